This design comes from an exercise in tuning for small area, a short achievable clock period and few clock cycles per item on the open sky130 flow, not from production work.
Only simulation tests tie the RTL to the original design; equivalence was not proved.
Runs are listed by start time; runs that overlapped did not see each other's results, and the first one shown may already differ from the original design.
Some runs may be left out. An edit can pass the tests and still lose a function that they never use.
Power and IR drop assume default switching activity.

### flow/config.mk
export PLATFORM = sky130hd
export DESIGN_NAME = svm_detection
export DESIGN_NICKNAME = svm_detection
export VERILOG_FILES = /design/flow/design.v
export SDC_FILE = /design/flow/constraint.sdc
export NUM_CORES = 4
export LEC_CHECK = 0
export CAP_MARGIN = 20
export CORE_MARGIN = 2
export CORE_UTILIZATION = 40
export SLEW_MARGIN = 20
export SYNTH_MEMORY_MAX_BITS = 16384
### flow/constraint.sdc
create_clock -name core_clock -period 8.0 [get_ports {clk}]
set_input_delay 1.6000 -clock core_clock [delete_from_list [all_inputs] [get_ports {clk}]]
set_output_delay 1.6000 -clock core_clock [all_outputs]
set_load 0.01 [all_outputs]
### flow/design.v
`timescale 1ns / 1ps
module multi_sum
#(
	parameter VALUE_WIDTH = 8,
	parameter VALUE_COUNT = 2,
	parameter SUM_WIDTH = 9
)
(
    input [VALUE_WIDTH * VALUE_COUNT - 1:0] values,
    output [SUM_WIDTH - 1:0] sum
);
   function integer log2;
      input integer number;
      begin
         log2=0;
         while(2**log2<number) begin
            log2=log2+1;
         end
      end
   endfunction
	function integer sum_count;
		input integer count;
		input integer level;
		begin
			if (count % (2 ** level) > 0) begin
				sum_count = count / (2 ** level) + 1;
			end else begin
				sum_count = count / (2 ** level);
			end
		end
	endfunction
	wire [SUM_WIDTH-1:0] sum_tmp [0:VALUE_COUNT-1][0:VALUE_COUNT-1];
	generate
		genvar j, k;
		for (j = 0; j <= log2(VALUE_COUNT); j = j + 1) begin : add_level
			for (k = 0; k < sum_count(VALUE_COUNT, j); k = k + 1) begin : add_item
				if (j == 0)
					assign sum_tmp[0][k] = values[k * VALUE_WIDTH + VALUE_WIDTH - 1: k * VALUE_WIDTH];
				else if (2 * k + 1 < sum_count(VALUE_COUNT, j-1))
					assign sum_tmp[j][k] = sum_tmp[j-1][2 * k] + sum_tmp[j-1][2 * k + 1];
				else
					assign sum_tmp[j][k] = sum_tmp[j-1][2 * k];
			end
		end
	endgenerate
	assign sum = sum_tmp[log2(VALUE_COUNT)][0];
endmodule
`timescale 1ns / 1ps
module small_fifo
#(
	parameter WIDTH = 72,
	parameter MAX_DEPTH_BITS = 3
)
(
	input [WIDTH-1:0] din,
	input wr_en,
	input rd_en,
	output reg [WIDTH-1:0] dout,
	input clk,
	input reset
);
	localparam MAX_DEPTH = 2 ** MAX_DEPTH_BITS;
	reg [WIDTH-1:0] queue [0:MAX_DEPTH-1];
	reg [MAX_DEPTH_BITS-1:0] rd_ptr;
	reg [MAX_DEPTH_BITS-1:0] wr_ptr;
	always @(posedge clk) begin
		if (wr_en)
			queue[wr_ptr] <= din;
		if (rd_en)
			dout <= queue[rd_ptr];
	end
	always @(posedge clk) begin
		if (reset) begin
			rd_ptr <= 0;
			wr_ptr <= 0;
		end else begin
			if (wr_en) wr_ptr <= wr_ptr + 1'b1;
			if (rd_en) rd_ptr <= rd_ptr + 1'b1;
		end
	end
endmodule
`timescale 1ns / 1ps
module cordic
(
	input [15 - 1:0] x,
	input [15 - 1:0] y,
	input enable,
	output [15 - 1:0] result,
	output data_valid_nxt,
	input clk,
	input reset
);
	reg [17-1:0] e_value [0:15];
	reg [17-1:0] b_value [0:15];
	reg step_en [0:15];
	always @(*) begin
		e_value[0] = {x, {(17 - 15){1'b0}}};
		b_value[0] = {y, {(17 - 15){1'b0}}};
		step_en[0] = reset ? 0 : enable;
	end
	generate
		genvar step_id;
		for (step_id = 0; step_id < 15; step_id = step_id + 1) begin: cordic_step
			always @(posedge clk) begin
				if (e_value[step_id] >= (step_id == 0 ? 17'hd47f : step_id == 1 ? 17'h62a2 : step_id == 2 ? 17'h62a2 : step_id == 3 ? 17'h2fac : step_id == 4 ? 17'h1773 : step_id == 5 ? 17'hba1 : step_id == 6 ? 17'h5cb : step_id == 7 ? 17'h2e4 : step_id == 8 ? 17'h171 : step_id == 9 ? 17'hb8 : step_id == 10 ? 17'h5c : step_id == 11 ? 17'h2e : step_id == 12 ? 17'h17 : step_id == 13 ? 17'hb : step_id == 14 ? 17'h5 : 0)) begin
					e_value[step_id+1] <= e_value[step_id] - (step_id == 0 ? 17'hd47f : step_id == 1 ? 17'h62a2 : step_id == 2 ? 17'h62a2 : step_id == 3 ? 17'h2fac : step_id == 4 ? 17'h1773 : step_id == 5 ? 17'hba1 : step_id == 6 ? 17'h5cb : step_id == 7 ? 17'h2e4 : step_id == 8 ? 17'h171 : step_id == 9 ? 17'hb8 : step_id == 10 ? 17'h5c : step_id == 11 ? 17'h2e : step_id == 12 ? 17'h17 : step_id == 13 ? 17'hb : step_id == 14 ? 17'h5 : 0);
					b_value[step_id+1] <= b_value[step_id] - (b_value[step_id] >> (step_id == 0 ? 4'h2 : step_id == 1 ? 4'h3 : step_id == 2 ? 4'h3 : step_id == 3 ? 4'h4 : step_id == 4 ? 4'h5 : step_id == 5 ? 4'h6 : step_id == 6 ? 4'h7 : step_id == 7 ? 4'h8 : step_id == 8 ? 4'h9 : step_id == 9 ? 4'ha : step_id == 10 ? 4'hb : step_id == 11 ? 4'hc : step_id == 12 ? 4'hd : step_id == 13 ? 4'he : step_id == 14 ? 4'hf : 0));
				end else begin
					e_value[step_id+1] <= e_value[step_id];
					b_value[step_id+1] <= b_value[step_id];
				end
				step_en[step_id+1] <= step_en[step_id];
			end
		end
	endgenerate
	assign result = b_value[15][17 - 1:17 - 15];
	assign data_valid_nxt = step_en[15-1];
endmodule
`timescale 1ns / 1ps
module svm_kernel_cordic
(
	input [11 * 3 - 1:0] x,
	input [11 * 3 - 1:0] sv,
	input [4 - 1:0] sv_class,
	input [(0 + 16) * (8 - 1) - 1:0] coef_scaled,
	input [8 - 2:0] coef_sign,
	input new_computation,
	input clk,
	input reset,
	input data_valid,
	output [(8 + 16) * 28 - 1:0] distance
);
	reg enable_diff;
	reg [11 * 3 - 1:0] x_reg_diff;
	reg [11 * 3 - 1:0] sv_reg_diff;
	reg [4 - 1:0] sv_class_reg_diff;
	reg [(0 + 16) * (8 - 1) - 1:0] coef_scaled_reg_diff;
	reg [(8 - 1) - 1:0] coef_sign_reg_diff;
	reg new_computation_reg_diff;
	reg enable_sum;
	reg [4 - 1:0] sv_class_reg_sum;
	reg [(0 + 16) * (8 - 1) - 1:0] coef_scaled_reg_sum;
	reg [(8 - 1) - 1:0] coef_sign_reg_sum;
	reg new_computation_reg_sum;
	reg enable_ceil;
	reg [4 - 1:0] sv_class_reg_ceil;
	reg [(0 + 16) * (8 - 1) - 1:0] coef_scaled_reg_ceil;
	reg [(8 - 1) - 1:0] coef_sign_reg_ceil;
	reg new_computation_reg_ceil;
	reg enable_cord;
	reg [4 - 1:0] sv_class_reg_cord;
	reg [(0 + 16) * (8 - 1) - 1:0] coef_scaled_reg_cord;
	reg [(8 - 1) - 1:0] coef_sign_reg_cord;
	reg new_computation_reg_cord;
	reg enable_shift;
	wire [4 - 1:0] sv_class_reg_shift;
	wire [(8 - 1) - 1:0] coef_sign_reg_shift;
	wire new_computation_reg_shift;
	wire [4 - 1:0] cordic_shift_reg_shift;
	reg enable_dist;
	reg [4 - 1:0] sv_class_reg_dist;
	reg [(8 - 1) - 1:0] coef_sign_reg_dist;
	reg new_computation_reg_dist;
	wire [11 - 1:0] x_vector [0:3 - 1];
	wire [11 - 1:0] sv_vector [0:3 - 1];
	wire signed [0 + 16 - 1:0] coefs_scaled [0:8 - 2];
	reg signed [8 + 16 - 1:0] distances [0:28 - 1];
	wire signed [11 + 1 - 1:0] diff_vector [0:3 - 1];
	reg [11 - 1:0] diff_vector_abs [0:3 - 1];
	wire [11 * 3 - 1:0] diff_vector_packed;
	wire [11 + 2 - 1:0] diff_sum_out;
	reg [11 + 2 - 1:0] diff_sum;
	wire [11 + 2 - 1:0] cordic_shift_tmp;
	reg [4 - 1:0] cordic_shift;
	reg [15 - 1:0] cordic_input;
	wire [15 - 1:0] cordic_output [0:8 - 2];
	wire cordic_output_rdy_nxt;
	reg [15 - 1:0] cordic_output_shifted [0:8 - 2];
	generate
		genvar pack_var;
		for (pack_var = 0; pack_var < ((3)>(28)?(3):(28)); pack_var = pack_var + 1) begin: pack_block
if (pack_var < (3))
	assign x_vector[pack_var] = x_reg_diff[(11)*pack_var+((11)-1):(11)*pack_var];
if (pack_var < (3))
	assign sv_vector[pack_var] = sv_reg_diff[(11)*pack_var+((11)-1):(11)*pack_var];
if (pack_var < (8 - 1))
	assign coefs_scaled[pack_var] = coef_scaled_reg_cord[(0 + 16)*pack_var+((0 + 16)-1):(0 + 16)*pack_var];
if (pack_var < (28))
	assign distance[(8 + 16)*pack_var+((8 + 16)-1):(8 + 16)*pack_var] = distances[pack_var];
if (pack_var < (3))
	assign diff_vector_packed[(11)*pack_var+((11)-1):(11)*pack_var] = diff_vector_abs[pack_var];
		end
	endgenerate
	always @(posedge clk) begin
		x_reg_diff <= x;
		sv_reg_diff <= sv;
		sv_class_reg_diff <= sv_class;
		coef_scaled_reg_diff <= coef_scaled;
		coef_sign_reg_diff <= coef_sign;
		new_computation_reg_diff <= new_computation;
		enable_diff <= reset ? 0 : data_valid;
		sv_class_reg_sum <= sv_class_reg_diff;
		coef_scaled_reg_sum <= coef_scaled_reg_diff;
		coef_sign_reg_sum <= coef_sign_reg_diff;
		new_computation_reg_sum <= new_computation_reg_diff;
		enable_sum <= enable_diff;
		sv_class_reg_ceil <= sv_class_reg_sum;
		coef_scaled_reg_ceil <= coef_scaled_reg_sum;
		coef_sign_reg_ceil <= coef_sign_reg_sum;
		new_computation_reg_ceil <= new_computation_reg_sum;
		enable_ceil <= enable_sum;
		sv_class_reg_cord <= sv_class_reg_ceil;
		coef_scaled_reg_cord <= coef_scaled_reg_ceil;
		coef_sign_reg_cord <= coef_sign_reg_ceil;
		new_computation_reg_cord <= new_computation_reg_ceil;
		enable_cord <= enable_ceil;
		enable_shift <= cordic_output_rdy_nxt;
		sv_class_reg_dist <= sv_class_reg_shift;
		coef_sign_reg_dist <= coef_sign_reg_shift;
		coef_sign_reg_dist <= coef_sign_reg_shift;
		new_computation_reg_dist <= new_computation_reg_shift;
		enable_dist <= reset ? 0 : enable_shift;
	end
	small_fifo #(
		.WIDTH(4 + (8-1) + 1 + 4),
		.MAX_DEPTH_BITS(4)
	) cord_fifo (
		.din({sv_class_reg_cord, coef_sign_reg_cord, new_computation_reg_cord, cordic_shift}),
		.dout({sv_class_reg_shift, coef_sign_reg_shift, new_computation_reg_shift, cordic_shift_reg_shift}),
		.wr_en(enable_cord),
		.rd_en(cordic_output_rdy_nxt),
        .clk(clk),
        .reset(reset)
	);
	generate
		genvar i;
		for (i = 0; i < 3; i = i + 1) begin: square_block
			assign diff_vector[i] = x_vector[i] - sv_vector[i];
			always @(posedge clk) begin
				diff_vector_abs[i] <= diff_vector[i] >= 0 ? diff_vector[i] : -diff_vector[i];
			end
		end
	endgenerate
	multi_sum #(
		.VALUE_WIDTH(11),
		.VALUE_COUNT(3),
		.SUM_WIDTH(11 + 2)
	) diff_adder (
		.values(diff_vector_packed),
		.sum(diff_sum_out)
	);
	always @(posedge clk) begin
		diff_sum <= diff_sum_out;
	end
    assign cordic_shift_tmp = diff_sum[11 + 2 - 1 : 7];
	always @(posedge clk) begin
		cordic_shift <= cordic_shift_tmp > 15 ? 15 : cordic_shift_tmp;
		cordic_input <= {diff_sum[7-1:0], {(15-7){1'b0}}};
	end
	generate
		genvar coef_index;
		for (coef_index = 0; coef_index < 8 - 1; coef_index = coef_index + 1) begin: cordic_block
			wire data_rdy_nxt;
			cordic cordic_computer (
                .enable(enable_cord),
				.x(cordic_input),
				.y(coefs_scaled[coef_index]),
				.result(cordic_output[coef_index]),
				.data_valid_nxt(data_rdy_nxt),
				.clk(clk),
				.reset(reset)
			);
			if (coef_index == 0)
				assign cordic_output_rdy_nxt = data_rdy_nxt;
		end
	endgenerate
	generate
		for (coef_index = 0; coef_index < 8 - 1; coef_index = coef_index + 1) begin: shift_block
			always @(posedge clk) begin
				cordic_output_shifted[coef_index] <= cordic_output[coef_index] >> cordic_shift_reg_shift;
			end
		end
	endgenerate
	generate
		genvar dec_id;
		for (dec_id = 0; dec_id < 28; dec_id = dec_id + 1) begin: reset_block
			always @(posedge clk) begin
				if (reset)
					distances[dec_id] <= 0;
				else if (enable_dist && sv_class_reg_dist == (dec_id == 0 ? 4'h0 : dec_id == 1 ? 4'h0 : dec_id == 2 ? 4'h0 : dec_id == 3 ? 4'h0 : dec_id == 4 ? 4'h0 : dec_id == 5 ? 4'h0 : dec_id == 6 ? 4'h0 : dec_id == 7 ? 4'h1 : dec_id == 8 ? 4'h1 : dec_id == 9 ? 4'h1 : dec_id == 10 ? 4'h1 : dec_id == 11 ? 4'h1 : dec_id == 12 ? 4'h1 : dec_id == 13 ? 4'h2 : dec_id == 14 ? 4'h2 : dec_id == 15 ? 4'h2 : dec_id == 16 ? 4'h2 : dec_id == 17 ? 4'h2 : dec_id == 18 ? 4'h3 : dec_id == 19 ? 4'h3 : dec_id == 20 ? 4'h3 : dec_id == 21 ? 4'h3 : dec_id == 22 ? 4'h4 : dec_id == 23 ? 4'h4 : dec_id == 24 ? 4'h4 : dec_id == 25 ? 4'h5 : dec_id == 26 ? 4'h5 : dec_id == 27 ? 4'h6 : 0))
					distances[dec_id] <= (new_computation_reg_dist ? 0 : distances[dec_id]) + (coef_sign_reg_dist[(dec_id == 0 ? 4'h0 : dec_id == 1 ? 4'h1 : dec_id == 2 ? 4'h2 : dec_id == 3 ? 4'h3 : dec_id == 4 ? 4'h4 : dec_id == 5 ? 4'h5 : dec_id == 6 ? 4'h6 : dec_id == 7 ? 4'h1 : dec_id == 8 ? 4'h2 : dec_id == 9 ? 4'h3 : dec_id == 10 ? 4'h4 : dec_id == 11 ? 4'h5 : dec_id == 12 ? 4'h6 : dec_id == 13 ? 4'h2 : dec_id == 14 ? 4'h3 : dec_id == 15 ? 4'h4 : dec_id == 16 ? 4'h5 : dec_id == 17 ? 4'h6 : dec_id == 18 ? 4'h3 : dec_id == 19 ? 4'h4 : dec_id == 20 ? 4'h5 : dec_id == 21 ? 4'h6 : dec_id == 22 ? 4'h4 : dec_id == 23 ? 4'h5 : dec_id == 24 ? 4'h6 : dec_id == 25 ? 4'h5 : dec_id == 26 ? 4'h6 : dec_id == 27 ? 4'h6 : 0)] ? -cordic_output_shifted[(dec_id == 0 ? 4'h0 : dec_id == 1 ? 4'h1 : dec_id == 2 ? 4'h2 : dec_id == 3 ? 4'h3 : dec_id == 4 ? 4'h4 : dec_id == 5 ? 4'h5 : dec_id == 6 ? 4'h6 : dec_id == 7 ? 4'h1 : dec_id == 8 ? 4'h2 : dec_id == 9 ? 4'h3 : dec_id == 10 ? 4'h4 : dec_id == 11 ? 4'h5 : dec_id == 12 ? 4'h6 : dec_id == 13 ? 4'h2 : dec_id == 14 ? 4'h3 : dec_id == 15 ? 4'h4 : dec_id == 16 ? 4'h5 : dec_id == 17 ? 4'h6 : dec_id == 18 ? 4'h3 : dec_id == 19 ? 4'h4 : dec_id == 20 ? 4'h5 : dec_id == 21 ? 4'h6 : dec_id == 22 ? 4'h4 : dec_id == 23 ? 4'h5 : dec_id == 24 ? 4'h6 : dec_id == 25 ? 4'h5 : dec_id == 26 ? 4'h6 : dec_id == 27 ? 4'h6 : 0)] : cordic_output_shifted[(dec_id == 0 ? 4'h0 : dec_id == 1 ? 4'h1 : dec_id == 2 ? 4'h2 : dec_id == 3 ? 4'h3 : dec_id == 4 ? 4'h4 : dec_id == 5 ? 4'h5 : dec_id == 6 ? 4'h6 : dec_id == 7 ? 4'h1 : dec_id == 8 ? 4'h2 : dec_id == 9 ? 4'h3 : dec_id == 10 ? 4'h4 : dec_id == 11 ? 4'h5 : dec_id == 12 ? 4'h6 : dec_id == 13 ? 4'h2 : dec_id == 14 ? 4'h3 : dec_id == 15 ? 4'h4 : dec_id == 16 ? 4'h5 : dec_id == 17 ? 4'h6 : dec_id == 18 ? 4'h3 : dec_id == 19 ? 4'h4 : dec_id == 20 ? 4'h5 : dec_id == 21 ? 4'h6 : dec_id == 22 ? 4'h4 : dec_id == 23 ? 4'h5 : dec_id == 24 ? 4'h6 : dec_id == 25 ? 4'h5 : dec_id == 26 ? 4'h6 : dec_id == 27 ? 4'h6 : 0)]);
				else if (enable_dist && sv_class_reg_dist == (dec_id == 0 ? 4'h1 : dec_id == 1 ? 4'h2 : dec_id == 2 ? 4'h3 : dec_id == 3 ? 4'h4 : dec_id == 4 ? 4'h5 : dec_id == 5 ? 4'h6 : dec_id == 6 ? 4'h7 : dec_id == 7 ? 4'h2 : dec_id == 8 ? 4'h3 : dec_id == 9 ? 4'h4 : dec_id == 10 ? 4'h5 : dec_id == 11 ? 4'h6 : dec_id == 12 ? 4'h7 : dec_id == 13 ? 4'h3 : dec_id == 14 ? 4'h4 : dec_id == 15 ? 4'h5 : dec_id == 16 ? 4'h6 : dec_id == 17 ? 4'h7 : dec_id == 18 ? 4'h4 : dec_id == 19 ? 4'h5 : dec_id == 20 ? 4'h6 : dec_id == 21 ? 4'h7 : dec_id == 22 ? 4'h5 : dec_id == 23 ? 4'h6 : dec_id == 24 ? 4'h7 : dec_id == 25 ? 4'h6 : dec_id == 26 ? 4'h7 : dec_id == 27 ? 4'h7 : 0))
					distances[dec_id] <= (new_computation_reg_dist ? 0 : distances[dec_id]) + (coef_sign_reg_dist[(dec_id == 0 ? 4'h0 : dec_id == 1 ? 4'h0 : dec_id == 2 ? 4'h0 : dec_id == 3 ? 4'h0 : dec_id == 4 ? 4'h0 : dec_id == 5 ? 4'h0 : dec_id == 6 ? 4'h0 : dec_id == 7 ? 4'h1 : dec_id == 8 ? 4'h1 : dec_id == 9 ? 4'h1 : dec_id == 10 ? 4'h1 : dec_id == 11 ? 4'h1 : dec_id == 12 ? 4'h1 : dec_id == 13 ? 4'h2 : dec_id == 14 ? 4'h2 : dec_id == 15 ? 4'h2 : dec_id == 16 ? 4'h2 : dec_id == 17 ? 4'h2 : dec_id == 18 ? 4'h3 : dec_id == 19 ? 4'h3 : dec_id == 20 ? 4'h3 : dec_id == 21 ? 4'h3 : dec_id == 22 ? 4'h4 : dec_id == 23 ? 4'h4 : dec_id == 24 ? 4'h4 : dec_id == 25 ? 4'h5 : dec_id == 26 ? 4'h5 : dec_id == 27 ? 4'h6 : 0)] ? -cordic_output_shifted[(dec_id == 0 ? 4'h0 : dec_id == 1 ? 4'h0 : dec_id == 2 ? 4'h0 : dec_id == 3 ? 4'h0 : dec_id == 4 ? 4'h0 : dec_id == 5 ? 4'h0 : dec_id == 6 ? 4'h0 : dec_id == 7 ? 4'h1 : dec_id == 8 ? 4'h1 : dec_id == 9 ? 4'h1 : dec_id == 10 ? 4'h1 : dec_id == 11 ? 4'h1 : dec_id == 12 ? 4'h1 : dec_id == 13 ? 4'h2 : dec_id == 14 ? 4'h2 : dec_id == 15 ? 4'h2 : dec_id == 16 ? 4'h2 : dec_id == 17 ? 4'h2 : dec_id == 18 ? 4'h3 : dec_id == 19 ? 4'h3 : dec_id == 20 ? 4'h3 : dec_id == 21 ? 4'h3 : dec_id == 22 ? 4'h4 : dec_id == 23 ? 4'h4 : dec_id == 24 ? 4'h4 : dec_id == 25 ? 4'h5 : dec_id == 26 ? 4'h5 : dec_id == 27 ? 4'h6 : 0)] : cordic_output_shifted[(dec_id == 0 ? 4'h0 : dec_id == 1 ? 4'h0 : dec_id == 2 ? 4'h0 : dec_id == 3 ? 4'h0 : dec_id == 4 ? 4'h0 : dec_id == 5 ? 4'h0 : dec_id == 6 ? 4'h0 : dec_id == 7 ? 4'h1 : dec_id == 8 ? 4'h1 : dec_id == 9 ? 4'h1 : dec_id == 10 ? 4'h1 : dec_id == 11 ? 4'h1 : dec_id == 12 ? 4'h1 : dec_id == 13 ? 4'h2 : dec_id == 14 ? 4'h2 : dec_id == 15 ? 4'h2 : dec_id == 16 ? 4'h2 : dec_id == 17 ? 4'h2 : dec_id == 18 ? 4'h3 : dec_id == 19 ? 4'h3 : dec_id == 20 ? 4'h3 : dec_id == 21 ? 4'h3 : dec_id == 22 ? 4'h4 : dec_id == 23 ? 4'h4 : dec_id == 24 ? 4'h4 : dec_id == 25 ? 4'h5 : dec_id == 26 ? 4'h5 : dec_id == 27 ? 4'h6 : 0)]);
				else if (enable_dist && new_computation_reg_dist)
					distances[dec_id] <= 0;
				else
					distances[dec_id] <= distances[dec_id];
			end
		end
	endgenerate
endmodule
`timescale 1ns / 1ps
module svm_detection
(
    input [11 * 3 - 1:0] x,
	 input data_valid,
    input clk,
    input reset,
    output [4 - 1:0] result_class,
	 output new_result,
    output ready
);
	reg distance_ready_keep;
	reg signed [8 + 16 - 1:0] distances_keep [0:1-1][0:28-1];
	generate
		genvar r, p, c, k, d;
		for (r = 0; r < 1; r = r + 1) begin: roll
			localparam ROM_WIDTH = 11 * 3 + 4 + (16 + 0 + 1) * (8 - 1);
			reg [ROM_WIDTH - 1 : 0] sv_rom [0 : ((r == (1 - 1)) ? 64 : 64) - 1];
			initial $readmemh("sv_rom.hex", sv_rom);
			reg [7 - 1:0] counter_read;
			reg enable_read;
			reg enable_compute;
			reg [11 * 3 - 1:0] x_read;
			always @(posedge clk) begin
				if (reset) begin
					counter_read <= 0;
					enable_read <= 0;
					enable_compute <= 0;
					x_read <= 0;
				end else	begin
					if (ready && data_valid) begin
						counter_read <= 1;  
						enable_read <= 1;  
						enable_compute <= 1;
						x_read <= x;
					end else begin
						enable_compute <= enable_read;
						if (enable_read) begin
							if ((counter_read + 1) < ((r == (1 - 1)) ? 64 : 64)) begin
								counter_read <= counter_read + 1;
								enable_read <= 1;
							end else begin
								counter_read <= 0;
								enable_read <= 0;
							end
						end else begin
							counter_read <= 0;
							enable_read <= 0;
						end
					end
				end
			end
			if (r == 0) begin
				assign ready = !enable_read;
			end
			reg [ROM_WIDTH - 1 : 0] rom_read;
			always @(posedge clk) begin
				rom_read <= reset ? 0 : sv_rom[counter_read];
			end
			wire [11 * 3 - 1:0] sv_read;
			wire [4 - 1:0] sv_class_read;
			wire [(0 + 16) * (8 - 1) - 1:0] coef_read;
			wire [1 * (8 - 1) - 1:0] coef_sign_read;
			assign {coef_sign_read, coef_read, sv_class_read, sv_read} = rom_read;
			wire [(8 + 16) * (28) - 1:0] distance_computed;
			wire last_compute;
			wire new_computation_read;
			assign last_compute = enable_compute && !enable_read;
			assign new_computation_read = enable_read && counter_read == 1;
                svm_kernel_cordic kernel_computation (
                    .x(x_read),
                    .sv(sv_read),
                    .sv_class(sv_class_read),
                    .coef_scaled(coef_read),
                    .coef_sign(coef_sign_read),
                    .new_computation(new_computation_read),
                    .data_valid(enable_compute),
                    .clk(clk),
                    .reset(reset),
                    .distance(distance_computed)
                );
			reg enable_reg_keep [0:20-1];
			always @(posedge clk) begin
				enable_reg_keep[0] <= reset ? 0 : last_compute;
			end
			for (k = 1; k < 20; k = k + 1) begin: wait_for_keep
				always @(posedge clk) begin
					enable_reg_keep[k] <= reset ? 0 : enable_reg_keep[k-1];
				end
			end
			reg enable_keep;
			always @(posedge clk) begin
				enable_keep <= reset ? 0 : enable_reg_keep[20-1];
				if (r == 0) begin
					distance_ready_keep <= enable_keep;
				end
			end
			for (d = 0; d < 28; d = d + 1) begin:unpack_distance
				always @(posedge clk) begin
					if (enable_keep)
						distances_keep[r][d] <= distance_computed[(d + 1) * (8 + 16) - 1 : d * (8 + 16)];
				end
			end
		end
	endgenerate
	localparam sum_first_count = 1 % 2 > 0 ? (1 / 2 + 1) : (1 / 2);
	reg enable_reg_compare [0:1-1];
	wire enable_compare;
	wire signed [8 + 16 - 1:0] distances_sum [0:28-1];
	generate
		genvar u, v;
		for (d = 0; d < 28; d = d + 1) begin: add_distance
			reg signed [8 + 16 - 1:0] distances_sum_tmp [0:1-1][0:sum_first_count-1];
			for (u = 0; u < 1; u = u + 1) begin : add_distances_level
				for (v = 0; v < (1 % (2 ** (u+1)) > 0 ? (1 / (2 ** (u+1)) + 1) : (1 / (2 ** (u+1)))); v = v + 1) begin : add_distances
					always @(posedge clk) begin
						if (u == 0 && (2 * v + 1) < 1)
							distances_sum_tmp[u][v] <= distances_keep[2 * v][d] + distances_keep[2 * v + 1][d];
						else if (u == 0)
							distances_sum_tmp[u][v] <= distances_keep[2 * v][d];
						else if (2 * v + 1 < (1 % (2 ** u) > 0 ? (1 / (2 ** u) + 1) : (1 / (2 ** u))))
							distances_sum_tmp[u][v] <= distances_sum_tmp[u-1][2 * v] + distances_sum_tmp[u-1][2 * v + 1];
						else
							distances_sum_tmp[u][v] <= distances_sum_tmp[u-1][2 * v];
					end
					always @(posedge clk) begin
						if (d == 0) begin
							if (u == 0)
								enable_reg_compare[0] <= distance_ready_keep;
							else
								enable_reg_compare[u] <= enable_reg_compare[u-1];
						end
					end
					if (u == (1 - 1) && v == 0)
						assign distances_sum[d] = distances_sum_tmp[u][v];
				end
			end
		end
	endgenerate
	assign enable_compare = enable_reg_compare[1-1];
	reg signed [0 + 17 - 1 : 0] rho [0 : 28 - 1];
	generate
		genvar dec_id;
		for (dec_id = 0; dec_id < 28; dec_id = dec_id + 1) begin:init_rho
			always @(posedge clk) begin
				if (reset)
					rho[dec_id] <= (dec_id == 0 ? 17'sh1fe70 : dec_id == 1 ? 17'sh1f943 : dec_id == 2 ? 17'sh1fab6 : dec_id == 3 ? 17'sh1f86c : dec_id == 4 ? 17'sh1f9ed : dec_id == 5 ? 17'sh1f812 : dec_id == 6 ? 17'sh1f789 : dec_id == 7 ? 17'sh1f982 : dec_id == 8 ? 17'sh1fab9 : dec_id == 9 ? 17'sh1f534 : dec_id == 10 ? 17'sh1fb2a : dec_id == 11 ? 17'sh1f6ec : dec_id == 12 ? 17'sh1f09e : dec_id == 13 ? 17'sh3b8 : dec_id == 14 ? 17'sh1fa0a : dec_id == 15 ? 17'sh1f1 : dec_id == 16 ? 17'sh1f8b0 : dec_id == 17 ? 17'sh1f85e : dec_id == 18 ? 17'sh1f827 : dec_id == 19 ? 17'sh1fe02 : dec_id == 20 ? 17'sh1f877 : dec_id == 21 ? 17'sh1f2ca : dec_id == 22 ? 17'sh6a8 : dec_id == 23 ? 17'sh1fc89 : dec_id == 24 ? 17'sh1f866 : dec_id == 25 ? 17'sh1f91e : dec_id == 26 ? 17'sh1f739 : dec_id == 27 ? 17'sh88 : 0);
				else
					rho[dec_id] <= rho[dec_id];
			end
		end
	endgenerate
	reg enable_vote;
	reg comparisons [0:28-1];
	generate
		for (d = 0; d < 28; d = d + 1) begin:unpack_distance
			always @(posedge clk) begin
				if (enable_compare)
					comparisons[d] <= distances_sum[d] > rho[d];
				if (d == 0)
					enable_vote <= reset ? 0 : enable_compare;
			end
		end
	endgenerate
	wire [8-2:0] votes_list [0:8-1];
	generate
		for (dec_id = 0; dec_id < 28; dec_id = dec_id + 1) begin:select_votes
			assign votes_list[(dec_id == 0 ? 4'h0 : dec_id == 1 ? 4'h0 : dec_id == 2 ? 4'h0 : dec_id == 3 ? 4'h0 : dec_id == 4 ? 4'h0 : dec_id == 5 ? 4'h0 : dec_id == 6 ? 4'h0 : dec_id == 7 ? 4'h1 : dec_id == 8 ? 4'h1 : dec_id == 9 ? 4'h1 : dec_id == 10 ? 4'h1 : dec_id == 11 ? 4'h1 : dec_id == 12 ? 4'h1 : dec_id == 13 ? 4'h2 : dec_id == 14 ? 4'h2 : dec_id == 15 ? 4'h2 : dec_id == 16 ? 4'h2 : dec_id == 17 ? 4'h2 : dec_id == 18 ? 4'h3 : dec_id == 19 ? 4'h3 : dec_id == 20 ? 4'h3 : dec_id == 21 ? 4'h3 : dec_id == 22 ? 4'h4 : dec_id == 23 ? 4'h4 : dec_id == 24 ? 4'h4 : dec_id == 25 ? 4'h5 : dec_id == 26 ? 4'h5 : dec_id == 27 ? 4'h6 : 0)][(dec_id == 0 ? 4'h0 : dec_id == 1 ? 4'h1 : dec_id == 2 ? 4'h2 : dec_id == 3 ? 4'h3 : dec_id == 4 ? 4'h4 : dec_id == 5 ? 4'h5 : dec_id == 6 ? 4'h6 : dec_id == 7 ? 4'h1 : dec_id == 8 ? 4'h2 : dec_id == 9 ? 4'h3 : dec_id == 10 ? 4'h4 : dec_id == 11 ? 4'h5 : dec_id == 12 ? 4'h6 : dec_id == 13 ? 4'h2 : dec_id == 14 ? 4'h3 : dec_id == 15 ? 4'h4 : dec_id == 16 ? 4'h5 : dec_id == 17 ? 4'h6 : dec_id == 18 ? 4'h3 : dec_id == 19 ? 4'h4 : dec_id == 20 ? 4'h5 : dec_id == 21 ? 4'h6 : dec_id == 22 ? 4'h4 : dec_id == 23 ? 4'h5 : dec_id == 24 ? 4'h6 : dec_id == 25 ? 4'h5 : dec_id == 26 ? 4'h6 : dec_id == 27 ? 4'h6 : 0)] = comparisons[dec_id];
			assign votes_list[(dec_id == 0 ? 4'h1 : dec_id == 1 ? 4'h2 : dec_id == 2 ? 4'h3 : dec_id == 3 ? 4'h4 : dec_id == 4 ? 4'h5 : dec_id == 5 ? 4'h6 : dec_id == 6 ? 4'h7 : dec_id == 7 ? 4'h2 : dec_id == 8 ? 4'h3 : dec_id == 9 ? 4'h4 : dec_id == 10 ? 4'h5 : dec_id == 11 ? 4'h6 : dec_id == 12 ? 4'h7 : dec_id == 13 ? 4'h3 : dec_id == 14 ? 4'h4 : dec_id == 15 ? 4'h5 : dec_id == 16 ? 4'h6 : dec_id == 17 ? 4'h7 : dec_id == 18 ? 4'h4 : dec_id == 19 ? 4'h5 : dec_id == 20 ? 4'h6 : dec_id == 21 ? 4'h7 : dec_id == 22 ? 4'h5 : dec_id == 23 ? 4'h6 : dec_id == 24 ? 4'h7 : dec_id == 25 ? 4'h6 : dec_id == 26 ? 4'h7 : dec_id == 27 ? 4'h7 : 0)][(dec_id == 0 ? 4'h0 : dec_id == 1 ? 4'h0 : dec_id == 2 ? 4'h0 : dec_id == 3 ? 4'h0 : dec_id == 4 ? 4'h0 : dec_id == 5 ? 4'h0 : dec_id == 6 ? 4'h0 : dec_id == 7 ? 4'h1 : dec_id == 8 ? 4'h1 : dec_id == 9 ? 4'h1 : dec_id == 10 ? 4'h1 : dec_id == 11 ? 4'h1 : dec_id == 12 ? 4'h1 : dec_id == 13 ? 4'h2 : dec_id == 14 ? 4'h2 : dec_id == 15 ? 4'h2 : dec_id == 16 ? 4'h2 : dec_id == 17 ? 4'h2 : dec_id == 18 ? 4'h3 : dec_id == 19 ? 4'h3 : dec_id == 20 ? 4'h3 : dec_id == 21 ? 4'h3 : dec_id == 22 ? 4'h4 : dec_id == 23 ? 4'h4 : dec_id == 24 ? 4'h4 : dec_id == 25 ? 4'h5 : dec_id == 26 ? 4'h5 : dec_id == 27 ? 4'h6 : 0)] = !comparisons[dec_id];
		end
	endgenerate
	wire [4-1:0] votes_sum [0:8-1];
	reg [4-1:0] votes [0:8-1];
	generate
		for (c = 0; c < 8; c = c + 1) begin:sum_votes
			multi_sum #(
				.VALUE_WIDTH(1),
				.VALUE_COUNT(8-1),
				.SUM_WIDTH(4)
			) square_adder (
				.values(votes_list[c]),
				.sum(votes_sum[c])
			);
			always @(posedge clk) begin
				if (enable_vote)
					votes[c] <= votes_sum[c];
			end
		end
	endgenerate
	reg enable_select;
	always @(posedge clk) begin
		enable_select <= reset ? 0 : enable_vote;
	end
	localparam select_first_count = 8 % 2 > 0 ? (8 / 2 + 1) : (8 / 2);
	reg [4-1:0] votes_tmp [0:3-1][0:select_first_count-1];
	reg [4-1:0] classes_tmp [0:3-1][0:select_first_count-1];
	reg enable_reg_out [0:3-1];
	generate
		for (u = 0; u < 3; u = u + 1) begin : max_level
			for (v = 0; v < (8 % (2 ** (u+1)) > 0 ? (8 / (2 ** (u+1)) + 1) : (8 / (2 ** (u+1)))); v = v + 1) begin : max_instance
				always @(posedge clk) begin
					if (u == 0) begin
						if ((2 * v + 1) < 8) begin
							votes_tmp[u][v] <= (votes[(2 * v + 1) < 8 ? (2 * v + 1) : 0] > votes[2 * v]) ? votes[(2 * v + 1) < 8 ? (2 * v + 1) : 0] : votes[2 * v];
							classes_tmp[u][v] <= (votes[(2 * v + 1) < 8 ? (2 * v + 1) : 0] > votes[2 * v]) ? (2 * v + 1) : (2 * v);
						end else begin
							votes_tmp[u][v] <= votes[2 * v];
							classes_tmp[u][v] <= (2 * v);
						end
					end else begin
						if ((2 * v + 1) < (8 % (2 ** u) > 0 ? (8 / (2 ** u) + 1) : (8 / (2 ** u)))) begin
							votes_tmp[u][v] <= (votes_tmp[u == 0 ? 0 : (u-1)][(2 * v + 1) < (8 % (2 ** u) > 0 ? (8 / (2 ** u) + 1) : (8 / (2 ** u))) ? (2 * v + 1) : 0] > votes_tmp[u == 0 ? 0 : (u-1)][2 * v]) ? votes_tmp[u == 0 ? 0 : (u-1)][(2 * v + 1) < (8 % (2 ** u) > 0 ? (8 / (2 ** u) + 1) : (8 / (2 ** u))) ? (2 * v + 1) : 0] : votes_tmp[u == 0 ? 0 : (u-1)][2 * v];
							classes_tmp[u][v] <= (votes_tmp[u == 0 ? 0 : (u-1)][(2 * v + 1) < (8 % (2 ** u) > 0 ? (8 / (2 ** u) + 1) : (8 / (2 ** u))) ? (2 * v + 1) : 0] > votes_tmp[u == 0 ? 0 : (u-1)][2 * v]) ? classes_tmp[u == 0 ? 0 : (u-1)][(2 * v + 1) < (8 % (2 ** u) > 0 ? (8 / (2 ** u) + 1) : (8 / (2 ** u))) ? (2 * v + 1) : 0] : classes_tmp[u == 0 ? 0 : (u-1)][2 * v];
						end else begin
							votes_tmp[u][v] <= votes_tmp[u-1][2 * v];
							classes_tmp[u][v] <= classes_tmp[u-1][2 * v];
						end
					end
				end
			end
			always @(posedge clk) begin
				if (u == 0)
					enable_reg_out[0] <= reset ? 0 : enable_select;
				else
					enable_reg_out[u] <= reset ? 0 : enable_reg_out[u-1];
			end
		end
	endgenerate
	assign new_result = enable_reg_out[3-1];
	assign result_class = classes_tmp[3-1][0];
endmodule
### flow/sv_rom.hex
0000000001efa0000000000000000000a014181
0000000000000000000000000121b800a01422a
00000000000000000000000000001a00a0f6028
00000000000000003800a000803cca0668cb196
000000000000000000000000006df200a0cd196
000000000000000000000000d0000000a0d69ad
00000000000000000000000001feda00a01419a
0000000001ea9c000000000000000000a014156
000000000000000000000000012d2400a01413c
000000000052bc000000000000000005381414d
00000000000000000054560000000000a18a028
00000000005a50000000000000000020a01a0af
00000000000000000000009b18000020a01a0b8
0200000000e09c708fffffffffecce20a0140c6
02000000011dea0001fffe7877fffe20a014165
000000000000000000234c0000000020b056092
020000000004040000161400aa886a260cc1983
020000000024ca00002b4c1e06017a20a076916
02000000000000000000000000247820b0ce10f
0000000001fffe000000000000000020a0140ae
020000000010e4000016000ba6068a22dc140d0
0400000001a61c0001fffe0290000040a07e028
06006c00cc0bdc027018f4155bfffe40a224828
060000001941540000578394d3fffe40a094828
060000001aa57200012badfffffffe40a0ba028
06000000900b7201226c5ffffffffe40a0d6828
06000000008d000001fffed37058a440a07e828
0400000001fffe000000002812000040a06e828
06006000c00b060232109a13581248510088828
060000000000000000000000de002260a03b028
040000000000004032000013de0000623824828
060000000057c800000001fffe024060a01408e
040000000000000000000032d2000060a047028
06d87000002c2600000001fffe2a72612414030
0c000000000990000001f08a44000060a05004a
0e000000a60bbc003614e02d11fffe60a1d9028
02000000000000000000000001ffe460d03b028
0200000000000000000000000128a260a03b028
02000000000000000000000001fffe60a03b028
1e077e019d8a51fffffffe7a6293e6809c138da
02000000000000000000000001b2be809c1390e
1e0074052fb5965f6e521d798be96a809c1390e
1e000006182d51fffe1f29fffe2bcc82604c098
160000000000014f780001fffeee0880a03d828
1e275002827c05ffe821fbfffffd1680a03d828
1e17fe053211331a020d45712635ea81d42c828
1ffffe017c4209fffe09d9fffe7fc080b81d028
02000000000000000000000000e82aa0a014112
0600000000000000000001fffffffea0a014143
080000000000000001fffe00000000a0a0140e6
10000000000001fffe000000000000a0a07a828
02000000000000000000000001fffea0a014112
080000000000000001fffe00000000a0a06f028
0800000000000000008e6e00000000a0a0710e2
080000000000000001fffe00000000a0a074028
7e126c1ee818542ae0660450964af8c80021828
46000020b6000000000001ffff808ee0a014030
fe01fddd302852bab40ab1ffff94f0e0a014030
26000000000c7c00000001fffffffee0a014028
1000000000000032f2000000000000e0a01e028
10000000000001fffe000000000000e0a01e028
10000000000001fffe000000000000e0a01e028
10000000000001fffe000000000000e0a01e028
10000000000001fffe000000000000e0a01e028
### flow/run.sh
#!/bin/bash
# synth_recipe.tcl (not shown) runs the flow's synth.tcl, then flattens the netlist and writes it again
# the make line also repeats each setting of config.mk as NAME=value (left out here)
make -C /OpenROAD-flow-scripts/flow DESIGN_CONFIG=/design/flow/config.mk WORK_HOME=/design/flow/orfs CLKGATE_MAP_FILE= SYNTH_SCRIPT=/design/flow/synth_recipe.tcl finish
==> out/results.ini, run 1 <==
[clock_network]
cts_tree=built
cts-buffers-inserted=582
cts_resized=0
clock-sinks=5252
cts_root_buffer=clkbuf_16
cts_max_path_buffers=4
clkLatencyLatePin_ns=1.14
htree_levels=6
hold_buffers=0
cts_setup_buffers=0
cts.clk_slew.worst_paths_ns=0.07

[yosys]
synth_edf_count=976
async_flop_share_pct=0
ys_warn_count=89
synth_area_um2=271000
syn_area_per_cell_um2=9.17
synth_cells=29537
synth_seq_cells=5252
synth_top_flop_cell=dfxtp_1
yosysUniqueCellTypes=128
ys_seq_area_share_pct=42.4

[routing]
dr.pass1.iters=9
wirelength_um=926000
vias=217952
via_per_inst=5.56
antenna_left=0
drt_iter0_drc=20187
routedWlPerCell_um=23.6
drc_errors=0

[place]
placed_area_um2=283000
gp_congestion=1.00
dp_hpwl_um=694000
io_buffers=40
place_inst=38007

[floorplanning]
core_um2=676000
io_pins=42
die_x_um=827
num_rows=302
die_h_um=827
initial_core_util_pct=40.1
dieArea_um2=684000

[finish]
fillers=64585
design_area_um2=304000
layout.nets=31763
drive_gt1_share_pct=6.55
stdcell_count=39197
area_growth_pct=12.2

[run]
maxCapViolCount=0

[global_route]
grt_max_degree=165
grt_pass1_wl_um=1340000
grt_pass1_vias=208333
track_usage_pct=26.0
overflow=0
grt_antenna_before_repair=81

[critical_path]
cp-end-kind=flop
r2r_slack_ns=1.42
crit_type=reg2reg
crit_fanout=38
cp-start-kind=flop
rr_startpoint=roll[0].kernel_computation.new_computation_reg_dist$_DFF_P_
rr_worst_depth=20
required_ns=9.06
worstPathArrival_ns=7.63
reg2reg_to=roll[0].kernel_computation.distances[1][22]$_SDFFE_PP0P_

[power]
p_per_area_nw_per_um2=352
power_uw=107000
power.leakage_uw=0.125
vdd_drop_max_v=0.000342

[timing]
fmax_mhz=152
finClkSkew_ns=0.0755
period_share_pct=82.2
slew_headroom_pct=14.9
fin_tns_setup_ns=0
setup_viol=0
rsz0062_at_grt=false
drv_slew=0
tightest_slew_ns=1.26
finalHoldViolCount=0
finalCriticalPeriod_ns=6.58

[worst_hold_path]
min_path_cells=0
worstHoldPathType=reg2reg
whs_endpoint=roll[0].kernel_computation.coef_scaled_reg_sum[85]$_DFF_P_
min_from=roll[0].kernel_computation.coef_scaled_reg_diff[85]$_DFF_P_

[status]
status=finished clean

placed cells by master, fill, tap and decap left out, types with 197 or more instances in the layout:
master and n:
o31ai_1 527, ha_1 1935, a21boi_0 282, a222oi_1 197, nor2b_1 925, and2_1 253
inv_1 2171, buf_4 464, nand4_1 200, clkbuf_16 597, nand2_1 2554, nand3_1 408
xor2_1 655, a21o_1 374, nand2b_1 455, nor2_1 2642, or3_1 211, edfxtp_1 976
dfxtp_1 4265, o21ai_0 1600, nor3_1 515, a21oi_1 1888, a31oi_1 245, xnor2_1 1891
worst max path at each step:
stage,start,end,slack [ns]
2_1_floorplan,roll[0].kernel_computation.new_computation_reg_dist$_DFF_P_,roll[0].kernel_computation.distances[24][21]$_SDFFE_PP0P_,0.83
3_3_place_gp,flop,roll[0].kernel_computation.distances[24][21]$_SDFFE_PP0P_,1.42
3_5_place_dp,flop,roll[0].kernel_computation.distances[24][21]$_SDFFE_PP0P_,1.46
4_1_cts,flop,roll[0].kernel_computation.distances[24][21]$_SDFFE_PP0P_,1.48
5_1_grt,roll[0].kernel_computation.new_computation_reg_dist$_DFF_P_,roll[0].kernel_computation.distances[1][22]$_SDFFE_PP0P_,1.23
6_report,roll[0].kernel_computation.new_computation_reg_dist$_DFF_P_,roll[0].kernel_computation.distances[1][22]$_SDFFE_PP0P_,1.42
critical path: stages (launching register included):
cell and delay, ns:
dfxtp_4 0.81, buf_4 0.63, buf_4 0.53, nor2b_1 0.16, ha_1 0.23, inv_1 0.08
fa_1 0.21, nor2b_1 0.06, o31ai_1 0.37, a32oi_1 0.18, a2111oi_0 0.96, nor3_1 0.19
o31ai_1 0.50, a21oi_1 0.15, a21oi_1 0.28, a41o_1 0.27, o21ai_1 0.12, a21oi_1 0.22
mux2i_1 0.21, a22oi_1 0.08, a21oi_1 0.17
stage by stage:
| step | hold slack [ns] | utilization, % | setup slack (ns) |
|---|---|---|---|
| floorplan | 0.310 | - | 0.830 |
| global placement | 0.310 | 41.9 | 1.42 |
| detailed placement | 0.312 | 41.9 | 1.46 |
| CTS | 0.290 | 45.0 | 1.48 |
| global route | 0.305 | 45.0 | 1.23 |
| finish | 0.304 | 45.0 | 1.42 |
cells in the mapped netlist, drive strengths merged (259+ instances only):
master	count	area share, %
a21boi	287	0.80
a21o	376	1.0
a21oi	1896	3.5
and2	259	0.60
clkbuf	844	1.2
dfxtp	4276	32
edfxtp	976	11
ha	1935	8.9
inv	2220	3.1
nand2	2571	3.6
nand2b	457	1.1
nand3	410	0.76
nor2	2671	3.7
nor2b	928	2.1
nor3	523	0.97
o21ai	1638	3.0
o31ai	534	1.5
xnor2	1919	6.3
xor2	673	2.2
where the power goes:
part	internal, uW	leakage [uW]	total, uW	switching [uW]
sequential	33200	0.0446	38200	5020
combinational	17200	0.0709	40600	23400
clock	16600	0.00988	28300	11700
total	67000	0.125	107000	40100
state kept, by name (all words and copies together), names as in the netlist, 100 cells and up:
| name | count |
|---|---|
| roll.kernel_computation.coef_scaled_reg_sum | 100 |
| add_distance.distances_sum_tmp | 661 |
| roll.kernel_computation.distances | 672 |
| roll.kernel_computation.coef_scaled_reg_cord | 100 |
| roll.kernel_computation.cordic_block.cordic_computer.e_value | 220 |
| roll.kernel_computation.cordic_block.cordic_computer.b_value | 1771 |
| roll.kernel_computation.cord_fifo.queue | 240 |
| distances_keep | 661 |
| roll.kernel_computation.cordic_output_shifted | 105 |
| roll.kernel_computation.coef_scaled_reg_diff | 100 |
| roll.kernel_computation.coef_scaled_reg_ceil | 100 |
| roll.rom_read | 141 |
cell type report:
type                       instances  area [um^2]  area share [%]
sequential                      5252       115000            37.8
antenna                          116          290          0.0955
clock buffer                     752        16200            5.32
tap                             8968        11200            3.69
clock inverter                   322         4170            1.37
inverter                        2241         8440            2.78
multi-input combinational      21021       144000            47.5
timing repair buffer             525         4320            1.42
cell families (layout without fill, tap and decap cells):
| family | after synthesis | count (layout) | share of synthesized area, % |
|---|---|---|---|
| DFF | 5252 | 5252 | 42.4 |
| muxes | 248 | 248 | 1.35 |
| buffers and inverters | 3265 | 3840 | 4.56 |
| xor gates and xnor gates | 2637 | 2637 | 8.83 |
| AOI/OAI and AO/OA | 6959 | 6959 | 16.6 |
| and+or+nand+nor | 8954 | 8954 | 15.6 |
| other | 1 | 118 | 0.00138 |
| adders and majority gates | 2221 | 2221 | 10.6 |
layer usage:
metal,share of wire (%),track usage [%],vias to the layer above
li1,-,-,103813
met1,40,31.7,103790
met2,45,42.0,8074
met3,7.3,4.44,2245
met4,8.1,18.0,30
met5,0.040,0,-
## Run 2: large edit since run 1, in outline
flow/design.v: 532 -> 8501 lines; modules unchanged: 0
  svm_absd: new, 164 lines
  svm_dsum: new, 2652 lines, not shown
  svm_kern: new, 507 lines, not shown
  svm_dec: new, 4724 lines, shown in part
  svm_fin: new, 61 lines
  svm_cnt: new, 13 lines
  svm_sel: new, 22 lines
  svm_detection: edited, 230 -> 357 lines, not shown
  removed: multi_sum, small_fifo, cordic, svm_kernel_cordic
  code outside the modules changed too, not shown
==> module svm_absd as of run 2 <==
module svm_absd (
    input [32:0] x,
    output [935:0] ad
);
    wire [10:0] f0 = x[10:0];
    wire [10:0] f1 = x[21:11];
    wire [10:0] f2 = x[32:22];
    wire [11:0] d0 = {1'b0, f0} - 12'd385;
    assign ad[11:0] = {d0[11], d0[10:0] ^ {11{d0[11]}}};
    wire [11:0] d1 = {1'b0, f1} - 12'd40;
    assign ad[23:12] = {d1[11], d1[10:0] ^ {11{d1[11]}}};
    wire [11:0] d2 = {1'b0, f2} - 12'd40;
    assign ad[35:24] = {d2[11], d2[10:0] ^ {11{d2[11]}}};
    wire [11:0] d3 = {1'b0, f0} - 12'd554;
    assign ad[47:36] = {d3[11], d3[10:0] ^ {11{d3[11]}}};
    wire [11:0] d4 = {1'b0, f0} - 12'd40;
    assign ad[59:48] = {d4[11], d4[10:0] ^ {11{d4[11]}}};
    wire [11:0] d5 = {1'b0, f1} - 12'd492;
    assign ad[71:60] = {d5[11], d5[10:0] ^ {11{d5[11]}}};
    wire [11:0] d6 = {1'b0, f0} - 12'd406;
    assign ad[83:72] = {d6[11], d6[10:0] ^ {11{d6[11]}}};
    wire [11:0] d7 = {1'b0, f1} - 12'd406;
    assign ad[95:84] = {d7[11], d7[10:0] ^ {11{d7[11]}}};
    wire [11:0] d8 = {1'b0, f2} - 12'd410;
    assign ad[107:96] = {d8[11], d8[10:0] ^ {11{d8[11]}}};
    wire [11:0] d9 = {1'b0, f1} - 12'd410;
    assign ad[119:108] = {d9[11], d9[10:0] ^ {11{d9[11]}}};
    wire [11:0] d10 = {1'b0, f0} - 12'd429;
    assign ad[131:120] = {d10[11], d10[10:0] ^ {11{d10[11]}}};
    wire [11:0] d11 = {1'b0, f1} - 12'd429;
    assign ad[143:132] = {d11[11], d11[10:0] ^ {11{d11[11]}}};
    wire [11:0] d12 = {1'b0, f0} - 12'd410;
    assign ad[155:144] = {d12[11], d12[10:0] ^ {11{d12[11]}}};
    wire [11:0] d13 = {1'b0, f0} - 12'd342;
    assign ad[167:156] = {d13[11], d13[10:0] ^ {11{d13[11]}}};
    wire [11:0] d14 = {1'b0, f0} - 12'd316;
    assign ad[179:168] = {d14[11], d14[10:0] ^ {11{d14[11]}}};
    wire [11:0] d15 = {1'b0, f0} - 12'd333;
    assign ad[191:180] = {d15[11], d15[10:0] ^ {11{d15[11]}}};
    wire [11:0] d16 = {1'b0, f2} - 12'd334;
    assign ad[203:192] = {d16[11], d16[10:0] ^ {11{d16[11]}}};
    wire [11:0] d17 = {1'b0, f1} - 12'd788;
    assign ad[215:204] = {d17[11], d17[10:0] ^ {11{d17[11]}}};
    wire [11:0] d18 = {1'b0, f0} - 12'd175;
    assign ad[227:216] = {d18[11], d18[10:0] ^ {11{d18[11]}}};
    wire [11:0] d19 = {1'b0, f1} - 12'd52;
    assign ad[239:228] = {d19[11], d19[10:0] ^ {11{d19[11]}}};
    wire [11:0] d20 = {1'b0, f0} - 12'd184;
    assign ad[251:240] = {d20[11], d20[10:0] ^ {11{d20[11]}}};
    wire [11:0] d21 = {1'b0, f0} - 12'd198;
    assign ad[263:252] = {d21[11], d21[10:0] ^ {11{d21[11]}}};
    wire [11:0] d22 = {1'b0, f0} - 12'd357;
    assign ad[275:264] = {d22[11], d22[10:0] ^ {11{d22[11]}}};
    wire [11:0] d23 = {1'b0, f0} - 12'd146;
    assign ad[287:276] = {d23[11], d23[10:0] ^ {11{d23[11]}}};
    wire [11:0] d24 = {1'b0, f1} - 12'd172;
    assign ad[299:288] = {d24[11], d24[10:0] ^ {11{d24[11]}}};
    wire [11:0] d25 = {1'b0, f2} - 12'd44;
    assign ad[311:300] = {d25[11], d25[10:0] ^ {11{d25[11]}}};
    wire [11:0] d26 = {1'b0, f0} - 12'd387;
    assign ad[323:312] = {d26[11], d26[10:0] ^ {11{d26[11]}}};
    wire [11:0] d27 = {1'b0, f1} - 12'd387;
    assign ad[335:324] = {d27[11], d27[10:0] ^ {11{d27[11]}}};
    wire [11:0] d28 = {1'b0, f2} - 12'd387;
    assign ad[347:336] = {d28[11], d28[10:0] ^ {11{d28[11]}}};
    wire [11:0] d29 = {1'b0, f0} - 12'd278;
    assign ad[359:348] = {d29[11], d29[10:0] ^ {11{d29[11]}}};
    wire [11:0] d30 = {1'b0, f1} - 12'd237;
    assign ad[371:360] = {d30[11], d30[10:0] ^ {11{d30[11]}}};
    wire [11:0] d31 = {1'b0, f0} - 12'd271;
    assign ad[383:372] = {d31[11], d31[10:0] ^ {11{d31[11]}}};
    wire [11:0] d32 = {1'b0, f1} - 12'd412;
    assign ad[395:384] = {d32[11], d32[10:0] ^ {11{d32[11]}}};
    wire [11:0] d33 = {1'b0, f0} - 12'd174;
    assign ad[407:396] = {d33[11], d33[10:0] ^ {11{d33[11]}}};
    wire [11:0] d34 = {1'b0, f0} - 12'd208;
    assign ad[419:408] = {d34[11], d34[10:0] ^ {11{d34[11]}}};
    wire [11:0] d35 = {1'b0, f2} - 12'd183;
    assign ad[431:420] = {d35[11], d35[10:0] ^ {11{d35[11]}}};
    wire [11:0] d36 = {1'b0, f1} - 12'd252;
    assign ad[443:432] = {d36[11], d36[10:0] ^ {11{d36[11]}}};
    wire [11:0] d37 = {1'b0, f1} - 12'd1097;
    assign ad[455:444] = {d37[11], d37[10:0] ^ {11{d37[11]}}};
    wire [11:0] d38 = {1'b0, f1} - 12'd297;
    assign ad[467:456] = {d38[11], d38[10:0] ^ {11{d38[11]}}};
    wire [11:0] d39 = {1'b0, f1} - 12'd372;
    assign ad[479:468] = {d39[11], d39[10:0] ^ {11{d39[11]}}};
    wire [11:0] d40 = {1'b0, f1} - 12'd253;
    assign ad[491:480] = {d40[11], d40[10:0] ^ {11{d40[11]}}};
    wire [11:0] d41 = {1'b0, f1} - 12'd221;
    assign ad[503:492] = {d41[11], d41[10:0] ^ {11{d41[11]}}};
    wire [11:0] d42 = {1'b0, f1} - 12'd273;
    assign ad[515:504] = {d42[11], d42[10:0] ^ {11{d42[11]}}};
    wire [11:0] d43 = {1'b0, f2} - 12'd1088;
    assign ad[527:516] = {d43[11], d43[10:0] ^ {11{d43[11]}}};
    wire [11:0] d44 = {1'b0, f1} - 12'd118;
    assign ad[539:528] = {d44[11], d44[10:0] ^ {11{d44[11]}}};
    wire [11:0] d45 = {1'b0, f1} - 12'd73;
    assign ad[551:540] = {d45[11], d45[10:0] ^ {11{d45[11]}}};
    wire [11:0] d46 = {1'b0, f2} - 12'd142;
    assign ad[563:552] = {d46[11], d46[10:0] ^ {11{d46[11]}}};
    wire [11:0] d47 = {1'b0, f0} - 12'd142;
    assign ad[575:564] = {d47[11], d47[10:0] ^ {11{d47[11]}}};
    wire [11:0] d48 = {1'b0, f1} - 12'd142;
    assign ad[587:576] = {d48[11], d48[10:0] ^ {11{d48[11]}}};
    wire [11:0] d49 = {1'b0, f0} - 12'd48;
    assign ad[599:588] = {d49[11], d49[10:0] ^ {11{d49[11]}}};
    wire [11:0] d50 = {1'b0, f2} - 12'd73;
    assign ad[611:600] = {d50[11], d50[10:0] ^ {11{d50[11]}}};
    wire [11:0] d51 = {1'b0, f0} - 12'd74;
    assign ad[623:612] = {d51[11], d51[10:0] ^ {11{d51[11]}}};
    wire [11:0] d52 = {1'b0, f1} - 12'd160;
    assign ad[635:624] = {d52[11], d52[10:0] ^ {11{d52[11]}}};
    wire [11:0] d53 = {1'b0, f1} - 12'd946;
    assign ad[647:636] = {d53[11], d53[10:0] ^ {11{d53[11]}}};
    wire [11:0] d54 = {1'b0, f2} - 12'd52;
    assign ad[659:648] = {d54[11], d54[10:0] ^ {11{d54[11]}}};
    wire [11:0] d55 = {1'b0, f0} - 12'd218;
    assign ad[671:660] = {d55[11], d55[10:0] ^ {11{d55[11]}}};
    wire [11:0] d56 = {1'b0, f1} - 12'd39;
    assign ad[683:672] = {d56[11], d56[10:0] ^ {11{d56[11]}}};
    wire [11:0] d57 = {1'b0, f2} - 12'd39;
    assign ad[695:684] = {d57[11], d57[10:0] ^ {11{d57[11]}}};
    wire [11:0] d58 = {1'b0, f0} - 12'd270;
    assign ad[707:696] = {d58[11], d58[10:0] ^ {11{d58[11]}}};
    wire [11:0] d59 = {1'b0, f0} - 12'd152;
    assign ad[719:708] = {d59[11], d59[10:0] ^ {11{d59[11]}}};
    wire [11:0] d60 = {1'b0, f1} - 12'd152;
    assign ad[731:720] = {d60[11], d60[10:0] ^ {11{d60[11]}}};
    wire [11:0] d61 = {1'b0, f2} - 12'd152;
    assign ad[743:732] = {d61[11], d61[10:0] ^ {11{d61[11]}}};
    wire [11:0] d62 = {1'b0, f1} - 12'd123;
    assign ad[755:744] = {d62[11], d62[10:0] ^ {11{d62[11]}}};
    wire [11:0] d63 = {1'b0, f1} - 12'd89;
    assign ad[767:756] = {d63[11], d63[10:0] ^ {11{d63[11]}}};
    wire [11:0] d64 = {1'b0, f2} - 12'd117;
    assign ad[779:768] = {d64[11], d64[10:0] ^ {11{d64[11]}}};
    wire [11:0] d65 = {1'b0, f1} - 12'd58;
    assign ad[791:780] = {d65[11], d65[10:0] ^ {11{d65[11]}}};
    wire [11:0] d66 = {1'b0, f2} - 12'd46;
    assign ad[803:792] = {d66[11], d66[10:0] ^ {11{d66[11]}}};
    wire [11:0] d67 = {1'b0, f0} - 12'd274;
    assign ad[815:804] = {d67[11], d67[10:0] ^ {11{d67[11]}}};
    wire [11:0] d68 = {1'b0, f0} - 12'd323;
    assign ad[827:816] = {d68[11], d68[10:0] ^ {11{d68[11]}}};
    wire [11:0] d69 = {1'b0, f0} - 12'd230;
    assign ad[839:828] = {d69[11], d69[10:0] ^ {11{d69[11]}}};
    wire [11:0] d70 = {1'b0, f1} - 12'd245;
    assign ad[851:840] = {d70[11], d70[10:0] ^ {11{d70[11]}}};
    wire [11:0] d71 = {1'b0, f1} - 12'd222;
    assign ad[863:852] = {d71[11], d71[10:0] ^ {11{d71[11]}}};
    wire [11:0] d72 = {1'b0, f0} - 12'd226;
    assign ad[875:864] = {d72[11], d72[10:0] ^ {11{d72[11]}}};
    wire [11:0] d73 = {1'b0, f1} - 12'd226;
    assign ad[887:876] = {d73[11], d73[10:0] ^ {11{d73[11]}}};
    wire [11:0] d74 = {1'b0, f1} - 12'd232;
    assign ad[899:888] = {d74[11], d74[10:0] ^ {11{d74[11]}}};
    wire [11:0] d75 = {1'b0, f1} - 12'd67;
    assign ad[911:900] = {d75[11], d75[10:0] ^ {11{d75[11]}}};
    wire [11:0] d76 = {1'b0, f2} - 12'd512;
    assign ad[923:912] = {d76[11], d76[10:0] ^ {11{d76[11]}}};
    wire [11:0] d77 = {1'b0, f1} - 12'd60;
    assign ad[935:924] = {d77[11], d77[10:0] ^ {11{d77[11]}}};
endmodule
==> module svm_dec as of run 2, first 27 of 4724 lines <==
module svm_dec (
    input [2504:0] r_all,
    output [828:0] rows
);
    wire tq_1 = 1'b1 ^ ~r_all[510] ^ ~r_all[480];
    wire tq_2 = (1'b1 & ~r_all[510]) | (1'b1 & ~r_all[480]) | (~r_all[510] & ~r_all[480]);
    wire tq_3 = ~r_all[420] ^ ~r_all[360] ^ ~r_all[300];
    wire tq_4 = (~r_all[420] & ~r_all[360]) | (~r_all[420] & ~r_all[300]) | (~r_all[360] & ~r_all[300]);
    wire tq_5 = ~r_all[511] ^ ~r_all[481] ^ ~r_all[421];
    wire tq_6 = (~r_all[511] & ~r_all[481]) | (~r_all[511] & ~r_all[421]) | (~r_all[481] & ~r_all[421]);
    wire tq_7 = ~r_all[361] ^ ~r_all[301] ^ ~r_all[241];
    wire tq_8 = (~r_all[361] & ~r_all[301]) | (~r_all[361] & ~r_all[241]) | (~r_all[301] & ~r_all[241]);
    wire tq_9 = r_all[166] ^ r_all[136];
    wire tq_10 = r_all[166] & r_all[136];
    wire tq_11 = 1'b1 ^ ~r_all[512] ^ ~r_all[482];
    wire tq_12 = (1'b1 & ~r_all[512]) | (1'b1 & ~r_all[482]) | (~r_all[512] & ~r_all[482]);
    wire tq_13 = ~r_all[422] ^ ~r_all[362] ^ ~r_all[302];
    wire tq_14 = (~r_all[422] & ~r_all[362]) | (~r_all[422] & ~r_all[302]) | (~r_all[362] & ~r_all[302]);
    wire tq_15 = ~r_all[242] ^ r_all[167] ^ r_all[137];
    wire tq_16 = (~r_all[242] & r_all[167]) | (~r_all[242] & r_all[137]) | (r_all[167] & r_all[137]);
    wire tq_17 = r_all[107] ^ r_all[47];
    wire tq_18 = r_all[107] & r_all[47];
    wire tq_19 = ~r_all[513] ^ ~r_all[483] ^ ~r_all[423];
    wire tq_20 = (~r_all[513] & ~r_all[483]) | (~r_all[513] & ~r_all[423]) | (~r_all[483] & ~r_all[423]);
    wire tq_21 = ~r_all[363] ^ ~r_all[303] ^ ~r_all[243];
    wire tq_22 = (~r_all[363] & ~r_all[303]) | (~r_all[363] & ~r_all[243]) | (~r_all[303] & ~r_all[243]);
    wire tq_23 = r_all[168] ^ r_all[138] ^ r_all[108];
==> module svm_fin as of run 2 <==
module svm_fin (
    input [828:0] rows,
    output [27:0] win
);
    wire [17:0] dv0 = {1'b1, rows[16], rows[15], rows[14], rows[13], rows[12], rows[11], rows[10], rows[9], rows[8], rows[7], rows[6], rows[5], rows[4], rows[3], rows[2], rows[1], rows[0]} + {1'b0, rows[33], rows[32], rows[31], rows[30], rows[29], rows[28], rows[27], rows[26], rows[25], rows[24], rows[23], rows[22], rows[21], rows[20], rows[19], rows[18], rows[17]};
    assign win[0] = ~dv0[17];
    wire [18:0] dv1 = {1'b1, rows[51], rows[50], rows[49], rows[48], rows[47], rows[46], rows[45], rows[44], rows[43], rows[42], rows[41], rows[40], rows[39], rows[38], rows[37], rows[36], rows[35], rows[34]} + {1'b0, 1'b0, rows[68], rows[67], rows[66], rows[65], rows[64], rows[63], rows[62], rows[61], rows[60], rows[59], rows[58], rows[57], rows[56], rows[55], rows[54], rows[53], rows[52]};
    assign win[1] = ~dv1[18];
    wire [17:0] dv2 = {1'b1, rows[85], rows[84], rows[83], rows[82], rows[81], rows[80], rows[79], rows[78], rows[77], rows[76], rows[75], rows[74], rows[73], rows[72], rows[71], rows[70], rows[69]} + {1'b0, 1'b0, rows[101], rows[100], rows[99], rows[98], rows[97], rows[96], rows[95], rows[94], rows[93], rows[92], rows[91], rows[90], rows[89], rows[88], rows[87], rows[86]};
    assign win[2] = ~dv2[17];
    wire [18:0] dv3 = {1'b1, rows[119], rows[118], rows[117], rows[116], rows[115], rows[114], rows[113], rows[112], rows[111], rows[110], rows[109], rows[108], rows[107], rows[106], rows[105], rows[104], rows[103], rows[102]} + {1'b0, 1'b0, rows[136], rows[135], rows[134], rows[133], rows[132], rows[131], rows[130], rows[129], rows[128], rows[127], rows[126], rows[125], rows[124], rows[123], rows[122], rows[121], rows[120]};
    assign win[3] = ~dv3[18];
    wire [17:0] dv4 = {1'b1, rows[153], rows[152], rows[151], rows[150], rows[149], rows[148], rows[147], rows[146], rows[145], rows[144], rows[143], rows[142], rows[141], rows[140], rows[139], rows[138], rows[137]} + {1'b0, rows[170], rows[169], rows[168], rows[167], rows[166], rows[165], rows[164], rows[163], rows[162], rows[161], rows[160], rows[159], rows[158], rows[157], rows[156], rows[155], rows[154]};
    assign win[4] = ~dv4[17];
    wire [14:0] dv5 = {1'b1, rows[184], rows[183], rows[182], rows[181], rows[180], rows[179], rows[178], rows[177], rows[176], rows[175], rows[174], rows[173], rows[172], rows[171]} + {1'b0, 1'b0, 1'b0, 1'b0, 1'b1, 1'b1, 1'b1, 1'b1, 1'b1, 1'b1, 1'b0, 1'b1, 1'b1, 1'b1, 1'b0};
    assign win[5] = ~dv5[14];
    wire [17:0] dv6 = {1'b1, rows[201], rows[200], rows[199], rows[198], rows[197], rows[196], rows[195], rows[194], rows[193], rows[192], rows[191], rows[190], rows[189], rows[188], rows[187], rows[186], rows[185]} + {1'b0, 1'b0, rows[217], rows[216], rows[215], rows[214], rows[213], rows[212], rows[211], rows[210], rows[209], rows[208], rows[207], rows[206], rows[205], rows[204], rows[203], rows[202]};
    assign win[6] = ~dv6[17];
    wire [18:0] dv7 = {1'b1, rows[235], rows[234], rows[233], rows[232], rows[231], rows[230], rows[229], rows[228], rows[227], rows[226], rows[225], rows[224], rows[223], rows[222], rows[221], rows[220], rows[219], rows[218]} + {1'b0, 1'b0, rows[252], rows[251], rows[250], rows[249], rows[248], rows[247], rows[246], rows[245], rows[244], rows[243], rows[242], rows[241], rows[240], rows[239], rows[238], rows[237], rows[236]};
    assign win[7] = ~dv7[18];
    wire [17:0] dv8 = {1'b1, rows[269], rows[268], rows[267], rows[266], rows[265], rows[264], rows[263], rows[262], rows[261], rows[260], rows[259], rows[258], rows[257], rows[256], rows[255], rows[254], rows[253]} + {1'b0, rows[286], rows[285], rows[284], rows[283], rows[282], rows[281], rows[280], rows[279], rows[278], rows[277], rows[276], rows[275], rows[274], rows[273], rows[272], rows[271], rows[270]};
    assign win[8] = ~dv8[17];
    wire [18:0] dv9 = {1'b1, rows[304], rows[303], rows[302], rows[301], rows[300], rows[299], rows[298], rows[297], rows[296], rows[295], rows[294], rows[293], rows[292], rows[291], rows[290], rows[289], rows[288], rows[287]} + {1'b0, 1'b0, rows[321], rows[320], rows[319], rows[318], rows[317], rows[316], rows[315], rows[314], rows[313], rows[312], rows[311], rows[310], rows[309], rows[308], rows[307], rows[306], rows[305]};
    assign win[9] = ~dv9[18];
    wire [17:0] dv10 = {1'b1, 1'b1, rows[337], rows[336], rows[335], rows[334], rows[333], rows[332], rows[331], rows[330], rows[329], rows[328], rows[327], rows[326], rows[325], rows[324], rows[323], rows[322]} + {1'b0, rows[354], rows[353], rows[352], rows[351], rows[350], rows[349], rows[348], rows[347], rows[346], rows[345], rows[344], rows[343], rows[342], rows[341], rows[340], rows[339], rows[338]};
    assign win[10] = ~dv10[17];
    wire [14:0] dv11 = {1'b1, rows[368], rows[367], rows[366], rows[365], rows[364], rows[363], rows[362], rows[361], rows[360], rows[359], rows[358], rows[357], rows[356], rows[355]} + {1'b0, 1'b0, 1'b0, 1'b1, 1'b0, 1'b0, 1'b1, 1'b0, 1'b0, 1'b0, 1'b1, 1'b0, 1'b1, 1'b0, 1'b0};
    assign win[11] = ~dv11[14];
    wire [17:0] dv12 = {1'b1, rows[385], rows[384], rows[383], rows[382], rows[381], rows[380], rows[379], rows[378], rows[377], rows[376], rows[375], rows[374], rows[373], rows[372], rows[371], rows[370], rows[369]} + {1'b0, 1'b0, rows[401], rows[400], rows[399], rows[398], rows[397], rows[396], rows[395], rows[394], rows[393], rows[392], rows[391], rows[390], rows[389], rows[388], rows[387], rows[386]};
    assign win[12] = ~dv12[17];
    wire [17:0] dv13 = {1'b1, 1'b1, rows[417], rows[416], rows[415], rows[414], rows[413], rows[412], rows[411], rows[410], rows[409], rows[408], rows[407], rows[406], rows[405], rows[404], rows[403], rows[402]} + {1'b0, rows[434], rows[433], rows[432], rows[431], rows[430], rows[429], rows[428], rows[427], rows[426], rows[425], rows[424], rows[423], rows[422], rows[421], rows[420], rows[419], rows[418]};
    assign win[13] = ~dv13[17];
    wire [16:0] dv14 = {1'b1, rows[450], rows[449], rows[448], rows[447], rows[446], rows[445], rows[444], rows[443], rows[442], rows[441], rows[440], rows[439], rows[438], rows[437], rows[436], rows[435]} + {1'b0, 1'b0, rows[465], rows[464], rows[463], rows[462], rows[461], rows[460], rows[459], rows[458], rows[457], rows[456], rows[455], rows[454], rows[453], rows[452], rows[451]};
    assign win[14] = ~dv14[16];
    wire [18:0] dv15 = {1'b1, rows[483], rows[482], rows[481], rows[480], rows[479], rows[478], rows[477], rows[476], rows[475], rows[474], rows[473], rows[472], rows[471], rows[470], rows[469], rows[468], rows[467], rows[466]} + {1'b0, rows[501], rows[500], rows[499], rows[498], rows[497], rows[496], rows[495], rows[494], rows[493], rows[492], rows[491], rows[490], rows[489], rows[488], rows[487], rows[486], rows[485], rows[484]};
    assign win[15] = ~dv15[18];
    wire [14:0] dv16 = {1'b1, rows[515], rows[514], rows[513], rows[512], rows[511], rows[510], rows[509], rows[508], rows[507], rows[506], rows[505], rows[504], rows[503], rows[502]} + {1'b0, 1'b0, 1'b0, rows[527], rows[526], rows[525], rows[524], rows[523], rows[522], rows[521], rows[520], rows[519], rows[518], rows[517], rows[516]};
    assign win[16] = ~dv16[14];
    wire [12:0] dv17 = {1'b1, 1'b1, rows[538], rows[537], rows[536], rows[535], rows[534], rows[533], rows[532], rows[531], rows[530], rows[529], rows[528]} + {1'b0, rows[550], rows[549], rows[548], rows[547], rows[546], rows[545], rows[544], rows[543], rows[542], rows[541], rows[540], rows[539]};
    assign win[17] = ~dv17[12];
    wire [18:0] dv18 = {1'b1, rows[568], rows[567], rows[566], rows[565], rows[564], rows[563], rows[562], rows[561], rows[560], rows[559], rows[558], rows[557], rows[556], rows[555], rows[554], rows[553], rows[552], rows[551]} + {1'b0, 1'b0, rows[585], rows[584], rows[583], rows[582], rows[581], rows[580], rows[579], rows[578], rows[577], rows[576], rows[575], rows[574], rows[573], rows[572], rows[571], rows[570], rows[569]};
    assign win[18] = ~dv18[18];
    wire [15:0] dv19 = {1'b1, rows[600], rows[599], rows[598], rows[597], rows[596], rows[595], rows[594], rows[593], rows[592], rows[591], rows[590], rows[589], rows[588], rows[587], rows[586]} + {1'b0, rows[615], rows[614], rows[613], rows[612], rows[611], rows[610], rows[609], rows[608], rows[607], rows[606], rows[605], rows[604], rows[603], rows[602], rows[601]};
    assign win[19] = ~dv19[15];
    wire [13:0] dv20 = {1'b1, rows[628], rows[627], rows[626], rows[625], rows[624], rows[623], rows[622], rows[621], rows[620], rows[619], rows[618], rows[617], rows[616]} + {1'b0, 1'b0, rows[640], rows[639], rows[638], rows[637], rows[636], rows[635], rows[634], rows[633], rows[632], rows[631], rows[630], rows[629]};
    assign win[20] = ~dv20[13];
    wire [18:0] dv21 = {1'b1, rows[658], rows[657], rows[656], rows[655], rows[654], rows[653], rows[652], rows[651], rows[650], rows[649], rows[648], rows[647], rows[646], rows[645], rows[644], rows[643], rows[642], rows[641]} + {1'b0, 1'b0, rows[675], rows[674], rows[673], rows[672], rows[671], rows[670], rows[669], rows[668], rows[667], rows[666], rows[665], rows[664], rows[663], rows[662], rows[661], rows[660], rows[659]};
    assign win[21] = ~dv21[18];
    wire [17:0] dv22 = {1'b1, 1'b1, rows[691], rows[690], rows[689], rows[688], rows[687], rows[686], rows[685], rows[684], rows[683], rows[682], rows[681], rows[680], rows[679], rows[678], rows[677], rows[676]} + {1'b0, rows[708], rows[707], rows[706], rows[705], rows[704], rows[703], rows[702], rows[701], rows[700], rows[699], rows[698], rows[697], rows[696], rows[695], rows[694], rows[693], rows[692]};
    assign win[22] = ~dv22[17];
    wire [13:0] dv23 = {1'b1, 1'b1, rows[720], rows[719], rows[718], rows[717], rows[716], rows[715], rows[714], rows[713], rows[712], rows[711], rows[710], rows[709]} + {1'b0, rows[733], rows[732], rows[731], rows[730], rows[729], rows[728], rows[727], rows[726], rows[725], rows[724], rows[723], rows[722], rows[721]};
    assign win[23] = ~dv23[13];
    wire [16:0] dv24 = {1'b1, 1'b1, rows[748], rows[747], rows[746], rows[745], rows[744], rows[743], rows[742], rows[741], rows[740], rows[739], rows[738], rows[737], rows[736], rows[735], rows[734]} + {1'b0, rows[764], rows[763], rows[762], rows[761], rows[760], rows[759], rows[758], rows[757], rows[756], rows[755], rows[754], rows[753], rows[752], rows[751], rows[750], rows[749]};
    assign win[24] = ~dv24[16];
    wire [12:0] dv25 = {1'b1, rows[776], rows[775], rows[774], rows[773], rows[772], rows[771], rows[770], rows[769], rows[768], rows[767], rows[766], rows[765]} + {1'b0, 1'b0, 1'b1, 1'b1, 1'b0, 1'b1, 1'b1, 1'b1, 1'b0, 1'b0, 1'b0, 1'b1, 1'b0};
    assign win[25] = ~dv25[12];
    wire [16:0] dv26 = {1'b1, rows[792], rows[791], rows[790], rows[789], rows[788], rows[787], rows[786], rows[785], rows[784], rows[783], rows[782], rows[781], rows[780], rows[779], rows[778], rows[777]} + {1'b0, 1'b0, rows[807], rows[806], rows[805], rows[804], rows[803], rows[802], rows[801], rows[800], rows[799], rows[798], rows[797], rows[796], rows[795], rows[794], rows[793]};
    assign win[26] = ~dv26[16];
    wire [12:0] dv27 = {1'b1, rows[819], rows[818], rows[817], rows[816], rows[815], rows[814], rows[813], rows[812], rows[811], rows[810], rows[809], rows[808]} + {1'b0, 1'b1, 1'b1, 1'b1, rows[828], rows[827], rows[826], rows[825], rows[824], rows[823], rows[822], rows[821], rows[820]};
    assign win[27] = ~dv27[12];
endmodule
==> module svm_cnt as of run 2 <==
module svm_cnt (
    input [27:0] win,
    output [23:0] vt
);
    assign vt[2:0] = {2'd0, win[0]} + {2'd0, win[1]} + {2'd0, win[2]} + {2'd0, win[3]} + {2'd0, win[4]} + {2'd0, win[5]} + {2'd0, win[6]};
    assign vt[5:3] = {2'd0, ~win[0]} + {2'd0, win[7]} + {2'd0, win[8]} + {2'd0, win[9]} + {2'd0, win[10]} + {2'd0, win[11]} + {2'd0, win[12]};
    assign vt[8:6] = {2'd0, ~win[1]} + {2'd0, ~win[7]} + {2'd0, win[13]} + {2'd0, win[14]} + {2'd0, win[15]} + {2'd0, win[16]} + {2'd0, win[17]};
    assign vt[11:9] = {2'd0, ~win[2]} + {2'd0, ~win[8]} + {2'd0, ~win[13]} + {2'd0, win[18]} + {2'd0, win[19]} + {2'd0, win[20]} + {2'd0, win[21]};
    assign vt[14:12] = {2'd0, ~win[3]} + {2'd0, ~win[9]} + {2'd0, ~win[14]} + {2'd0, ~win[18]} + {2'd0, win[22]} + {2'd0, win[23]} + {2'd0, win[24]};
    assign vt[17:15] = {2'd0, ~win[4]} + {2'd0, ~win[10]} + {2'd0, ~win[15]} + {2'd0, ~win[19]} + {2'd0, ~win[22]} + {2'd0, win[25]} + {2'd0, win[26]};
    assign vt[20:18] = {2'd0, ~win[5]} + {2'd0, ~win[11]} + {2'd0, ~win[16]} + {2'd0, ~win[20]} + {2'd0, ~win[23]} + {2'd0, ~win[25]} + {2'd0, win[27]};
    assign vt[23:21] = {2'd0, ~win[6]} + {2'd0, ~win[12]} + {2'd0, ~win[17]} + {2'd0, ~win[21]} + {2'd0, ~win[24]} + {2'd0, ~win[26]} + {2'd0, ~win[27]};
endmodule
==> module svm_sel as of run 2 <==
module svm_sel (
    input [23:0] vt,
    output [2:0] cls
);
    wire [2:0] vt0 = vt[2:0];
    wire [2:0] vt1 = vt[5:3];
    wire [2:0] vt2 = vt[8:6];
    wire [2:0] vt3 = vt[11:9];
    wire [2:0] vt4 = vt[14:12];
    wire [2:0] vt5 = vt[17:15];
    wire [2:0] vt6 = vt[20:18];
    wire [2:0] vt7 = vt[23:21];
    wire best0 = (vt0 >= vt1) & (vt0 >= vt2) & (vt0 >= vt3) & (vt0 >= vt4) & (vt0 >= vt5) & (vt0 >= vt6) & (vt0 >= vt7);
    wire best1 = (vt1 > vt0) & (vt1 >= vt2) & (vt1 >= vt3) & (vt1 >= vt4) & (vt1 >= vt5) & (vt1 >= vt6) & (vt1 >= vt7);
    wire best2 = (vt2 > vt0) & (vt2 > vt1) & (vt2 >= vt3) & (vt2 >= vt4) & (vt2 >= vt5) & (vt2 >= vt6) & (vt2 >= vt7);
    wire best3 = (vt3 > vt0) & (vt3 > vt1) & (vt3 > vt2) & (vt3 >= vt4) & (vt3 >= vt5) & (vt3 >= vt6) & (vt3 >= vt7);
    wire best4 = (vt4 > vt0) & (vt4 > vt1) & (vt4 > vt2) & (vt4 > vt3) & (vt4 >= vt5) & (vt4 >= vt6) & (vt4 >= vt7);
    wire best5 = (vt5 > vt0) & (vt5 > vt1) & (vt5 > vt2) & (vt5 > vt3) & (vt5 > vt4) & (vt5 >= vt6) & (vt5 >= vt7);
    wire best6 = (vt6 > vt0) & (vt6 > vt1) & (vt6 > vt2) & (vt6 > vt3) & (vt6 > vt4) & (vt6 > vt5) & (vt6 >= vt7);
    wire best7 = (vt7 > vt0) & (vt7 > vt1) & (vt7 > vt2) & (vt7 > vt3) & (vt7 > vt4) & (vt7 > vt5) & (vt7 > vt6);
    assign cls = {best4 | best5 | best6 | best7, best2 | best3 | best6 | best7, best1 | best3 | best5 | best7};
endmodule
removed: flow/sv_rom.hex
removed: flow/run.sh
==> flow/flow/run.sh (new file) <==
#!/bin/bash
# The standard layout (standard.sh: ORFS synthesis to final layout, same
# settings), with only the global router's layer capacities changed by
# flow/fastroute.tcl. make's output goes to standard_flow.log; ORFS keeps
# each step's log under orfs/logs.
set -euo pipefail
bash standard.sh FASTROUTE_TCL="$PWD/flow/fastroute.tcl" finish > standard_flow.log 2>&1
==> flow/flow/fastroute.tcl (new file) <==
# Global routing as the platform's fastroute.tcl, but with less of met1 and met2
# offered to the global router: the many small cells' pins leave the detailed
# router little room on those layers, and the upper layers stay mostly empty.
set_global_routing_layer_adjustment met1 0.55
set_global_routing_layer_adjustment met2 0.35
set_global_routing_layer_adjustment met3 0.2
set_global_routing_layer_adjustment met4 0.2
set_global_routing_layer_adjustment met5 0.2

set_routing_layers -clock $::env(MIN_CLK_ROUTING_LAYER)-$::env(MAX_ROUTING_LAYER)
set_routing_layers -signal $::env(MIN_ROUTING_LAYER)-$::env(MAX_ROUTING_LAYER)
==> flow/standard.sh (new file) <==
#!/bin/bash
# synth_recipe.tcl (not shown) runs the flow's synth.tcl, then flattens the netlist and writes it again
# the make line also repeats each setting of config.mk as NAME=value (left out here)
make -C /OpenROAD-flow-scripts/flow DESIGN_CONFIG=/design/flow/config.mk WORK_HOME=/design/flow/orfs CLKGATE_MAP_FILE= SYNTH_SCRIPT=/design/flow/synth_recipe.tcl "${@:-finish}"
--- a/flow/config.mk
+++ b/flow/config.mk
@@ -5,8 +5,10 @@
 export SDC_FILE = /design/flow/constraint.sdc
 export NUM_CORES = 4
 export LEC_CHECK = 0
+export ABC_AREA = 1
 export CAP_MARGIN = 20
 export CORE_MARGIN = 2
-export CORE_UTILIZATION = 40
+export CORE_UTILIZATION = 30
+export PLACE_DENSITY = 0.34
+export SETUP_SLACK_MARGIN = 4
 export SLEW_MARGIN = 20
-export SYNTH_MEMORY_MAX_BITS = 16384
==> out/results.ini, run 2 <==
[critical_path]
cp-end-kind=flop
required_ns=8.96
worstPathArrival_ns=5.20
cp-start-kind=flop
crit_type=reg2reg
crit_fanout=9

[yosys]
syn_area_per_cell_um2=6.06
yosysMostFrequentCell=nand2_1
synth_seq_cells=4512
synth_area_um2=479000
synth_top_flop_cell=dfxtp_1
synthTopCellsByArea=nand2_1 19%, dfxtp_1 19%, nand3_1 12%
synthSimpleGateAreaFrac_pct=38.0
async_flop_share_pct=0
yosysUniqueCellTypes=67
synthXorXnorAreaFrac_pct=2.60
ys_seq_area_share_pct=18.9
synth_top_family_by_area=simple AND/OR/NAND/NOR gates
synth_compound_area_share_pct=13.4
synthMuxAreaShare_pct=0.0460
ys_warn_count=1
synth_edf_count=0
synthTopCellsByCount=24284 x nand2_1, 11204 x nand3_1, 8715 x inv_1
synthAdderAreaFrac_pct=16.6
yosys.area.top_type_share_pct=19.0
yosysTopAreaCell=nand2_1
synth_cells=78974

[place]
dp_hpwl_um=2800000
gp_congestion=1.12
io_buffers=39
placed_area_um2=504000

[floorplanning]
core_um2=1590000
die_h_um=1270
initial_core_util_pct=30.0
die_x_um=1270
dieArea_um2=1610000
io_pins=42
num_rows=464

[routing]
dr.pass1.iters=7
via_per_inst=5.66
antenna_left=0
routedWlPerCell_um=35.1
drc_errors=0
wirelength_um=3540000
vias=570526
drt_iter0_drc=38519

[global_route]
grt_antenna_before_repair=635
overflow=0
grt_pass1_wl_um=4800000
track_usage_pct=53.8
grt_pass1_vias=590626
grt_max_degree=100

[finish]
largest_reg_flops=2061
design_area_um2=535000
area_growth_pct=11.7
drive_gt1_share_pct=6.09
layout.nets=82684
layout.cells.most_common=nand2_1
largest-register=rp
layout_common_cells=24022 x nand2_1, 11174 x nand3_1, 8575 x inv_1
top_regs=rp (2061), ad_r (936), rows_r (825)

[timing]
fmax_mhz=236
fin_tns_setup_ns=0
rsz0062_at_grt=true
finalHoldViolCount=0
finClkSkew_ns=0.141
tightest_slew_ns=1.44
period_share_pct=53.0
drv_slew=0
setup_viol=0
finalCriticalPeriod_ns=4.24
slew_headroom_pct=4.22

[clock_network]
htree_levels=6
cts_tree=built
clock-sinks=4512
cts.clk_slew.worst_paths_ns=0.06
cts-buffers-inserted=598
cts_root_buffer=clkbuf_16
clkLatencyLatePin_ns=1.28
cts_max_path_buffers=5

[status]
status=finished clean

[worst_hold_path]
worstHoldPathType=reg2reg

[run]
maxCapViolCount=0

[run 2: cell count changes in the layout (fill, tap and decap cells not counted), moves of 925 or more]
cell	delta
nand2_1	+21468
nand3_1	+10766
inv_1	+6404
o21ai_0	+3767
nor2_1	+2577
fa_1	+1927
a21oi_1	+1851
xnor2_1	-1520
diode_2	+1438
buf_4	+1275
nand4_1	+1069
edfxtp_1	-976
nor2b_1	-925
[run 2: cells by family after synthesis]
| group | Yosys count |
|---|---|
| AOI/OAI and AO/OA | 11774 |
| xor gates and xnor gates | 1418 |
| adders and majority gates | 5059 |
| buffers and inverters | 12929 |
| DFF | 4512 |
| muxes | 22 |
| other | 2 |
| and+or+nand+nor | 43258 |
[run 2: stage by stage]
stage               hold slack [ns]  util (%)  std cells  worst slack, ns
floorplan                     0.310         -      78974             3.98
global placement              0.311      31.6      97963             1.85
detailed placement            0.312      31.6      97971             2.72
CTS                           0.297      33.0      99116             3.91
global route                  0.304      33.5     100313             3.72
finish                        0.285      33.6     100830             3.76
[run 2: worst max-delay path, stage by stage (launching register included)]
cell	delay, ns
dfxtp_4	0.38
buf_12	0.16
buf_16	0.15
buf_4	0.14
fa_1	0.37
inv_1	0.07
fa_1	0.41
inv_1	0.08
fa_1	0.45
ha_1	0.30
nand3_1	0.07
nand2_1	0.19
a31oi_4	0.13
xnor2_2	0.96
[run 2: worst paths after layout]
kind | slack, ns | endpoint | startpoint | cells past startpoint
worst max-delay path | 3.76 | es[376]$_DFF_P_ | ad_r[35]$_DFF_P_ | 13
worst min-delay path | 0.29 | rows_r[818]$_DFF_P_ | rp[1898]$_SDFF_PP0_ | 0
worst max register to register | 3.76 | es[376]$_DFF_P_ | ad_r[35]$_DFF_P_ | 13
worst min register to register | 0.29 | rows_r[818]$_DFF_P_ | rp[1898]$_SDFF_PP0_ | 0
[run 2: final cells by class]
class / count / area [um^2]
Antenna cell: 1554 / 3890
Clock buffer: 752 / 16500
Clock inverter: 332 / 4640
Fill cell: 181143 / 1060000
Inverter: 9028 / 34300
Multi-Input combinational cell: 61534 / 342000
Sequential cell: 4512 / 90800
Tap cell: 21203 / 26500
Timing Repair Buffer: 1914 / 15600
Timing Repair inverter: 1 / 16.3
[run 2: what timing repair did]
item	in CTS	in global routing
gates cloned	2	3
pin swaps	23	149
resized for setup	329	915
hold buffers	0	0
endpoints found under the setup margin	807	1063
buffers inserted	59	142
[run 2: per-layer routing]
metal  up-vias  GRT usage [%]  wire length, um
li1     256447              -                -
met1    262883           69.5          1160000
met2     37378           67.5          1300000
met3     13112           39.6           660000
met4       706           41.4           396000
met5         -           6.67            15700
Testbench counts for the RTL of run 2, summed over its fixed seeds: cycles 1,024, items 960.
Power of run 2 is not shown: the default activity estimate is doubtful for this run.
==> inputs of run 3 (changes only) <==
==> flow/flow/fastroute.tcl (replaced) <==
# Global routing as the platform's fastroute.tcl, but with less of met1 and met2
# offered to the global router: the many small cells' pins leave the detailed
# router little room on those layers, and the upper layers stay mostly empty.
set_global_routing_layer_adjustment met1 0.7
set_global_routing_layer_adjustment met2 0.45
set_global_routing_layer_adjustment met3 0.2
set_global_routing_layer_adjustment met4 0.2
set_global_routing_layer_adjustment met5 0.2

set_routing_layers -clock $::env(MIN_CLK_ROUTING_LAYER)-$::env(MAX_ROUTING_LAYER)
set_routing_layers -signal $::env(MIN_ROUTING_LAYER)-$::env(MAX_ROUTING_LAYER)
--- a/flow/config.mk
+++ b/flow/config.mk
@@ -7,8 +7,10 @@
 export LEC_CHECK = 0
 export ABC_AREA = 1
 export CAP_MARGIN = 20
+export CELL_PAD_IN_SITES_DETAIL_PLACEMENT = 1
+export CELL_PAD_IN_SITES_GLOBAL_PLACEMENT = 1
 export CORE_MARGIN = 2
 export CORE_UTILIZATION = 30
-export PLACE_DENSITY = 0.34
+export PLACE_DENSITY = 0.5
 export SETUP_SLACK_MARGIN = 4
 export SLEW_MARGIN = 20
==> out/results.ini, run 3 <==
[clock_network]
htree_levels=6
cts-buffers-inserted=591
clkLatencyLatePin_ns=1.31
cts_max_path_buffers=5
cts_tree=built
clock-sinks=4512
cts_root_buffer=clkbuf_16
cts.clk_slew.worst_paths_ns=0.06

[routing]
via_per_inst=5.86
drt_iter0_drc=26896
wirelength_um=3690000
routedWlPerCell_um=36.4
dr.pass1.iters=9
antenna_left=0
drc_errors=0
vias=594687

[global_route]
track_usage_pct=64.3
grt_antenna_before_repair=799
overflow=0
grt_pass1_vias=677076
grt_max_degree=100
grt_pass1_wl_um=5080000

[critical_path]
cp_top_family=buffers and inverters
worstPathArrival_ns=5.39
crit_chain=clkinv_2, ha_1, a21oi_1, buf_4, inv_1, a21oi_1, inv_1, nor2_4, inv_1, o21ai_0
crit_path_max_incr_delay_ns=0.69
crit_type=reg2reg
critPathSlowestCell=dfxtp_1
cp-end-kind=flop
crit_fanout=12
cp-start-kind=flop
required_ns=9.12
crit_cells=10
cpMostUsedCell=inv_1
r2r_slack_ns=3.74
rr_worst_depth=10
cp_num_buf_inv=5

[finish]
fillers=207776
layout_common_cells=23975 x nand2_1, 11170 x nand3_1, 8565 x inv_1
largest-register=rp
top_regs=rp (2061), ad_r (936), rows_r (825)
seqCellArea_um2=90900
multi_input_area_um2=343000
largest_reg_flops=2061
layout.nets=82715
layout.cells.most_common=nand2_1
drive_gt1_share_pct=6.33
area_growth_pct=12.2
stdcell_count=101421
design_area_um2=537000

[yosys]
synth_area_um2=479000
synth_seq_cells=4512
async_flop_share_pct=0
ys_warn_count=1
yosysTopAreaCell=nand2_1
yosysUniqueCellTypes=67
synth_edf_count=0
synth_cells=78974
yosys.area.top_type_share_pct=19.0
yosysMostFrequentCell=nand2_1
synthTopCellsByCount=24284 x nand2_1, 11204 x nand3_1, 8715 x inv_1
ys_seq_area_share_pct=18.9
syn_area_per_cell_um2=6.06
synthTopCellsByArea=nand2_1 19%, dfxtp_1 19%, nand3_1 12%
synth_top_flop_cell=dfxtp_1

[worst_hold_path]
worstHoldPathType=reg2reg
min_path_cells=0

[place]
gp_congestion=1.16
place_inst=97974
io_buffers=39
dp_hpwl_um=2900000
placed_area_um2=504000

[floorplanning]
dieArea_um2=1610000
num_rows=464
die_x_um=1270
core_um2=1590000
initial_core_util_pct=30.0
io_pins=42
die_h_um=1270

[status]
status=failed layout checks
violations=max-capacitance violations, max-slew violations

[timing]
drv_slew=8
slew_headroom_pct=-2.74
tightest_slew_ns=1.54
whs_ns=0.321
fmax_mhz=235
finalHoldViolCount=0
setup_viol=0
finClkSkew_ns=0.115
fin_tns_setup_ns=0
period_share_pct=53.3
rsz0062_at_grt=true
finalCriticalPeriod_ns=4.26

[run]
maxCapViolCount=3

-- run 3: metal layers --
layer	global-route usage (%)	vias to the layer above	part of all wire (%)
met5	32.8	-	1.5
met4	53.7	1242	14
met3	56.7	20133	24
met2	75.7	56498	35
met1	78.5	259719	26
li1	-	257095	-
-- run 3: worst paths after layout --
check	from	to
max	xr[14]$_DFF_P_	ad_r[234]$_DFF_P_
min	rp[1896]$_SDFF_PP0_	rows_r[816]$_DFF_P_
max reg2reg	xr[14]$_DFF_P_	ad_r[234]$_DFF_P_
min reg2reg	rp[1896]$_SDFF_PP0_	rows_r[816]$_DFF_P_
-- run 3: cell type report --
cell class | count | area share (%)
antenna | 2127 | 0.992
clock buffer | 745 | 3.02
clock inverter | 319 | 0.816
inverter | 9028 | 6.41
multi-input combinational | 61537 | 63.9
sequential | 4512 | 16.9
tap | 21203 | 4.94
timing repair buffer | 1949 | 2.99
timing repair inverter | 1 | 0.00559
-- run 3: timing repair --
action | 4_1_cts | 5_1_grt
pin swaps | 44 | 148
hold buffers | 0 | 0
gates resized for setup | 405 | 1091
buffers inserted | 65 | 166
cloned | 1 | 6
endpoints found under the setup margin | 848 | 1239
-- run 3: metrics by stage --
step | worst slack, ns | utilization, %
2_1_floorplan | 3.98 | -
5_1_grt | 3.59 | 33.6
3_3_place_gp | 2.57 | 31.6
6_report | 3.74 | 33.7
4_1_cts | 3.83 | 33.0
3_5_place_dp | 2.66 | 31.6
-- run 3: cell families (layout without fill, tap and decap cells) --
kind of cell / count (synthesis) / in the layout / share of synthesized area, %
XOR/XNOR: 1418 / 1418 / 2.60
flip-flops: 4512 / 4512 / 18.9
buffers and inverters: 12929 / 12042 / 10.5
AND/OR/NAND/NOR: 43258 / 43262 / 38.0
other: 2 / 2129 / 0.00157
multiplexers: 22 / 22 / 0.0460
AO/OA/AOI/OAI: 11774 / 11774 / 13.4
adder cells (fa/ha/maj): 5059 / 5059 / 16.6
Power of run 3 is not shown: the default activity estimate is doubtful for this run.

[re-timing with driven ports]
How much do the figures lean on ideal ports? The routed layouts below were timed once more, with nothing changed but the port constraints. Step 1 sets driving cells, clkbuf_16 on the clock port and buf_2 on the other inputs (assumed; they add their load-dependent delay and slew). Step 2 times the ports against the registers' clock, not the clock port: input delays grow and output delays shrink by t, the midpoint of the rising clock arrivals with the driver on. Slacks: ideal / step 1 / step 2; pairs: ideal / step 1.
| run | t, ns | setup WS [ns] | worst register clock-pin slew, ns |
|---|---|---|---|
| run 1 | 1.263 | 1.423 / 1.423 / 1.423 | 0.07 / 0.07 |
| run 2 | 1.406 | 3.759 / 3.759 / 3.759 | 0.10 / 0.10 |
| run 3 | 1.468 | 3.737 / 3.737 / 3.737 | 0.09 / 0.09 |
